From an optimization exercise on the open Yosys and OpenROAD flow, aimed at small area; shortcuts taken in it are not production practice.
Where RTL was checked, it was by simulation tests only, not by an equivalence proof against the original.
Order is by start time. A run may have started before the one above it ended, and the first run may already hold edits.
The series may have gaps, and a smaller design here may also do less where the tests do not look.
No functional check of the RTL was part of runs 1, 7 and 8.
Power is estimated from default activity; no workload was simulated.

==> design.v <==
module ChrisLinn(clk,rst,k1,k2,k3,k4,k5,k6,k7,hK,lK,out,bugO,yimashuchu);
	input clk,rst;
	input k1,k2,k3,k4,k5,k6,k7,hK,lK;
	output out,bugO;
	output [4:0] yimashuchu;
	wire d1,d2,d3,d4,d5,d6,d7,dh,dl;
	BugKiller inst13(.in(k1),.clk1M(clk),.rst(rst),.out(d1));
	BugKiller inst14(.in(k2),.clk1M(clk),.rst(rst),.out(d2));
	BugKiller inst15(.in(k3),.clk1M(clk),.rst(rst),.out(d3));
	BugKiller inst16(.in(k4),.clk1M(clk),.rst(rst),.out(d4));
	BugKiller inst17(.in(k5),.clk1M(clk),.rst(rst),.out(d5));
	BugKiller inst18(.in(k6),.clk1M(clk),.rst(rst),.out(d6));
	BugKiller inst19(.in(k7),.clk1M(clk),.rst(rst),.out(d7));
	BugKiller inst20(.in(hK),.clk1M(clk),.rst(rst),.out(dh));
	BugKiller inst21(.in(lK),.clk1M(clk),.rst(rst),.out(dl));
	AngryPuppy inst2(.in1(d1),.in2(d2),.in3(d3),.in4(d4),.in5(d5),.in6(d6),.in7(d7),
		.hKey(dh),.lKey(dl),.signal(yimashuchu));
	Gen inst(.signal(yimashuchu),.clk1M(clk),.rst(rst),.out(out));
	assign bugO = d1;
endmodule
module BugKiller (in,clk1M,rst,out);
	input  in,clk1M,rst;
	output out;
	wire in,clk1M;
	reg out;
	reg [19:0] ti;
	reg [2:0] sta;
	always @ (posedge clk1M)
		if(rst)
		begin
			ti=0;
			sta=3'b000;
			out=1;
		end
		else
		begin
			ti=ti+1;	
			case(sta)
				3'b000 :
							begin
								if(in==1)
									sta=3'b000;
								else 
									begin
										sta=3'b001;
										ti=0;
									end
							end
				3'b001 :
							begin
								if(ti<10000)
									sta=3'b001;
								else	
									sta=3'b010;
							end
				3'b010 :
							begin
								if(in==1)
									sta=3'b000;
								else
									sta=3'b011;
							end
				3'b011 :
							begin
								if(in==1)
									begin
										sta=3'b100;
										ti=0;
									end
								else
									sta=3'b011;
							end						
				3'b100 :
							begin
								if(ti<200000)
									sta=3'b100;
								else
										sta=3'b101;
							end
				3'b101 :
							begin
								if(in==1)
									sta=3'b000;
								else
									sta=3'b011;
							end
			endcase
			case(sta)
				3'b000 : out=1;
				3'b001 : out=1;
				3'b010 : out=1;
				3'b011 : out=0;					
				3'b100 : out=0;
				3'b101 : out=0;
			endcase
		end
endmodule
module AngryPuppy (in1,in2,in3,in4,in5,in6,in7,hKey,lKey,signal);
	input  in1,in2,in3,in4,in5,in6,in7,hKey,lKey;
	output [4:0] signal;
	wire in1,in2,in3,in4,in5,in6,in7,hKey,lKey;
	reg [4:0] signal;
	always @(in1 or in2 or in3 or in4 or in5 or in6 or in7 or hKey or lKey)
		begin
			if(!hKey)
				begin
					if(!in1)      signal<=5'b10000;
					else if(!in2) signal<=5'b10001;
					else if(!in3) signal<=5'b10010;
					else if(!in4) signal<=5'b10011;
					else if(!in5) signal<=5'b10100;
					else if(!in6) signal<=5'b10101;
					else if(!in7) signal<=5'b10110;
					else 		  signal<=5'b11111;
				end
			else if(!lKey)
				begin
					if(!in1)      signal<=5'b01000;
					else if(!in2) signal<=5'b01001;
					else if(!in3) signal<=5'b01010;
					else if(!in4) signal<=5'b01011;
					else if(!in5) signal<=5'b01100;
					else if(!in6) signal<=5'b01101;
					else if(!in7) signal<=5'b01110;
					else 		  signal<=5'b11111;
				end
			else
				begin
					if(!in1) 	  signal<=5'b00000;
					else if(!in2) signal<=5'b00001;
					else if(!in3) signal<=5'b00010;
					else if(!in4) signal<=5'b00011;
					else if(!in5) signal<=5'b00100;
					else if(!in6) signal<=5'b00101;
					else if(!in7) signal<=5'b00110;
					else 		  signal<=5'b11111;
				end
		end
endmodule
module Gen(signal,clk1M,rst,out);
	input [4:0] signal;
	input clk1M;
	input rst;
	output out;
	wire [4:0] signal;
	reg [20:0] ti;
	wire clk1M;
	reg out;
	always @ (posedge clk1M)
		if(rst)
			begin
				ti=0;
				out=0;
			end
		else
			begin
				ti=ti+1;
				case(signal)
					5'b00000:
						if(ti<500000/523)		out=0;
						else if(ti>1000000/523) ti=0;
						else if(ti>500000/523) 	out=1;
					5'b00001:
						if(ti<500000/587)		out=0;
						else if(ti>1000000/587) ti=0;
						else if(ti>500000/587) 	out=1;
					5'b00010:
						if(ti<500000/659)		out=0;
						else if(ti>1000000/659) ti=0;
						else if(ti>500000/659) 	out=1;
					5'b00011:
						if(ti<500000/698)		out=0;
						else if(ti>1000000/698) ti=0;
						else if(ti>500000/698) 	out=1;
					5'b00100:
						if(ti<500000/784)		out=0;
						else if(ti>1000000/784) ti=0;
						else if(ti>500000/784) 	out=1;
					5'b00101:
						if(ti<500000/880)		out=0;
						else if(ti>1000000/880) ti=0;
						else if(ti>500000/880) 	out=1;
					5'b00110:
						if(ti<500000/998)		out=0;
						else if(ti>1000000/998) ti=0;
						else if(ti>500000/998) 	out=1;
					5'b01000:
						if(ti<1000000/523)		out=0;
						else if(ti>2000000/523) ti=0;
						else if(ti>1000000/523) out=1;
					5'b01001:
						if(ti<1000000/587)		out=0;
						else if(ti>2000000/587) ti=0;
						else if(ti>1000000/587) out=1;
					5'b01010:
						if(ti<1000000/659)		out=0;
						else if(ti>2000000/659) ti=0;
						else if(ti>1000000/659) out=1;
					5'b01011:
						if(ti<1000000/698)		out=0;
						else if(ti>2000000/698) ti=0;
						else if(ti>1000000/698) out=1;
					5'b01100:
						if(ti<1000000/784)		out=0;
						else if(ti>2000000/784) ti=0;
						else if(ti>1000000/784) out=1;
					5'b01101:
						if(ti<1000000/880)		out=0;
						else if(ti>2000000/880) ti=0;
						else if(ti>1000000/880) out=1;
					5'b01110:
						if(ti<1000000/998)		out=0;
						else if(ti>2000000/998) ti=0;
						else if(ti>1000000/998) out=1;
					5'b10000:
						if(ti<250000/523)		out=0;
						else if(ti>500000/523) 	ti=0;
						else if(ti>250000/523) 	out=1;
					5'b10001:
						if(ti<250000/587)		out=0;
						else if(ti>500000/587) 	ti=0;
						else if(ti>250000/587) 	out=1;
					5'b10010:
						if(ti<250000/659)		out=0;
						else if(ti>500000/659) 	ti=0;
						else if(ti>250000/659) 	out=1;
					5'b10011:
						if(ti<250000/698)		out=0;
						else if(ti>500000/698) 	ti=0;
						else if(ti>250000/698) 	out=1;
					5'b10100:
						if(ti<250000/784)		out=0;
						else if(ti>500000/784) 	ti=0;
						else if(ti>250000/784) 	out=1;
					5'b10101:
						if(ti<250000/880)		out=0;
						else if(ti>500000/880) 	ti=0;
						else if(ti>250000/880) 	out=1;
					5'b10110:
						if(ti<250000/998)		out=0;
						else if(ti>500000/998) 	ti=0;
						else if(ti>250000/998) 	out=1;
					5'b11111:
						begin
							out=0;
							ti=0;
						end
				endcase
	end
endmodule
==> run.sh <==
#!/bin/bash
# synth_recipe.tcl (not shown) runs the flow's synth.tcl, then flattens the netlist and writes it again
# the make line also repeats each setting of config.mk as NAME=value (left out here)
make -C /OpenROAD-flow-scripts/flow DESIGN_CONFIG=/design/flow/config.mk WORK_HOME=/design/flow/orfs CLKGATE_MAP_FILE= SYNTH_SCRIPT=/design/flow/synth_recipe.tcl finish
==> config.mk <==
export PLATFORM = sky130hd
export DESIGN_NAME = ChrisLinn
export DESIGN_NICKNAME = ChrisLinn
export VERILOG_FILES = /design/flow/design.v
export SDC_FILE = /design/flow/constraint.sdc
export NUM_CORES = 4
export LEC_CHECK = 0
export CAP_MARGIN = 20
export CORE_MARGIN = 2
export CORE_UTILIZATION = 40
export SLEW_MARGIN = 20
==> constraint.sdc <==
create_clock -name core_clock -period 10.0 [get_ports {clk}]
set_input_delay 2.0000 -clock core_clock [delete_from_list [all_inputs] [get_ports {clk}]]
set_output_delay 2.0000 -clock core_clock [all_outputs]
set_load 0.01 [all_outputs]
==> results.txt, run 1 <==
clock sink total 238; Avg Synthesized Cell Area 7.36 sq um; number of global-route vias before repair 13700; Post-Route Skew 0.0264 ns; share of synthesized flip-flops with an asynchronous set or reset 0%; worst endpoint required time 10.51 ns; number of buffers inserted to repair setup after CTS 0; clock group share of total power 49.0%; critical path buffer and inverter count 0; total of hold buffers inserted after clock tree synthesis 0; routability cong. 1.01; number of standard-cell rows in the floorplan 73; Post-Synth XOR/XNOR Area 10.8%; Setup crit end kind register; Comb pwr share 5.9%; Via density 5.83; post-layout util 43.8%; TritonCTS clock tree yes; Synth top area share 29.5%; post-route ant nets 0; count of mapped cells out of synthesis 2196; layout filler cell count 4052; DR pass1 iterations 6; chain of cells forming the critical path ha_1 > and3_1 > and3_1 > o2111ai_1 > a211o_1 > nor2_1 > o311ai_0 > a31oi_1 > o2111ai_1 > nor4_1 > a41o_1 > o311a_1; die span in x 205 microns; reported leakage power 5.67 nW; sequential standard cell area 4760 sq um; flop and latch count out of synthesis 238; area used by multi-input combinational logic 10600 sq um; aggregate global routing overflow 0; share of cell area taken by muxes after synthesis 0.449%; post-synthesis compound-gate area fraction 20.6%; maximum count of clock buffers along a single path 3; GRT Total Usage 20.5%; kind of launch point of the worst setup path register; DP Worst Slack 5.06 ns; worst-path maximum fanout 23; simple-gate share of the synthesized area 32.4%; I/O pin cnt 18; largest family of logic cells by synthesized area simple AND/OR/NAND/NOR gates; Total Die Area 42000 sq um; highest clock rate 194 MHz; CORE AREA 39800 sq um; Worst EP arrival 5.67 ns; final total negative setup slack 0 ns; count of vias placed by the detailed router 15500; netlist area before placement 16200 sq um; shortest clock period the worst path allows after layout 5.16 ns; number of instances resized during post-cts repair 0; initial core utilization 40.6%; total length of routed wires 44500 microns; worst slew pin tran 1.03 ns; most used flip-flop cell after synthesis sky130_fd_sc_hd__dfxtp_1; # nets final 2130; max-slew headroom at the worst pin 30.8%; H-tree depth 1; RSZ-0062 raised after global routing false; sequential element share of the synthesized area 29.5%; switching share of power 23.9%; wire length per cell after detailed routing 16.8 microns; count of max-cap constraint violations 0; share of synthesized cell area in full adder, half adder and majority cells 1.07%; fin crit share 51.6%; classification of the worst setup path reg2reg; outcome timing/DRC/antenna clean; Hold/Removal Path Class reg2reg; buffer type at the clock tree root sky130_fd_sc_hd__clkbuf_16; dpl hpwl 31900 microns; clock insertion delay at the later pin of the skew report 0.57 ns; Die H 205 microns; library cells used by synthesis 95; number of buffers added by the clock tree synthesis step 28; Non-Filler Cell Area, Final 17400 sq um; clock slew seen by the registers of the worst setup and hold paths 0.07 ns; cell type contributing the most total cell area after synthesis sky130_fd_sc_hd__dfxtp_1; internal power consumption 1.68 mW; Synth area leaders sky130_fd_sc_hd__dfxtp_1 29%, sky130_fd_sc_hd__nor2_1 7.6%, sky130_fd_sc_hd__xnor2_1 6.4%; proportion of layout cells with a drive suffix above 1 5.12%; DRC violations left 0; cell class contributing the biggest share of worst-path delay compound AO/OA/AOI/OAI gates; count of yosys warnings during synthesis 3; final worst setup slack 4.84 ns; antenna violations before repair 1; Seq pwr share 45.1%; library cell contributing the largest single delay on the critical path sky130_fd_sc_hd__ha_1; Final Hold Viols 0; Syn-to-layout area delta 7.77%; largest net degree at the start of global routing 56; IR drop worst, VDD 126 uV; Placed Area 16400 sq um; delay of the slowest cell on the worst path 0.84 ns; antenna cell count 0; EDFF count, synth 0; DR iter-0 viols 1306; NetSw 0.527 mW; final setup violation count 0; # port buffers 17; power per unit of standard cell area 126 nW/um^2; fin. max-slew vios 0; wire length of the first global-routing pass 71500 microns
==> routing by layer <==
layer	part of all wire, %	wire, microns	GRT usage [%]
met1	46	20400	28.1
met2	44	19500	32.9
met3	7.0	3120	3.39
met4	3.1	1390	6.42
met5	0	0	0
==> worst paths after layout <==
check	from	endpoint	slack [ns]	cells after the start
setup / recovery	inst.ti[1]	inst.out	4.84	12
hold / removal	inst17.ti[0]	inst17.ti[0]	0.44	1
hold reg to reg	inst17.ti[0]	inst17.ti[0]	0.44	1
setup reg to reg	inst.ti[1]	inst.out	4.84	12
==> cell usage in the layout, fill, tap and decap left out, types with 21 or more instances in the layout <==
cell type,count
sky130_fd_sc_hd__a211oi_1,21
sky130_fd_sc_hd__a21oi_1,116
sky130_fd_sc_hd__a31oi_1,40
sky130_fd_sc_hd__and3_1,54
sky130_fd_sc_hd__clkbuf_16,28
sky130_fd_sc_hd__dfxtp_1,238
sky130_fd_sc_hd__inv_1,51
sky130_fd_sc_hd__nand2_1,172
sky130_fd_sc_hd__nand2b_1,28
sky130_fd_sc_hd__nand3_1,112
sky130_fd_sc_hd__nand4_1,55
sky130_fd_sc_hd__nor2_1,329
sky130_fd_sc_hd__nor2b_1,30
sky130_fd_sc_hd__nor3_1,86
sky130_fd_sc_hd__nor4_1,23
sky130_fd_sc_hd__o211ai_1,21
sky130_fd_sc_hd__o21ai_0,101
sky130_fd_sc_hd__or3_1,28
sky130_fd_sc_hd__xnor2_1,119
sky130_fd_sc_hd__xor2_1,79
==> stage by stage <==
step	power, mW	instances	hold slack, ns
finish	2.20	2652	0.445
global placement	1.14	2601	0.423
global route	2.30	2652	0.476
floorplan	1.10	2204	0.413
detailed placement	1.14	2601	0.442
CTS	2.24	2652	0.452
==> power groups by stage <==
stage	registers, mW	logic [mW]	clock network, mW
2_1_floorplan	1.00	0.102	0
3_3_place_gp	1.01	0.130	0
4_1_cts	0.993	0.131	1.12
6_report	0.994	0.130	1.08
3_5_place_dp	1.01	0.130	0
5_1_grt	0.997	0.146	1.15
==> registers in the layout (all words and copies together) (netlist names), 20 cells and up <==
signal / count
inst16.ti: 20
inst17.ti: 20
inst.ti: 21
inst14.ti: 20
inst15.ti: 20
inst19.ti: 20
inst18.ti: 20
inst20.ti: 20
inst21.ti: 20
inst13.ti: 20
==> final cells by class <==
type / instances / area share, %
clock buffer: 37 / 4.33
clock inverter: 14 / 1.25
inverter: 53 / 1.14
multi-input combinational: 1760 / 60.9
sequential: 238 / 27.3
tap: 525 / 3.77
timing repair buffer: 25 / 1.29
==> synthesized netlist by cell type, drive strengths merged, types with 7 or more instances <==
cell type,count
xnor2,119
o311ai,7
nand2b,28
dfxtp,238
o22ai,12
and2,17
a311oi,7
o21a,13
nor2b,30
a41oi,9
a211o,10
xor2,80
nand3b,8
nor3,100
o21bai,8
and4,17
nor3b,7
or2,18
a32oi,9
nand3,112
a21boi,11
a31oi,41
or3,28
a21oi,116
o211ai,21
o31ai,17
o41ai,7
o21ai,106
nand2,173
and3,54
nor4,28
ha,13
clkbuf,120
nor2,330
inv,53
or4,8
buf,33
nand4,57
a211oi,21
==> logic make-up after synthesis <==
group	after synthesis
simple gates	1036
compound gates	495
flops	238
buf+inv	206
xor+xnor	199
fa+ha+maj	14
mux	7
other cells	1
==> worst reg2reg max path: cells and delay by family (launching register included) <==
family	cells	cell delay [ns]
AO/OA/AOI/OAI	7	1.79
AND/OR/NAND/NOR	4	1.78
adder cells (fa/ha/maj)	1	0.84
flip-flops	1	0.71
==> run 2: changes to the inputs <==
==> design.v (replaced) <==
module ChrisLinn(clk,rst,k1,k2,k3,k4,k5,k6,k7,hK,lK,out,bugO,yimashuchu);
	input clk,rst;
	input k1,k2,k3,k4,k5,k6,k7,hK,lK;
	output out,bugO;
	output [4:0] yimashuchu;
	wire d1,d2,d3,d4,d5,d6,d7,dh,dl;
	BugKiller inst13(.in(k1),.clk1M(clk),.rst(rst),.out(d1));
	BugKiller inst14(.in(k2),.clk1M(clk),.rst(rst),.out(d2));
	BugKiller inst15(.in(k3),.clk1M(clk),.rst(rst),.out(d3));
	BugKiller inst16(.in(k4),.clk1M(clk),.rst(rst),.out(d4));
	BugKiller inst17(.in(k5),.clk1M(clk),.rst(rst),.out(d5));
	BugKiller inst18(.in(k6),.clk1M(clk),.rst(rst),.out(d6));
	BugKiller inst19(.in(k7),.clk1M(clk),.rst(rst),.out(d7));
	BugKiller inst20(.in(hK),.clk1M(clk),.rst(rst),.out(dh));
	BugKiller inst21(.in(lK),.clk1M(clk),.rst(rst),.out(dl));
	AngryPuppy inst2(.in1(d1),.in2(d2),.in3(d3),.in4(d4),.in5(d5),.in6(d6),.in7(d7),
		.hKey(dh),.lKey(dl),.signal(yimashuchu));
	Gen inst(.signal(yimashuchu),.clk1M(clk),.rst(rst),.out(out));
	assign bugO = d1;
endmodule
module BugKiller (in,clk1M,rst,out);
	input  in,clk1M,rst;
	output out;
	reg g, idle;
	reg [17:0] y;
	wire tA = ~g & ((y & 18'h37a07) == 18'h17207);
	wire tB =  g & ((y & 18'h3beff) == 18'h21e84);
	wire term = ~idle & (tA | tB);
	always @ (posedge clk1M) begin
		y <= ~({y[16:0], ~(y[17] ^ y[10])} | {18{idle}});
		if (rst) begin
			g <= 1'b0;
			idle <= 1'b1;
		end else begin
			idle <= idle ? (g ^ in) : term;
			if (term) g <= ~in;
		end
	end
	assign out = ~g;
endmodule
module AngryPuppy (in1,in2,in3,in4,in5,in6,in7,hKey,lKey,signal);
	input  in1,in2,in3,in4,in5,in6,in7,hKey,lKey;
	output [4:0] signal;
	wire in1,in2,in3,in4,in5,in6,in7,hKey,lKey;
	reg [4:0] signal;
	always @(in1 or in2 or in3 or in4 or in5 or in6 or in7 or hKey or lKey)
		begin
			if(!hKey)
				begin
					if(!in1)      signal<=5'b10000;
					else if(!in2) signal<=5'b10001;
					else if(!in3) signal<=5'b10010;
					else if(!in4) signal<=5'b10011;
					else if(!in5) signal<=5'b10100;
					else if(!in6) signal<=5'b10101;
					else if(!in7) signal<=5'b10110;
					else 		  signal<=5'b11111;
				end
			else if(!lKey)
				begin
					if(!in1)      signal<=5'b01000;
					else if(!in2) signal<=5'b01001;
					else if(!in3) signal<=5'b01010;
					else if(!in4) signal<=5'b01011;
					else if(!in5) signal<=5'b01100;
					else if(!in6) signal<=5'b01101;
					else if(!in7) signal<=5'b01110;
					else 		  signal<=5'b11111;
				end
			else
				begin
					if(!in1) 	  signal<=5'b00000;
					else if(!in2) signal<=5'b00001;
					else if(!in3) signal<=5'b00010;
					else if(!in4) signal<=5'b00011;
					else if(!in5) signal<=5'b00100;
					else if(!in6) signal<=5'b00101;
					else if(!in7) signal<=5'b00110;
					else 		  signal<=5'b11111;
				end
		end
endmodule
module Gen(signal,clk1M,rst,out);
	input [4:0] signal;
	input clk1M;
	input rst;
	output out;
	reg [11:0] ti;
	reg out;
	reg [11:0] H, P;
	wire [11:0] t = ti + 12'd1;
	always @* begin
		case(signal)
			5'b00000: begin H = 500000/523;  P = 1000000/523; end
			5'b00001: begin H = 500000/587;  P = 1000000/587; end
			5'b00010: begin H = 500000/659;  P = 1000000/659; end
			5'b00011: begin H = 500000/698;  P = 1000000/698; end
			5'b00100: begin H = 500000/784;  P = 1000000/784; end
			5'b00101: begin H = 500000/880;  P = 1000000/880; end
			5'b00110: begin H = 500000/998;  P = 1000000/998; end
			5'b01000: begin H = 1000000/523; P = 2000000/523; end
			5'b01001: begin H = 1000000/587; P = 2000000/587; end
			5'b01010: begin H = 1000000/659; P = 2000000/659; end
			5'b01011: begin H = 1000000/698; P = 2000000/698; end
			5'b01100: begin H = 1000000/784; P = 2000000/784; end
			5'b01101: begin H = 1000000/880; P = 2000000/880; end
			5'b01110: begin H = 1000000/998; P = 2000000/998; end
			5'b10000: begin H = 250000/523;  P = 500000/523; end
			5'b10001: begin H = 250000/587;  P = 500000/587; end
			5'b10010: begin H = 250000/659;  P = 500000/659; end
			5'b10011: begin H = 250000/698;  P = 500000/698; end
			5'b10100: begin H = 250000/784;  P = 500000/784; end
			5'b10101: begin H = 250000/880;  P = 500000/880; end
			default:  begin H = 250000/998;  P = 500000/998; end
		endcase
	end
	wire sil = &signal;
	always @ (posedge clk1M)
		if (rst | sil) begin
			ti <= 12'd0;
			out <= 1'b0;
		end else begin
			if (t < H) out <= 1'b0;
			else if (t > H && t <= P) out <= 1'b1;
			ti <= (t > P) ? 12'd0 : t;
		end
endmodule
==> results.txt, run 2 <==
Synth top area share 54.8%; worst endpoint required time 8.00 ns; leading cell type by number of instances after synthesis sky130_fd_sc_hd__dfxtp_1; kind of launch point of the worst setup path register; power per unit of standard cell area 200 nW/um^2; Post-Route Skew 0.00728 ns; layout filler cell count 1655; I/O pin cnt 18; DP Worst Slack 5.77 ns; total length of routed wires 13400 microns; IR drop worst, VDD 128 uV; Setup crit end kind output pin; number of instances resized during post-cts repair 0; clock slew seen by the registers of the worst setup and hold paths 0.07 ns; maximum count of clock buffers along a single path 2; wire length per cell after detailed routing 14.0 microns; netlist area before placement 7060 sq um; RSZ-0062 raised after global routing false; final worst setup slack 5.35 ns; final total negative setup slack 0 ns; list of most frequent post-synthesis cells 193 x sky130_fd_sc_hd__dfxtp_1, 184 x sky130_fd_sc_hd__nor2_1, 32 x sky130_fd_sc_hd__ha_1; Die H 137 microns; Hold/Removal Path Class reg2reg; wire length of the first global-routing pass 22800 microns; DR iter-0 viols 298; antenna cell count 0; share of synthesized flip-flops with an asynchronous set or reset 0%; H-tree depth 4; dpl hpwl 9580 microns; count of mapped cells out of synthesis 714; Avg Synthesized Cell Area 9.88 sq um; outcome timing/DRC/antenna clean; number of cells on the worst hold path 1; classification of the worst setup path reg2out; number of standard-cell rows in the floorplan 48; library cells used by synthesis 47; sequential element share of the synthesized area 54.8%; Worst EP arrival 2.65 ns; Final Hold Viols 0; flop and latch count out of synthesis 193; DR pass1 iterations 4; die span in x 137 microns; largest net degree at the start of global routing 22; EDFF count, synth 0; clock sink total 193; Via density 5.11; Synth area leaders sky130_fd_sc_hd__dfxtp_1 55%, sky130_fd_sc_hd__nor2_1 9.8%, sky130_fd_sc_hd__ha_1 5.7%; clock insertion delay at the later pin of the skew report 0.43 ns; cell type contributing the most total cell area after synthesis sky130_fd_sc_hd__dfxtp_1; number of global-route vias before repair 4831; max-slew headroom at the worst pin 48.5%; routability cong. 0.856; number of buffers inserted to repair setup after CTS 0; fin. max-slew vios 0; initial core utilization 40.8%; post-route ant nets 0; buffer type at the clock tree root sky130_fd_sc_hd__clkbuf_16; number of buffers added by the clock tree synthesis step 17; count of yosys warnings during synthesis 3; commonest non-fill, non-tap cell in the layout sky130_fd_sc_hd__dfxtp_1; # nets final 761; most used flip-flop cell after synthesis sky130_fd_sc_hd__dfxtp_1; antenna violations before repair 0; CORE AREA 17300 sq um; shortest clock period the worst path allows after layout 4.65 ns; fin crit share 46.5%; worst-path maximum fanout 9; Syn-to-layout area delta 12.7%; proportion of layout cells with a drive suffix above 1 5.07%; DRC violations left 0; final setup violation count 0; Total Die Area 18700 sq um; worst slew pin tran 0.767 ns; number of cells on the worst reg-to-reg path 13; # port buffers 17; total of hold buffers inserted after clock tree synthesis 0; TritonCTS clock tree yes; count of vias placed by the detailed router 4883; aggregate global routing overflow 0; highest clock rate 215 MHz; GRT Total Usage 15.4%; most used cells in the layout excluding fill and tap cells 193 x sky130_fd_sc_hd__dfxtp_1, 184 x sky130_fd_sc_hd__nor2_1, 32 x sky130_fd_sc_hd__ha_1; reported leakage power 3.13 nW; count of max-cap constraint violations 0
run 2: cell count changes after synthesis, sizes merged, moves of 98 or more:
| cell | change |
|---|---|
| nand2 | -152 |
| nand3 | -105 |
| nor2 | -146 |
| nor3 | -98 |
| o21ai | -99 |
| xnor2 | -102 |
run 2: worst paths after layout:
kind	startpoint	end	slack [ns]
setup / recovery	inst18.g	yimashuchu[1]	5.35
hold / removal	inst13.y[8]	inst13.y[9]	0.37
setup reg to reg	inst18.g	inst.out	5.73
hold reg to reg	inst13.y[8]	inst13.y[9]	0.37
run 2: where the power goes:
| group | switching (mW) | total (mW) | internal (mW) |
|---|---|---|---|
| clock | 0.285 | 0.666 | 0.382 |
| sequential | 0.0477 | 0.874 | 0.826 |
| combinational | 0.0186 | 0.0486 | 0.0300 |
| total | 0.351 | 1.59 | 1.24 |
run 2: final cells by class:
class | instances | area, sq um | area share (%)
flip-flops and latches | 193 | 3860 | 48.6
multi-input cells | 473 | 2980 | 37.5
clock buffers | 20 | 457 | 5.74
well taps | 225 | 282 | 3.54
repair buffers | 18 | 178 | 2.23
clock inverters | 11 | 131 | 1.65
inverters | 15 | 58.8 | 0.739
run 2: worst max-delay path: stages, from the launching register on:
cell                              delay, ns
sky130_fd_sc_hd__dfxtp_1               0.62
sky130_fd_sc_hd__nor2_1                0.13
sky130_fd_sc_hd__o31ai_1               0.65
sky130_fd_sc_hd__inv_1                 0.27
sky130_fd_sc_hd__clkdlybuf4s50_1       0.55
run 2: metrics by stage:
| stage | instance area (sq um) | instances | total power [mW] | utilization (%) | hold WS [ns] |
|---|---|---|---|---|---|
| after detailed placement | 7370 | 924 | 0.940 | 42.6 | 0.366 |
| after floorplan | 7060 | 714 | 0.916 | - | 0.363 |
| after global routing | 7950 | 955 | 1.65 | 46.0 | 0.395 |
| after global placement | 7370 | 924 | 0.936 | 42.6 | 0.367 |
| final | 7950 | 955 | 1.59 | 46.0 | 0.374 |
| after CTS | 7950 | 955 | 1.61 | 46.0 | 0.374 |
run 2: cells by family (layout without fill, tap and decap cells):
logic type	count (synthesis)	after routing	synth area share, %
AOI/OAI and AO/OA	92	92	9.04
and+or+nand+nor	318	318	23.7
DFF	193	193	54.8
buffers and inverters	48	64	2.94
muxes	3	3	0.443
adders and majority gates	32	32	5.67
xor gates and xnor gates	28	28	3.48
run 2: layer usage:
metal  up-vias  global-route usage (%)  share of wire (%)
met5         -                       0                  0
met4         0                    6.36                1.9
met3        24                    4.37                3.5
met2        60                    24.3                 46
met1      2311                    20.0                 49
li1       2488                       -                  -
==> run 3: changes to the inputs <==
--- a/design.v
+++ b/design.v
@@ -85,43 +85,43 @@
 	input clk1M;
 	input rst;
 	output out;
-	reg [11:0] ti;
+	localparam C = 2;
+	reg [11:0] s;
 	reg out;
-	reg [11:0] H, P;
-	wire [11:0] t = ti + 12'd1;
+	reg [11:0] K, P;
 	always @* begin
 		case(signal)
-			5'b00000: begin H = 500000/523;  P = 1000000/523; end
-			5'b00001: begin H = 500000/587;  P = 1000000/587; end
-			5'b00010: begin H = 500000/659;  P = 1000000/659; end
-			5'b00011: begin H = 500000/698;  P = 1000000/698; end
-			5'b00100: begin H = 500000/784;  P = 1000000/784; end
-			5'b00101: begin H = 500000/880;  P = 1000000/880; end
-			5'b00110: begin H = 500000/998;  P = 1000000/998; end
-			5'b01000: begin H = 1000000/523; P = 2000000/523; end
-			5'b01001: begin H = 1000000/587; P = 2000000/587; end
-			5'b01010: begin H = 1000000/659; P = 2000000/659; end
-			5'b01011: begin H = 1000000/698; P = 2000000/698; end
-			5'b01100: begin H = 1000000/784; P = 2000000/784; end
-			5'b01101: begin H = 1000000/880; P = 2000000/880; end
-			5'b01110: begin H = 1000000/998; P = 2000000/998; end
-			5'b10000: begin H = 250000/523;  P = 500000/523; end
-			5'b10001: begin H = 250000/587;  P = 500000/587; end
-			5'b10010: begin H = 250000/659;  P = 500000/659; end
-			5'b10011: begin H = 250000/698;  P = 500000/698; end
-			5'b10100: begin H = 250000/784;  P = 500000/784; end
-			5'b10101: begin H = 250000/880;  P = 500000/880; end
-			default:  begin H = 250000/998;  P = 500000/998; end
+			5'b00000: begin K = 500000/523-1+C; P = 1000000/523+C; end
+			5'b00001: begin K = 500000/587-1+C; P = 1000000/587+C; end
+			5'b00010: begin K = 500000/659-1+C; P = 1000000/659+C; end
+			5'b00011: begin K = 500000/698-1+C; P = 1000000/698+C; end
+			5'b00100: begin K = 500000/784-1+C; P = 1000000/784+C; end
+			5'b00101: begin K = 500000/880-1+C; P = 1000000/880+C; end
+			5'b00110: begin K = 500000/998-1+C; P = 1000000/998+C; end
+			5'b01000: begin K = 1000000/523-1+C; P = 2000000/523+C; end
+			5'b01001: begin K = 1000000/587-1+C; P = 2000000/587+C; end
+			5'b01010: begin K = 1000000/659-1+C; P = 2000000/659+C; end
+			5'b01011: begin K = 1000000/698-1+C; P = 2000000/698+C; end
+			5'b01100: begin K = 1000000/784-1+C; P = 2000000/784+C; end
+			5'b01101: begin K = 1000000/880-1+C; P = 2000000/880+C; end
+			5'b01110: begin K = 1000000/998-1+C; P = 2000000/998+C; end
+			5'b10000: begin K = 250000/523-1+C; P = 500000/523+C; end
+			5'b10001: begin K = 250000/587-1+C; P = 500000/587+C; end
+			5'b10010: begin K = 250000/659-1+C; P = 500000/659+C; end
+			5'b10011: begin K = 250000/698-1+C; P = 500000/698+C; end
+			5'b10100: begin K = 250000/784-1+C; P = 500000/784+C; end
+			5'b10101: begin K = 250000/880-1+C; P = 500000/880+C; end
+			default:  begin K = 250000/998-1+C; P = 500000/998+C; end
 		endcase
 	end
 	wire sil = &signal;
 	always @ (posedge clk1M)
 		if (rst | sil) begin
-			ti <= 12'd0;
+			s <= C;
 			out <= 1'b0;
 		end else begin
-			if (t < H) out <= 1'b0;
-			else if (t > H && t <= P) out <= 1'b1;
-			ti <= (t > P) ? 12'd0 : t;
+			if (s < K) out <= 1'b0;
+			else if (s > K && s < P) out <= 1'b1;
+			s <= (s >= P) ? C : s + 12'd1;
 		end
 endmodule
--- a/config.mk
+++ b/config.mk
@@ -7,5 +7,6 @@
 export LEC_CHECK = 0
 export CAP_MARGIN = 20
 export CORE_MARGIN = 2
-export CORE_UTILIZATION = 40
+export CORE_UTILIZATION = 80
+export CTS_BUF_LIST = sky130_fd_sc_hd__clkbuf_8
 export SLEW_MARGIN = 20
==> results.txt, run 3 <==
flop and latch count out of synthesis 193; max-slew headroom at the worst pin 39.9%; total length of routed wires 15900 microns; RSZ-0062 raised after global routing false; count of max-cap constraint violations 0; netlist area before placement 6880 sq um; Worst EP arrival 5.26 ns; worst setup slack for register-to-register paths 5.11 ns; Synth area leaders sky130_fd_sc_hd__dfxtp_1 56%, sky130_fd_sc_hd__nor2_1 11%, sky130_fd_sc_hd__ha_1 5.8%; count of yosys warnings during synthesis 3; leading cell type by number of instances after synthesis sky130_fd_sc_hd__nor2_1; fin crit share 48.9%; worst endpoint required time 10.36 ns; DR pass1 iterations 6; Via density 6.42; Post-Route Skew 0.0169 ns; library cell contributing the largest single delay on the critical path sky130_fd_sc_hd__a2111oi_0; GRT Total Usage 34.7%; routability cong. 0.982; shortest clock period the worst path allows after layout 4.89 ns; Synth top area share 56.2%; Setup crit end kind register; fin. max-slew vios 0; share of synthesized flip-flops with an asynchronous set or reset 0%; highest clock rate 204 MHz; commonest non-fill, non-tap cell in the layout sky130_fd_sc_hd__nor2_1; library cells used by synthesis 47; DR iter-0 viols 276; Die H 96.7 microns; Hold/Removal Path Class reg2reg; IR drop worst, VDD 193 uV; Total Die Area 9350 sq um; count of vias placed by the detailed router 5322; delay of the slowest cell on the worst path 0.60 ns; most used cells in the layout excluding fill and tap cells 199 x sky130_fd_sc_hd__nor2_1, 193 x sky130_fd_sc_hd__dfxtp_1, 32 x sky130_fd_sc_hd__ha_1; Fin Hold WS 0.382 ns; critical path buffer and inverter count 3; list of most frequent post-synthesis cells 199 x sky130_fd_sc_hd__nor2_1, 193 x sky130_fd_sc_hd__dfxtp_1, 32 x sky130_fd_sc_hd__ha_1; worst slew pin tran 0.900 ns; I/O pin cnt 18; number of buffers added by the clock tree synthesis step 17; final worst setup slack 5.11 ns; maximum count of clock buffers along a single path 2; chain of cells forming the critical path inv_1 > a221oi_1 > nor2_1 > inv_1 > ha_1 > inv_1 > o31ai_1 > nor2_1 > nor3_1 > o21ai_1 > ha_1 > a21o_1 > a21o_1 > a2111oi_0 > nand4b_1 > or2_2; kind of launch point of the worst setup path register; Avg Synthesized Cell Area 9.74 sq um; largest net degree at the start of global routing 25; worst-path maximum fanout 12; count of mapped cells out of synthesis 706; most repeated library cell on the critical path sky130_fd_sc_hd__inv_1; DRC violations left 0; number of global-route vias before repair 5460; die span in x 96.7 microns; proportion of layout cells with a drive suffix above 1 5.11%; wire length of the first global-routing pass 26200 microns; EDFF count, synth 0; reported leakage power 3.04 nW; CORE AREA 8260 sq um; cell type contributing the most total cell area after synthesis sky130_fd_sc_hd__dfxtp_1; sequential standard cell area 3860 sq um; # port buffers 17; Syn-to-layout area delta 8.86%; clock insertion delay at the later pin of the skew report 0.47 ns; Final Hold Viols 0; final total negative setup slack 0 ns; number of buffers inserted to repair setup after CTS 0; most used flip-flop cell after synthesis sky130_fd_sc_hd__dfxtp_1; area used by multi-input combinational logic 2830 sq um; initial core utilization 83.3%; antenna violations before repair 0; cell class contributing the biggest share of worst-path delay compound AO/OA/AOI/OAI gates; outcome timing/DRC/antenna clean; power per unit of standard cell area 198 nW/um^2; buffer type at the clock tree root sky130_fd_sc_hd__clkbuf_8; H-tree depth 4; clock slew seen by the registers of the worst setup and hold paths 0.11 ns; wire length per cell after detailed routing 19.1 microns; total of hold buffers inserted after clock tree synthesis 0; sequential element share of the synthesized area 56.2%; DP Worst Slack 5.35 ns; layout filler cell count 343; number of standard-cell rows in the floorplan 33; # nets final 755; dpl hpwl 9350 microns; aggregate global routing overflow 0; number of instances resized during post-cts repair 0; post-route ant nets 0; final setup violation count 0; clock sink total 193; classification of the worst setup path reg2reg; antenna cell count 0; TritonCTS clock tree yes
-- run 3: layout make-up --
cell class / count / share of cell area, %
clock inverter: 14 / 2.81
clock buffer: 17 / 3.13
timing repair buffer: 17 / 2.27
tap: 105 / 1.75
multi-input combinational: 472 / 37.9
inverter: 11 / 0.568
sequential: 193 / 51.6
-- run 3: metal layers --
| layer | GRT usage [%] | vias up | wire, microns |
|---|---|---|---|
| li1 | - | 2447 | - |
| met1 | 41.1 | 2549 | 6280 |
| met2 | 59.1 | 256 | 7950 |
| met3 | 8.02 | 70 | 1060 |
| met4 | 17.9 | 0 | 582 |
| met5 | 0 | - | 0 |
-- run 3: power breakdown --
part,internal [mW],switching [mW]
logic,0.0293,0.0237
clock network,0.240,0.312
registers,0.826,0.0515
-- run 3: final timing paths --
path / startpoint / to / cells past startpoint
min: inst21.y[8] / inst21.y[9] / 1
min reg2reg: inst21.y[8] / inst21.y[9] / 1
max reg2reg: inst15.g / inst.s[1] / 16
max: inst15.g / inst.s[1] / 16
-- run 3: kinds of logic (layout without fill, tap and decap cells) --
group	count (synthesis)	in the layout	share of synthesized area, %
compound gates	80	80	7.84
buf+inv	41	59	2.60
xor+xnor	28	28	3.57
mux	2	2	0.291
fa+ha+maj	32	32	5.82
simple gates	330	330	23.7
flops	193	193	56.2
-- run 3: per-stage QoR --
stage,cells,instance area (sq um),util [%],total power [mW]
2_1_floorplan,706,6880,-,0.915
6_report,829,7490,90.7,1.48
3_3_place_gp,798,7040,85.3,0.932
5_1_grt,829,7490,90.7,1.52
4_1_cts,829,7490,90.7,1.48
3_5_place_dp,798,7040,85.3,0.939
==> run 4: changes to the inputs <==
--- a/config.mk
+++ b/config.mk
@@ -7,6 +7,6 @@
 export LEC_CHECK = 0
 export CAP_MARGIN = 20
 export CORE_MARGIN = 2
-export CORE_UTILIZATION = 80
-export CTS_BUF_LIST = sky130_fd_sc_hd__clkbuf_8
+export CORE_UTILIZATION = 70
+export CTS_BUF_LIST = sky130_fd_sc_hd__clkbuf_4 sky130_fd_sc_hd__clkbuf_8
 export SLEW_MARGIN = 20
==> results.txt, run 4 <==
kind of launch point of the worst setup path register; DP Worst Slack 5.30 ns; shortest clock period the worst path allows after layout 4.80 ns; highest clock rate 208 MHz; aggregate global routing overflow 0; final worst setup slack 5.20 ns; DR pass1 iterations 5; Synth top area share 56.2%; number of instances resized during post-cts repair 0; worst-case hold path end point inst20.y[9]; fin crit share 48.0%; clock sink total 193; commonest non-fill, non-tap cell in the layout sky130_fd_sc_hd__nor2_1; Synth area leaders sky130_fd_sc_hd__dfxtp_1 56%, sky130_fd_sc_hd__nor2_1 11%, sky130_fd_sc_hd__ha_1 5.8%; flop and latch count out of synthesis 193; most used cells in the layout excluding fill and tap cells 199 x sky130_fd_sc_hd__nor2_1, 193 x sky130_fd_sc_hd__dfxtp_1, 32 x sky130_fd_sc_hd__ha_1; EDFF count, synth 0; Avg Synthesized Cell Area 9.74 sq um; chain of cells forming the critical path inv_1 > a221oi_1 > nor2_1 > inv_1 > ha_1 > inv_1 > o31ai_1 > nor2_1 > nor3_1 > o21ai_1 > ha_1 > a21o_1 > a21o_1 > a2111oi_0 > nand4b_1 > or2_2; most repeated library cell on the critical path sky130_fd_sc_hd__inv_1; I/O pin cnt 18; RSZ-0062 raised after global routing false; proportion of layout cells with a drive suffix above 1 4.98%; Syn-to-layout area delta 8.68%; Fin Hold WS 0.381 ns; initial core utilization 71.3%; largest net degree at the start of global routing 25; count of vias placed by the detailed router 4811; number of cells on the worst hold path 1; sequential standard cell area 3860 sq um; Total Die Area 10600 sq um; fin. max-slew vios 0; GRT Total Usage 24.9%; outcome timing/DRC/antenna clean; Via density 5.62; buffer type at the clock tree root sky130_fd_sc_hd__clkbuf_8; sequential element share of the synthesized area 56.2%; max-slew headroom at the worst pin 42.7%; Setup crit end kind register; library cell contributing the largest single delay on the critical path sky130_fd_sc_hd__a2111oi_0; reported leakage power 3.02 nW; worst endpoint required time 10.35 ns; total of hold buffers inserted after clock tree synthesis 0; critical path buffer and inverter count 3; clock insertion delay at the later pin of the skew report 0.46 ns; number of cells on the worst reg-to-reg path 16; antenna cell count 0; # port buffers 17; cell class contributing the biggest share of worst-path delay compound AO/OA/AOI/OAI gates; layout filler cell count 662; delay of the slowest cell on the worst path 0.61 ns; antenna violations before repair 0; capture instance of the worst register-to-register path inst.s[1]; maximum count of clock buffers along a single path 2; total power after layout 1.42 mW; area used by multi-input combinational logic 2830 sq um; clock slew seen by the registers of the worst setup and hold paths 0.09 ns; worst slew pin tran 0.857 ns; worst setup slack for register-to-register paths 5.20 ns; Hold/Removal Path Class reg2reg; Worst EP arrival 5.16 ns; most used flip-flop cell after synthesis sky130_fd_sc_hd__dfxtp_1; count of yosys warnings during synthesis 3; post-route ant nets 0; CORE AREA 9640 sq um; wire length per cell after detailed routing 14.6 microns; number of buffers added by the clock tree synthesis step 17; Final Hold Viols 0; # nets final 755; share of synthesized flip-flops with an asynchronous set or reset 0%; list of most frequent post-synthesis cells 199 x sky130_fd_sc_hd__nor2_1, 193 x sky130_fd_sc_hd__dfxtp_1, 32 x sky130_fd_sc_hd__ha_1; library cells used by synthesis 47; number of global-route vias before repair 4387; cell type contributing the most total cell area after synthesis sky130_fd_sc_hd__dfxtp_1; H-tree depth 4; DRC violations left 0; final setup violation count 0; final total negative setup slack 0 ns; TritonCTS clock tree yes; netlist area before placement 6880 sq um; die span in x 103 microns; leading cell type by number of instances after synthesis sky130_fd_sc_hd__nor2_1; startpoint of the worst setup timing path inst15.g; routability cong. 0.909; number of standard-cell rows in the floorplan 36; worst reg2reg path startpoint inst15.g; wire length of the first global-routing pass 20400 microns; Post-Route Skew 0.0105 ns; Die H 103 microns; source of the worst hold timing path inst20.y[8]; total length of routed wires 12500 microns; dpl hpwl 8760 microns; count of max-cap constraint violations 0; power per unit of standard cell area 190 nW/um^2; number of buffers inserted to repair setup after CTS 0; worst-path maximum fanout 12; DR iter-0 viols 171; classification of the worst setup path reg2reg; count of mapped cells out of synthesis 706; IR drop worst, VDD 178 uV
[run 4: worst max-delay path by stage]
stage                endpoint  slack [ns]  cells after the start
global placement    inst.s[1]        5.64                     16
CTS                 inst.s[1]        5.27                     16
detailed placement  inst.s[1]        5.30                     16
finish              inst.s[1]        5.20                     16
global route        inst.s[1]        4.71                     16
floorplan           inst.s[1]        6.40                     17
[run 4: kinds of logic (layout without fill, tap and decap cells)]
kind of cell / after synthesis / in the layout / synth area share [%]
compound gates: 80 / 80 / 7.84
fa+ha+maj: 32 / 32 / 5.82
simple gates: 330 / 330 / 23.7
buf+inv: 41 / 58 / 2.60
xor+xnor: 28 / 28 / 3.57
flops: 193 / 193 / 56.2
mux: 2 / 2 / 0.291
[run 4: final cells by class]
class                   count  area share (%)
clock inverters            10            1.71
multi-input cells         472            37.9
repair buffers             17            2.28
flip-flops and latches    193            51.7
well taps                 133            2.23
inverters                  11           0.569
clock buffers              20            3.60
[run 4: per-stage QoR]
step	utilization (%)	instance area, sq um	instances
finish	77.5	7470	856
global route	77.5	7470	856
CTS	77.5	7470	856
detailed placement	73.4	7080	826
global placement	73.4	7080	826
floorplan	-	6880	706
[run 4: layer usage]
metal	track usage [%]	vias to the layer above	part of all wire, %
met5	0	-	0
met4	7.79	0	1.5
met3	6.98	20	5.1
met2	39.7	100	47
met1	33.2	2258	47
li1	-	2433	-
[run 4: power breakdown]
part | internal (mW) | total (mW) | leakage (nW) | switching, mW
Combinational | 0.0292 | 0.0492 | 1.21 | 0.0200
Sequential | 0.825 | 0.872 | 1.60 | 0.0467
Clock | 0.240 | 0.500 | 0.206 | 0.261
Total | 1.09 | 1.42 | 3.02 | 0.327
[run 4: worst register-to-register path: cells and delay by family (launching register included)]
family | cells | cell delay [ns]
buffers and inverters | 3 | 0.35
flip-flops | 1 | 0.52
AO/OA/AOI/OAI | 6 | 1.76
AND/OR/NAND/NOR | 5 | 1.50
adder cells (fa/ha/maj) | 2 | 0.55
==> run 5: changes to the inputs <==
==> flow/run.sh (new file) <==
#!/bin/bash
# Layout flow: the standard ORFS flow (standard.sh) with three changes:
#  - synthesis maps logic with an area-oriented ABC script (flow/abc.script)
#    and without the half/full-adder extraction step;
#  - ports are buffered with sky130_fd_sc_hd__buf_1;
#  - clock tree synthesis uses clkbuf_8 and no dummy loads.
# Every ORFS step writes its own log under orfs/logs; make's output goes to
# flow_make.log here.
set -euo pipefail
W=$(pwd)
rm -rf "$W/scripts"
cp -r "$FLOW_HOME/scripts" "$W/scripts"
cp "$W/flow/abc.script" "$W/scripts/abc_speed.script"
bash "$W/standard.sh" \
  SCRIPTS_DIR="$W/scripts" \
  ADDER_MAP_FILE= \
  BUFFER_PORTS_ARGS="-buffer_cell sky130_fd_sc_hd__buf_1" \
  CTS_ARGS="-sink_clustering_enable -repair_clock_nets -buf_list sky130_fd_sc_hd__clkbuf_8 -dont_use_dummy_load" \
  finish > "$W/flow_make.log" 2>&1
==> flow/abc.script (new file) <==
strash
&get -n
&deepsyn -T 60
&put
&get -n
&dch -f
&nf -a
&put
==> standard.sh (new file) <==
#!/bin/bash
# synth_recipe.tcl (not shown) runs the flow's synth.tcl, then flattens the netlist and writes it again
# the make line also repeats each setting of config.mk as NAME=value (left out here)
make -C /OpenROAD-flow-scripts/flow DESIGN_CONFIG=/design/flow/config.mk WORK_HOME=/design/flow/orfs CLKGATE_MAP_FILE= SYNTH_SCRIPT=/design/flow/synth_recipe.tcl "${@:-finish}"
--- a/config.mk
+++ b/config.mk
@@ -8,5 +8,4 @@
 export CAP_MARGIN = 20
 export CORE_MARGIN = 2
 export CORE_UTILIZATION = 70
-export CTS_BUF_LIST = sky130_fd_sc_hd__clkbuf_4 sky130_fd_sc_hd__clkbuf_8
 export SLEW_MARGIN = 20
removed: run.sh
==> results.txt, run 5 <==
outcome timing/DRC/antenna clean; proportion of layout cells with a drive suffix above 1 2.56%; largest family of logic cells by synthesized area simple AND/OR/NAND/NOR gates; DR iter-0 viols 241; endpoint of the most critical setup path inst.s[1]; aggregate global routing overflow 0; highest clock rate 223 MHz; share of cell area taken by muxes after synthesis 0%; antenna violations before repair 0; classification of the worst setup path reg2reg; count of mapped cells out of synthesis 630; initial core utilization 71.3%; wire length per cell after detailed routing 14.8 microns; startpoint of the worst setup timing path inst13.g; Hold/Removal Path Class reg2reg; Setup crit end kind register; switching share of power 22.3%; Seq pwr share 67.9%; count of yosys warnings during synthesis 3; buffer type at the clock tree root sky130_fd_sc_hd__clkbuf_8; H-tree depth 4; leading cell type by number of instances after synthesis sky130_fd_sc_hd__nor2_1; clock slew seen by the registers of the worst setup and hold paths 0.09 ns; Worst EP arrival 4.79 ns; Avg Synthesized Cell Area 9.73 sq um; library cell contributing the largest single delay on the critical path sky130_fd_sc_hd__a211oi_1; Synth top area share 63.1%; Final Hold Viols 0; EDFF count, synth 0; max-slew headroom at the worst pin 34.2%; worst reg2reg path startpoint inst13.g; count of vias placed by the detailed router 4510; kind of launch point of the worst setup path register; number of standard-cell rows in the floorplan 34; wire length of the first global-routing pass 19300 microns; number of buffers added by the clock tree synthesis step 17; number of cells on the worst reg-to-reg path 15; dpl hpwl 7970 microns; clock group share of total power 28.7%; count of max-cap constraint violations 0; share of synthesized cell area in full adder, half adder and majority cells 0.490%; maximum count of clock buffers along a single path 2; fin crit share 44.8%; DR pass1 iterations 5; list of most frequent post-synthesis cells 196 x sky130_fd_sc_hd__nor2_1, 193 x sky130_fd_sc_hd__dfxtp_1, 35 x sky130_fd_sc_hd__a21oi_1; Post-Route Skew 0.0364 ns; total of hold buffers inserted after clock tree synthesis 0; post-route ant nets 0; sequential element share of the synthesized area 63.1%; worst endpoint required time 10.31 ns; DRC violations left 0; final worst setup slack 5.52 ns; reported leakage power 2.45 nW; Total Die Area 9520 sq um; Synth area leaders sky130_fd_sc_hd__dfxtp_1 63%, sky130_fd_sc_hd__nor2_1 12%, sky130_fd_sc_hd__a21oi_1 2.9%; routability cong. 0.874; Post-Synth XOR/XNOR Area 0.858%; library cells used by synthesis 39; CORE AREA 8590 sq um; power per unit of standard cell area 196 nW/um^2; number of global-route vias before repair 4275; DP Worst Slack 5.59 ns; Comb pwr share 3.4%; capture instance of the worst register-to-register path inst.s[1]; netlist area before placement 6130 sq um; TritonCTS clock tree yes; Syn-to-layout area delta 7.07%; Die H 97.6 microns; largest net degree at the start of global routing 21; clock sink total 193; GRT Total Usage 25.1%; total length of routed wires 11500 microns; I/O pin cnt 18; NetSw 0.287 mW; worst slew pin tran 0.987 ns; Via density 5.84; flop and latch count out of synthesis 193; final setup violation count 0; worst setup slack for register-to-register paths 5.52 ns; # port buffers 17; cell type contributing the most total cell area after synthesis sky130_fd_sc_hd__dfxtp_1; commonest non-fill, non-tap cell in the layout sky130_fd_sc_hd__nor2_1; number of buffers inserted to repair setup after CTS 0; shortest clock period the worst path allows after layout 4.48 ns; antenna cell count 0; internal power consumption 1.00 mW; post-synthesis compound-gate area fraction 11.0%; clock insertion delay at the later pin of the skew report 0.45 ns; number of instances resized during post-cts repair 0; fin. max-slew vios 0; most used flip-flop cell after synthesis sky130_fd_sc_hd__dfxtp_1; RSZ-0062 raised after global routing false; IR drop worst, VDD 160 uV; delay of the slowest cell on the worst path 0.75 ns; simple-gate share of the synthesized area 24.2%; die span in x 97.6 microns; most used cells in the layout excluding fill and tap cells 196 x sky130_fd_sc_hd__nor2_1, 193 x sky130_fd_sc_hd__dfxtp_1, 35 x sky130_fd_sc_hd__a21oi_1; final total negative setup slack 0 ns; chain of cells forming the critical path or2_0 > a211oi_1 > a21oi_1 > o21a_1 > o32ai_1 > a21boi_0 > o31ai_1 > a221oi_1 > a221oi_1 > o21ai_0 > a22oi_1 > o21ai_0 > a222oi_1 > o211ai_1 > o21bai_1; worst-path maximum fanout 12; # nets final 677; share of synthesized flip-flops with an asynchronous set or reset 0%
run 5: cell types whose count changed after synthesis, sizes merged, moves of 8 or more:
cell / before / now
a211o: 10 / 0
o21a: 1 / 9
nand3: 16 / 4
clkbuf: 25 / 0
inv: 10 / 0
o21ai: 12 / 25
xor2: 16 / 3
nand4b: 4 / 18
xnor2: 12 / 3
nor4bb: 12 / 0
ha: 32 / 0
or3: 2 / 10
a21oi: 23 / 35
nor3: 6 / 14
run 5: metal layers:
| layer | part of all wire [%] | routed length [microns] | up-vias | track usage [%] |
|---|---|---|---|---|
| met4 | 1.9 | 221 | 0 | 10.7 |
| met2 | 47 | 5420 | 87 | 39.7 |
| met5 | 0 | 0 | - | 0 |
| met1 | 47 | 5350 | 2124 | 32.9 |
| li1 | - | - | 2279 | - |
| met3 | 4.2 | 476 | 20 | 6.26 |
run 5: how the worst min path moves through the flow:
stage	startpoint	to	slack (ns)	depth (start not counted)
after floorplan	inst13.y[8]	inst13.y[9]	0.36	1
after global placement	inst16.y[8]	inst16.y[9]	0.37	1
after detailed placement	inst19.y[8]	inst19.y[9]	0.37	1
after CTS	inst16.y[8]	inst16.y[9]	0.36	1
after global routing	inst16.y[8]	inst16.y[9]	0.36	1
final	inst16.y[8]	inst16.y[9]	0.36	1
run 5: cell families (layout without fill, tap and decap cells):
kind of cell               Yosys count  in the layout
AOI/OAI and AO/OA                  110            110
buffers and inverters                6             40
xor gates and xnor gates             6              6
DFF                                193            193
adders and majority gates            3              3
and+or+nand+nor                    312            312
run 5: metrics by stage:
stage          power (mW)  std cells  cell area (sq um)  utilization, %  hold slack (ns)
2_1_floorplan       0.909        630               6130               -            0.363
3_3_place_gp        0.927        755               6330            73.6            0.365
3_5_place_dp        0.933        755               6330            73.6            0.372
4_1_cts              1.29        772               6560            76.3            0.362
5_1_grt              1.33        772               6560            76.3            0.364
6_report             1.29        772               6560            76.3            0.355
run 5: critical path, delay by kind of cell (launching register included):
| family | cells | cell delay, ns |
|---|---|---|
| AO/OA/AOI/OAI | 14 | 3.62 |
| flip-flops | 1 | 0.43 |
| AND/OR/NAND/NOR | 1 | 0.30 |
run 5: final cells by class:
class	instances	area, sq um
Clock buffer	17	234
Fill cell	616	2030
Inverter	6	22.5
Multi-Input combinational cell	431	2240
Sequential cell	193	3860
Tap cell	108	135
Timing Repair Buffer	17	63.8
run 5: power by group through the flow:
stage / Clock (mW) / Combinational (mW) / Sequential [mW]
detailed placement: 0 / 0.0440 / 0.889
finish: 0.370 / 0.0436 / 0.874
floorplan: 0 / 0.0331 / 0.876
global placement: 0 / 0.0402 / 0.887
global route: 0.402 / 0.0507 / 0.882
CTS: 0.375 / 0.0443 / 0.873
==> run 6: changes to the inputs <==
--- a/flow/run.sh
+++ b/flow/run.sh
@@ -15,5 +15,5 @@
   SCRIPTS_DIR="$W/scripts" \
   ADDER_MAP_FILE= \
   BUFFER_PORTS_ARGS="-buffer_cell sky130_fd_sc_hd__buf_1" \
-  CTS_ARGS="-sink_clustering_enable -repair_clock_nets -buf_list sky130_fd_sc_hd__clkbuf_8 -dont_use_dummy_load" \
+  CTS_ARGS="-sink_clustering_enable -repair_clock_nets -buf_list sky130_fd_sc_hd__clkbuf_8 -dont_use_dummy_load -sink_buffer_max_cap_derate 1.0" \
   finish > "$W/flow_make.log" 2>&1
==> results.txt, run 6 <==
TritonCTS clock tree yes; outcome timing/DRC/antenna clean; cell type contributing the most total cell area after synthesis sky130_fd_sc_hd__dfxtp_1; I/O pin cnt 18; Post-Route Skew 0.0364 ns; number of instances resized during post-cts repair 0; DP Worst Slack 5.59 ns; count of yosys warnings during synthesis 3; fin. max-slew vios 0; library cells used by synthesis 39; delay of the slowest cell on the worst path 0.75 ns; capture instance of the worst register-to-register path inst.s[1]; Hold/Removal Path Class reg2reg; shortest clock period the worst path allows after layout 4.48 ns; startpoint of the worst setup timing path inst13.g; cell class contributing the biggest share of worst-path delay compound AO/OA/AOI/OAI gates; largest net degree at the start of global routing 21; CORE AREA 8590 sq um; endpoint of the most critical setup path inst.s[1]; leading cell type by number of instances after synthesis sky130_fd_sc_hd__nor2_1; # nets final 677; list of most frequent post-synthesis cells 196 x sky130_fd_sc_hd__nor2_1, 193 x sky130_fd_sc_hd__dfxtp_1, 35 x sky130_fd_sc_hd__a21oi_1; sequential element share of the synthesized area 63.1%; kind of launch point of the worst setup path register; worst slew pin tran 0.987 ns; Synth area leaders sky130_fd_sc_hd__dfxtp_1 63%, sky130_fd_sc_hd__nor2_1 12%, sky130_fd_sc_hd__a21oi_1 2.9%; GRT Total Usage 25.1%; post-route ant nets 0; most used cells in the layout excluding fill and tap cells 196 x sky130_fd_sc_hd__nor2_1, 193 x sky130_fd_sc_hd__dfxtp_1, 35 x sky130_fd_sc_hd__a21oi_1; worst-path maximum fanout 12; Final Hold Viols 0; worst endpoint required time 10.31 ns; count of max-cap constraint violations 0; final total negative setup slack 0 ns; # port buffers 17; clock slew seen by the registers of the worst setup and hold paths 0.09 ns; total length of routed wires 11500 microns; final setup violation count 0; number of global-route vias before repair 4275; post-layout util 76.3%; Setup crit end kind register; Die H 97.6 microns; wire length of the first global-routing pass 19300 microns; DR pass1 iterations 5; commonest non-fill, non-tap cell in the layout sky130_fd_sc_hd__nor2_1; share of synthesized flip-flops with an asynchronous set or reset 0%; highest clock rate 223 MHz; fin crit share 44.8%; proportion of layout cells with a drive suffix above 1 2.56%; chain of cells forming the critical path or2_0 > a211oi_1 > a21oi_1 > o21a_1 > o32ai_1 > a21boi_0 > o31ai_1 > a221oi_1 > a221oi_1 > o21ai_0 > a22oi_1 > o21ai_0 > a222oi_1 > o211ai_1 > o21bai_1; number of stages on the worst setup path 15; max-slew headroom at the worst pin 34.2%; Syn-to-layout area delta 7.07%; layout filler cell count 616; RSZ-0062 raised after global routing false; buffer type at the clock tree root sky130_fd_sc_hd__clkbuf_8; final worst setup slack 5.52 ns; number of cells on the worst reg-to-reg path 15; die span in x 97.6 microns; total of hold buffers inserted after clock tree synthesis 0; aggregate global routing overflow 0; critical path buffer and inverter count 0; number of buffers added by the clock tree synthesis step 17; maximum count of clock buffers along a single path 2; number of buffers inserted to repair setup after CTS 0; dpl hpwl 7970 microns; library cell contributing the largest single delay on the critical path sky130_fd_sc_hd__a211oi_1; Avg Synthesized Cell Area 9.73 sq um; power per unit of standard cell area 196 nW/um^2; clock insertion delay at the later pin of the skew report 0.45 ns; worst setup slack for register-to-register paths 5.52 ns; IR drop worst, VDD 160 uV; classification of the worst setup path reg2reg; antenna cell count 0; count of vias placed by the detailed router 4510; antenna violations before repair 0; worst reg2reg path startpoint inst13.g; initial core utilization 71.3%; H-tree depth 4; Worst EP arrival 4.79 ns; Via density 5.84; DRC violations left 0; wire length per cell after detailed routing 14.8 microns; reported leakage power 2.45 nW; EDFF count, synth 0; Synth top area share 63.1%; flop and latch count out of synthesis 193; most used flip-flop cell after synthesis sky130_fd_sc_hd__dfxtp_1; count of mapped cells out of synthesis 630; number of standard-cell rows in the floorplan 34; routability cong. 0.874; Total Die Area 9520 sq um; netlist area before placement 6130 sq um; clock sink total 193; DR iter-0 viols 241
==> run 6: where the power goes <==
part | internal (mW) | switching (mW) | leakage (nW)
Sequential | 0.825 | 0.0480 | 1.60
Clock | 0.151 | 0.219 | 0.122
Combinational | 0.0236 | 0.0200 | 0.724
Total | 1.00 | 0.287 | 2.45
==> run 6: routing by layer <==
metal  track usage (%)  up-vias  part of all wire [%]
met5                 0        -                     0
met4              10.7        0                   1.9
met3              6.26       20                   4.2
met2              39.7       87                    47
met1              32.9     2124                    47
li1                  -     2279                     -
==> run 6: cell families after synthesis <==
logic type	synth area share, %
adders and majority gates	0.490
xor gates and xnor gates	0.858
and+or+nand+nor	24.2
buffers and inverters	0.368
AOI/OAI and AO/OA	11.0
DFF	63.1
==> run 6: metrics by stage <==
stage	power [mW]	hold slack, ns	std cells	area [sq um]
after floorplan	0.909	0.363	630	6130
after global placement	0.927	0.365	755	6330
after detailed placement	0.933	0.372	755	6330
after CTS	1.29	0.362	772	6560
after global routing	1.33	0.364	772	6560
final	1.29	0.355	772	6560
==> run 6: worst min-delay path by stage <==
stage           startpoint     endpoint  slack, ns  cells after the start
6_report       inst16.y[8]  inst16.y[9]       0.36                      1
5_1_grt        inst16.y[8]  inst16.y[9]       0.36                      1
2_1_floorplan  inst13.y[8]  inst13.y[9]       0.36                      1
4_1_cts        inst16.y[8]  inst16.y[9]       0.36                      1
3_5_place_dp   inst19.y[8]  inst19.y[9]       0.37                      1
3_3_place_gp   inst16.y[8]  inst16.y[9]       0.37                      1
==> run 6: cell type report <==
class	count	area, sq um	share of cell area, %
clock buffer	17	234	3.57
inverter	6	22.5	0.343
multi-input combinational	431	2240	34.2
sequential	193	3860	58.9
tap	108	135	2.06
timing repair buffer	17	63.8	0.973
==> run 7: changes to the inputs <==
--- a/design.v
+++ b/design.v
@@ -21,22 +21,22 @@
 module BugKiller (in,clk1M,rst,out);
 	input  in,clk1M,rst;
 	output out;
-	reg g, idle;
+	reg o, idle;    
 	reg [17:0] y;
-	wire tA = ~g & ((y & 18'h37a07) == 18'h17207);
-	wire tB =  g & ((y & 18'h3beff) == 18'h21e84);
+	wire tA =  o & ((y & 18'h37a07) == 18'h17207);
+	wire tB = ~o & ((y & 18'h3beff) == 18'h21e84);
 	wire term = ~idle & (tA | tB);
 	always @ (posedge clk1M) begin
 		y <= ~({y[16:0], ~(y[17] ^ y[10])} | {18{idle}});
 		if (rst) begin
-			g <= 1'b0;
+			o <= 1'b1;
 			idle <= 1'b1;
 		end else begin
-			idle <= idle ? (g ^ in) : term;
-			if (term) g <= ~in;
+			idle <= idle ? ~(o ^ in) : term;
+			if (term) o <= in;
 		end
 	end
-	assign out = ~g;
+	assign out = o;
 endmodule
 module AngryPuppy (in1,in2,in3,in4,in5,in6,in7,hKey,lKey,signal);
 	input  in1,in2,in3,in4,in5,in6,in7,hKey,lKey;
@@ -85,43 +85,53 @@
 	input clk1M;
 	input rst;
 	output out;
-	localparam C = 2;
 	reg [11:0] s;
 	reg out;
 	reg [11:0] K, P;
 	always @* begin
 		case(signal)
-			5'b00000: begin K = 500000/523-1+C; P = 1000000/523+C; end
-			5'b00001: begin K = 500000/587-1+C; P = 1000000/587+C; end
-			5'b00010: begin K = 500000/659-1+C; P = 1000000/659+C; end
-			5'b00011: begin K = 500000/698-1+C; P = 1000000/698+C; end
-			5'b00100: begin K = 500000/784-1+C; P = 1000000/784+C; end
-			5'b00101: begin K = 500000/880-1+C; P = 1000000/880+C; end
-			5'b00110: begin K = 500000/998-1+C; P = 1000000/998+C; end
-			5'b01000: begin K = 1000000/523-1+C; P = 2000000/523+C; end
-			5'b01001: begin K = 1000000/587-1+C; P = 2000000/587+C; end
-			5'b01010: begin K = 1000000/659-1+C; P = 2000000/659+C; end
-			5'b01011: begin K = 1000000/698-1+C; P = 2000000/698+C; end
-			5'b01100: begin K = 1000000/784-1+C; P = 2000000/784+C; end
-			5'b01101: begin K = 1000000/880-1+C; P = 2000000/880+C; end
-			5'b01110: begin K = 1000000/998-1+C; P = 2000000/998+C; end
-			5'b10000: begin K = 250000/523-1+C; P = 500000/523+C; end
-			5'b10001: begin K = 250000/587-1+C; P = 500000/587+C; end
-			5'b10010: begin K = 250000/659-1+C; P = 500000/659+C; end
-			5'b10011: begin K = 250000/698-1+C; P = 500000/698+C; end
-			5'b10100: begin K = 250000/784-1+C; P = 500000/784+C; end
-			5'b10101: begin K = 250000/880-1+C; P = 500000/880+C; end
-			default:  begin K = 250000/998-1+C; P = 500000/998+C; end
+			5'b00000: begin K = 957; P = 1914; end
+			5'b00001: begin K = 852; P = 1705; end
+			5'b00010: begin K = 759; P = 1519; end
+			5'b00011: begin K = 717; P = 1434; end
+			5'b00100: begin K = 638; P = 1277; end
+			5'b00101: begin K = 569; P = 1138; end
+			5'b00110: begin K = 502; P = 1004; end
+			5'b00111: begin K = 502; P = 1004; end
+			5'b01000: begin K = 1913; P = 3826; end
+			5'b01001: begin K = 1704; P = 3409; end
+			5'b01010: begin K = 1518; P = 3036; end
+			5'b01011: begin K = 1433; P = 2867; end
+			5'b01100: begin K = 1276; P = 2553; end
+			5'b01101: begin K = 1137; P = 2274; end
+			5'b01110: begin K = 1003; P = 2006; end
+			5'b01111: begin K = 1003; P = 2006; end
+			5'b10000: begin K = 479; P = 958; end
+			5'b10001: begin K = 426; P = 853; end
+			5'b10010: begin K = 380; P = 760; end
+			5'b10011: begin K = 359; P = 718; end
+			5'b10100: begin K = 319; P = 639; end
+			5'b10101: begin K = 285; P = 570; end
+			5'b10110: begin K = 251; P = 503; end
+			5'b10111: begin K = 251; P = 503; end
+			5'b11000: begin K = 479; P = 958; end
+			5'b11001: begin K = 426; P = 853; end
+			5'b11010: begin K = 380; P = 760; end
+			5'b11011: begin K = 359; P = 718; end
+			5'b11100: begin K = 319; P = 639; end
+			5'b11101: begin K = 285; P = 570; end
+			5'b11110: begin K = 251; P = 503; end
+			5'b11111: begin K = 251; P = 503; end
 		endcase
 	end
 	wire sil = &signal;
 	always @ (posedge clk1M)
 		if (rst | sil) begin
-			s <= C;
+			s <= 2;
 			out <= 1'b0;
 		end else begin
 			if (s < K) out <= 1'b0;
 			else if (s > K && s < P) out <= 1'b1;
-			s <= (s >= P) ? C : s + 12'd1;
+			s <= (s >= P) ? 2 : s + 12'd1;
 		end
 endmodule
--- a/flow/run.sh
+++ b/flow/run.sh
@@ -15,5 +15,5 @@
   SCRIPTS_DIR="$W/scripts" \
   ADDER_MAP_FILE= \
   BUFFER_PORTS_ARGS="-buffer_cell sky130_fd_sc_hd__buf_1" \
-  CTS_ARGS="-sink_clustering_enable -repair_clock_nets -buf_list sky130_fd_sc_hd__clkbuf_8 -dont_use_dummy_load -sink_buffer_max_cap_derate 1.0" \
+  CTS_ARGS="-sink_clustering_enable -repair_clock_nets -buf_list sky130_fd_sc_hd__clkbuf_8 -dont_use_dummy_load" \
   finish > "$W/flow_make.log" 2>&1
==> flow/abc.script (replaced) <==
strash
&get -n
&deepsyn -T 60
&put
&get -n
&dch -f
&nf -a -R 1000
&put
strash
&get -n
&deepsyn -T 60
&put
&get -n
&dch -f
&nf -a -R 1000
&put
==> results.txt, run 7 <==
worst slew pin tran 1.04 ns; # port buffers 17; proportion of layout cells with a drive suffix above 1 2.53%; most used flip-flop cell after synthesis sky130_fd_sc_hd__dfxtp_1; library cells used by synthesis 39; worst endpoint required time 8.00 ns; commonest non-fill, non-tap cell in the layout sky130_fd_sc_hd__dfxtp_1; flop and latch count out of synthesis 193; worst reg2reg path startpoint inst13.o; Non-Filler Cell Area, Final 6560 sq um; post-route ant nets 0; worst setup slack for register-to-register paths 5.12 ns; count of yosys warnings during synthesis 3; share of synthesized flip-flops with an asynchronous set or reset 0%; wire length of the first global-routing pass 18900 microns; Via density 5.84; count of vias placed by the detailed router 4560; cell type contributing the most total cell area after synthesis sky130_fd_sc_hd__dfxtp_1; clock sink total 193; kind of launch point of the worst setup path register; count of max-cap constraint violations 0; Synth top area share 63.0%; fin. max-slew vios 0; Placed Area 6330 sq um; count of mapped cells out of synthesis 639; number of buffers added by the clock tree synthesis step 17; Total Die Area 9520 sq um; outcome timing/DRC/antenna clean; maximum count of clock buffers along a single path 2; number of instances resized during post-cts repair 0; number of cells on the worst reg-to-reg path 19; total length of routed wires 11000 microns; routability cong. 0.878; die span in x 97.6 microns; initial core utilization 71.3%; aggregate global routing overflow 0; worst-path maximum fanout 15; largest net degree at the start of global routing 21; max-slew headroom at the worst pin 29.8%; final setup violation count 0; antenna violations before repair 0; final total negative setup slack 0 ns; source of the worst hold timing path inst21.y[7]; Hold/Removal Path Class reg2reg; clock slew seen by the registers of the worst setup and hold paths 0.09 ns; Syn-to-layout area delta 7.06%; classification of the worst setup path reg2out; highest clock rate 197 MHz; Avg Synthesized Cell Area 9.59 sq um; Setup crit end kind output pin; fin crit share 50.8%; Post-Route Skew 0.0375 ns; number of standard-cell rows in the floorplan 34; sequential element share of the synthesized area 63.0%; worst-case hold path end point inst21.y[8]; DRC violations left 0; number of cells on the worst hold path 1; buffer type at the clock tree root sky130_fd_sc_hd__clkbuf_8; clock insertion delay at the later pin of the skew report 0.45 ns; most used cells in the layout excluding fill and tap cells 193 x sky130_fd_sc_hd__dfxtp_1, 185 x sky130_fd_sc_hd__nor2_1, 45 x sky130_fd_sc_hd__a21oi_1; number of buffers inserted to repair setup after CTS 0; CORE AREA 8590 sq um; wire length per cell after detailed routing 14.1 microns; IR drop worst, VDD 171 uV; Worst EP arrival 3.08 ns; Final Hold Viols 0; Synth area leaders sky130_fd_sc_hd__dfxtp_1 63%, sky130_fd_sc_hd__nor2_1 11%, sky130_fd_sc_hd__a21oi_1 3.7%; capture instance of the worst register-to-register path inst.s[2]; EDFF count, synth 0; reported leakage power 2.51 nW; netlist area before placement 6130 sq um; list of most frequent post-synthesis cells 193 x sky130_fd_sc_hd__dfxtp_1, 185 x sky130_fd_sc_hd__nor2_1, 45 x sky130_fd_sc_hd__a21oi_1; TritonCTS clock tree yes; total of hold buffers inserted after clock tree synthesis 0; GRT Total Usage 24.1%; dpl hpwl 7510 microns; total power after layout 1.28 mW; post-layout util 76.4%; H-tree depth 4; antenna cell count 0; number of global-route vias before repair 4279; RSZ-0062 raised after global routing false; DR iter-0 viols 252; power per unit of standard cell area 195 nW/um^2; Die H 97.6 microns; # nets final 686; I/O pin cnt 18; leading cell type by number of instances after synthesis sky130_fd_sc_hd__dfxtp_1; DR pass1 iterations 7; shortest clock period the worst path allows after layout 5.08 ns
## run 7: changes by cell type after synthesis, sizes merged, moves of 5 or more
cell / change
a211oi: -10
clkinv: +6
a21oi: +10
nor3: +5
nand2: +8
o21ai: +8
nor2: -11
## run 7: where the power goes
| part | switching [mW] | internal [mW] | leakage (nW) | total, mW |
|---|---|---|---|---|
| Combinational | 0.0192 | 0.0237 | 0.786 | 0.0429 |
| Clock | 0.215 | 0.151 | 0.122 | 0.366 |
| Sequential | 0.0460 | 0.824 | 1.60 | 0.870 |
## run 7: how the worst max path moves through the flow
stage              from            end  cells past startpoint
5_1_grt        inst13.o  yimashuchu[0]                      6
3_3_place_gp   inst13.o  yimashuchu[0]                      6
4_1_cts        inst13.o  yimashuchu[0]                      6
3_5_place_dp   inst13.o      inst.s[2]                     19
2_1_floorplan  inst13.o  yimashuchu[0]                      5
6_report       inst13.o  yimashuchu[0]                      6
## run 7: critical path, stage by stage, from the launching register on
cell	delay [ns]
sky130_fd_sc_hd__dfxtp_1	0.60
sky130_fd_sc_hd__nand2_1	0.20
sky130_fd_sc_hd__nor4_1	0.88
sky130_fd_sc_hd__a31o_1	0.37
sky130_fd_sc_hd__o211ai_1	0.22
sky130_fd_sc_hd__and2_0	0.24
sky130_fd_sc_hd__buf_1	0.14
## run 7: cell families after synthesis
logic type,after synthesis,share of synthesized area (%)
AOI/OAI and AO/OA,117,11.2
DFF,193,63.0
and+or+nand+nor,311,24.1
xor gates and xnor gates,6,0.857
buffers and inverters,12,0.735
## run 7: per-layer routing
layer / global-route usage [%] / vias up / part of all wire, %
li1: - / 2312 / -
met1: 32.0 / 2115 / 48
met2: 37.7 / 109 / 45
met3: 6.98 / 24 / 4.7
met4: 8.97 / 0 / 1.9
met5: 0 / - / 0
## run 7: area by class of cell
type | count | area, sq um
clock buffers | 17 | 234
fillers | 582 | 2030
inverters | 12 | 45.0
multi-input cells | 434 | 2220
flip-flops and latches | 193 | 3860
well taps | 108 | 135
repair buffers | 17 | 63.8
## run 7: stage by stage
stage	setup WS [ns]	hold WS, ns	instances
2_1_floorplan	5.84	0.363	639
3_3_place_gp	5.61	0.364	764
3_5_place_dp	5.32	0.370	764
4_1_cts	5.00	0.373	781
5_1_grt	4.67	0.379	781
6_report	4.92	0.372	781
==> run 8: changes to the inputs <==
--- a/config.mk
+++ b/config.mk
@@ -7,5 +7,5 @@
 export LEC_CHECK = 0
 export CAP_MARGIN = 20
 export CORE_MARGIN = 2
-export CORE_UTILIZATION = 70
+export CORE_UTILIZATION = 78
 export SLEW_MARGIN = 20
==> results.txt, run 8 <==
outcome timing/DRC/antenna clean; number of cells on the worst reg-to-reg path 20; DRC violations left 0; fin. max-slew vios 0; dpl hpwl 8440 microns; wire length of the first global-routing pass 20800 microns; commonest non-fill, non-tap cell in the layout sky130_fd_sc_hd__dfxtp_1; fin crit share 51.1%; Syn-to-layout area delta 6.94%; share of synthesized flip-flops with an asynchronous set or reset 0%; clock slew seen by the registers of the worst setup and hold paths 0.06 ns; classification of the worst setup path reg2out; number of buffers inserted to repair setup after CTS 0; CORE AREA 7690 sq um; Final Hold Viols 0; number of cells on the worst hold path 1; Die H 92.6 microns; die span in x 92.6 microns; clock group share of total power 28.6%; final setup violation count 0; Synth top area share 63.0%; worst-path maximum fanout 15; initial core utilization 79.7%; Worst EP arrival 3.11 ns; final worst setup slack 4.89 ns; total of hold buffers inserted after clock tree synthesis 0; antenna cell count 0; leading cell type by number of instances after synthesis sky130_fd_sc_hd__dfxtp_1; DP Worst Slack 5.26 ns; critical path buffer and inverter count 1; DR iter-0 viols 210; library cell contributing the largest single delay on the critical path sky130_fd_sc_hd__nor4_1; max-slew headroom at the worst pin 31.9%; netlist area before placement 6130 sq um; Synth area leaders sky130_fd_sc_hd__dfxtp_1 63%, sky130_fd_sc_hd__nor2_1 11%, sky130_fd_sc_hd__a21oi_1 3.7%; Seq pwr share 67.9%; Global Route met1 Usage 37.6%; switching share of power 22.4%; library cells used by synthesis 39; routability cong. 0.959; count of vias placed by the detailed router 4791; list of most frequent post-synthesis cells 193 x sky130_fd_sc_hd__dfxtp_1, 185 x sky130_fd_sc_hd__nor2_1, 45 x sky130_fd_sc_hd__a21oi_1; EDFF count, synth 0; Hold/Removal Path Class reg2reg; Comb pwr share 3.4%; sequential element share of the synthesized area 63.0%; # port buffers 17; worst endpoint required time 8.00 ns; delay of the slowest cell on the worst path 0.85 ns; wire length per cell after detailed routing 16.3 microns; IR drop worst, VDD 157 uV; Via density 6.18; capture instance of the worst register-to-register path inst.s[6]; kind of launch point of the worst setup path register; Total Die Area 8580 sq um; DR pass1 iterations 5; most used flip-flop cell after synthesis sky130_fd_sc_hd__dfxtp_1; maximum count of clock buffers along a single path 2; clock sink total 193; number of global-route vias before repair 4568; Setup crit end kind output pin; number of instances resized during post-cts repair 0; worst slew pin tran 1.01 ns; cell type contributing the most total cell area after synthesis sky130_fd_sc_hd__dfxtp_1; Top Usage Layer GRT met2; source of the worst hold timing path inst13.y[8]; final total negative setup slack 0 ns; shortest clock period the worst path allows after layout 5.11 ns; antenna violations before repair 0; internal power consumption 0.998 mW; GRT Total Usage 30.7%; total length of routed wires 12600 microns; flop and latch count out of synthesis 193; worst reg2reg path startpoint inst13.o; cell class contributing the biggest share of worst-path delay simple AND/OR/NAND/NOR gates; worst setup slack for register-to-register paths 5.18 ns; post-route ant nets 0; TritonCTS clock tree yes; count of max-cap constraint violations 0; count of mapped cells out of synthesis 639; count of yosys warnings during synthesis 3; highest clock rate 196 MHz; aggregate global routing overflow 0; Post-Route Skew 0.0424 ns; H-tree depth 4; worst-case hold path end point inst13.y[9]; Avg Synthesized Cell Area 9.59 sq um; fraction of met3 tracks used by global routing 7.97%; proportion of layout cells with a drive suffix above 1 2.53%; power per unit of standard cell area 196 nW/um^2; reported leakage power 2.51 nW; NetSw 0.287 mW; most used cells in the layout excluding fill and tap cells 193 x sky130_fd_sc_hd__dfxtp_1, 185 x sky130_fd_sc_hd__nor2_1, 45 x sky130_fd_sc_hd__a21oi_1; fraction of met2 tracks used by global routing 53.1%; number of standard-cell rows in the floorplan 32; chain of cells forming the critical path nand2_1 > nor4_1 > a31o_1 > o211ai_1 > and2_0 > buf_1; # nets final 686; clock insertion delay at the later pin of the skew report 0.45 ns; RSZ-0062 raised after global routing false; buffer type at the clock tree root sky130_fd_sc_hd__clkbuf_8; number of buffers added by the clock tree synthesis step 17; largest net degree at the start of global routing 21; I/O pin cnt 18
[run 8: power by group through the flow]
stage / registers, mW / clock network (mW) / logic, mW
final: 0.873 / 0.368 / 0.0444
after global routing: 0.879 / 0.404 / 0.0512
after global placement: 0.883 / 0 / 0.0396
after detailed placement: 0.888 / 0 / 0.0440
after CTS: 0.872 / 0.372 / 0.0450
after floorplan: 0.874 / 0 / 0.0332
[run 8: kinds of logic after synthesis]
| group | share of synthesized area (%) |
|---|---|
| AND/OR/NAND/NOR | 24.1 |
| flip-flops | 63.0 |
| AO/OA/AOI/OAI | 11.2 |
| buffers and inverters | 0.735 |
| XOR/XNOR | 0.857 |
[run 8: worst max path at each step]
| stage | startpoint | cells past startpoint | end | slack, ns |
|---|---|---|---|---|
| 6_report | inst13.o | 6 | yimashuchu[0] | 4.89 |
| 4_1_cts | inst13.o | 6 | yimashuchu[0] | 4.93 |
| 2_1_floorplan | inst13.o | 5 | yimashuchu[0] | 5.84 |
| 5_1_grt | inst13.o | 19 | inst.s[10] | 4.69 |
| 3_5_place_dp | inst13.o | 19 | inst.s[10] | 5.26 |
| 3_3_place_gp | inst13.o | 6 | yimashuchu[0] | 5.58 |
[run 8: layout make-up]
cell class	count	area, sq um
Inverter	12	45.0
Timing Repair Buffer	17	63.8
Clock buffer	17	234
Tap cell	102	128
Fill cell	429	1130
Multi-Input combinational cell	434	2220
Sequential cell	193	3860
[run 8: per-layer routing]
metal	up-vias	part of all wire [%]	wire [microns]
met5	-	0	0
met4	0	2.1	270
met3	32	5.1	640
met2	160	51	6430
met1	2301	42	5270
li1	2298	-	-
[run 8: through the flow]
step / hold slack [ns] / area, sq um / power (mW) / utilization, % / instances
4_1_cts: 0.380 / 6550 / 1.29 / 85.3 / 775
2_1_floorplan: 0.363 / 6130 / 0.907 / - / 639
6_report: 0.379 / 6550 / 1.29 / 85.3 / 775
3_5_place_dp: 0.367 / 6320 / 0.932 / 82.2 / 758
5_1_grt: 0.394 / 6550 / 1.33 / 85.3 / 775
3_3_place_gp: 0.368 / 6320 / 0.923 / 82.2 / 758
==> run 9: changes to the inputs <==
==> design.v: back to that of run 3 <==
--- a/config.mk
+++ b/config.mk
@@ -7,5 +7,5 @@
 export LEC_CHECK = 0
 export CAP_MARGIN = 20
 export CORE_MARGIN = 2
-export CORE_UTILIZATION = 78
+export CORE_UTILIZATION = 70
 export SLEW_MARGIN = 20
==> results.txt, run 9 <==
count of max-cap constraint violations 0; worst endpoint required time 10.33 ns; number of instances resized during post-cts repair 0; outcome timing/DRC/antenna clean; wire length of the first global-routing pass 19700 microns; non-filler instance count after layout 782; Post-Place Cells 765; leading cell type by number of instances after synthesis sky130_fd_sc_hd__nor2_1; CORE AREA 8590 sq um; clock slew seen by the registers of the worst setup and hold paths 0.10 ns; post-route ant nets 0; I/O pin cnt 18; Synth area leaders sky130_fd_sc_hd__dfxtp_1 63%, sky130_fd_sc_hd__nor2_1 13%, sky130_fd_sc_hd__nand2_1 2.4%; antenna cell count 0; clock sink total 193; power per unit of standard cell area 196 nW/um^2; classification of the worst setup path reg2reg; EDFF count, synth 0; reported leakage power 2.54 nW; Post-Route Skew 0.0364 ns; total power after layout 1.28 mW; maximum count of clock buffers along a single path 2; worst-path maximum fanout 11; max-slew headroom at the worst pin 33.6%; Synth top area share 63.2%; Non-Filler Cell Area, Final 6550 sq um; library cells used by synthesis 37; Via density 5.87; die span in x 97.5 microns; routability cong. 1.01; list of most frequent post-synthesis cells 207 x sky130_fd_sc_hd__nor2_1, 193 x sky130_fd_sc_hd__dfxtp_1, 39 x sky130_fd_sc_hd__nand2_1; shortest clock period the worst path allows after layout 4.89 ns; Die H 97.5 microns; aggregate global routing overflow 0; Avg Synthesized Cell Area 9.55 sq um; # nets final 687; kind of launch point of the worst setup path register; dpl hpwl 7600 microns; proportion of layout cells with a drive suffix above 1 2.52%; fin. max-slew vios 0; Worst EP arrival 5.21 ns; final worst setup slack 5.11 ns; most used cells in the layout excluding fill and tap cells 207 x sky130_fd_sc_hd__nor2_1, 193 x sky130_fd_sc_hd__dfxtp_1, 39 x sky130_fd_sc_hd__nand2_1; DP Worst Slack 5.30 ns; flop and latch count out of synthesis 193; count of yosys warnings during synthesis 3; IR drop worst, VDD 153 uV; fin crit share 48.9%; number of buffers inserted to repair setup after CTS 0; netlist area before placement 6110 sq um; final setup violation count 0; number of buffers added by the clock tree synthesis step 17; DR pass1 iterations 6; clock insertion delay at the later pin of the skew report 0.44 ns; total length of routed wires 11100 microns; cell type contributing the most total cell area after synthesis sky130_fd_sc_hd__dfxtp_1; GRT Total Usage 25.0%; sequential element share of the synthesized area 63.2%; number of global-route vias before repair 4353; total of hold buffers inserted after clock tree synthesis 0; Syn-to-layout area delta 7.08%; layout filler cell count 620; antenna violations before repair 0; buffer type at the clock tree root sky130_fd_sc_hd__clkbuf_8; DRC violations left 0; highest clock rate 205 MHz; wire length per cell after detailed routing 14.2 microns; count of mapped cells out of synthesis 640; # port buffers 17; DR iter-0 viols 295; Total Die Area 9500 sq um; most used flip-flop cell after synthesis sky130_fd_sc_hd__dfxtp_1; Setup crit end kind register; RSZ-0062 raised after global routing false; Hold/Removal Path Class reg2reg; Placed Area 6310 sq um; count of vias placed by the detailed router 4591; Final Hold Viols 0; largest net degree at the start of global routing 21; number of standard-cell rows in the floorplan 34; initial core utilization 71.1%; commonest non-fill, non-tap cell in the layout sky130_fd_sc_hd__nor2_1; TritonCTS clock tree yes; H-tree depth 4; final total negative setup slack 0 ns; share of synthesized flip-flops with an asynchronous set or reset 0%; worst slew pin tran 0.997 ns
run 9: power by group:
group | internal [mW] | switching [mW] | leakage [nW]
Clock | 0.151 | 0.216 | 0.122
Combinational | 0.0229 | 0.0205 | 0.819
Sequential | 0.824 | 0.0455 | 1.60
Total | 0.998 | 0.282 | 2.54
run 9: path summary, 6_finish.rpt:
path | from | to | slack, ns | cells after the start
setup / recovery | inst17.g | inst.s[2] | 5.11 | 23
hold / removal | inst20.y[8] | inst20.y[9] | 0.35 | 1
setup reg to reg | inst17.g | inst.s[2] | 5.11 | 23
hold reg to reg | inst20.y[8] | inst20.y[9] | 0.35 | 1
run 9: area by class of cell:
cell class                 count  area, sq um  area share [%]
clock buffer                  17          234            3.57
inverter                       3         11.3           0.172
multi-input combinational    444         2240            34.2
sequential                   193         3860            59.0
tap                          108          135            2.06
timing repair buffer          17         63.8           0.975
run 9: layer usage:
layer  vias to the layer above  GRT usage, %  wire (microns)
met5                         -             0               0
met4                         0          7.80             155
met3                        17          5.90             508
met2                       110          40.5            5250
met1                      2166          33.7            5180
li1                       2298             -               -
run 9: per-stage QoR:
step | hold slack, ns | util [%]
floorplan | 0.363 | -
global placement | 0.367 | 73.5
detailed placement | 0.367 | 73.5
CTS | 0.348 | 76.2
global route | 0.363 | 76.2
finish | 0.352 | 76.2
run 9: logic make-up (layout without fill, tap and decap cells):
family                     after synthesis  in the layout  synth area share (%)
xor gates and xnor gates                 6              6                 0.860
adders and majority gates                3              3                 0.491
AOI/OAI and AO/OA                       92             92                  9.37
DFF                                    193            193                  63.2
and+or+nand+nor                        343            343                  25.9
buffers and inverters                    3             37                 0.184
run 9: worst max-delay path, cell delays in order, from the launching register on:
cell and delay, ns:
sky130_fd_sc_hd__dfxtp_1 0.39, sky130_fd_sc_hd__nor3_1 0.44, sky130_fd_sc_hd__nand2_1 0.14, sky130_fd_sc_hd__nand2_1 0.15, sky130_fd_sc_hd__nor2_1 0.12, sky130_fd_sc_hd__o22a_1 0.23
sky130_fd_sc_hd__nor3_1 0.47, sky130_fd_sc_hd__o21ai_0 0.14, sky130_fd_sc_hd__nand2_1 0.11, sky130_fd_sc_hd__a21oi_1 0.13, sky130_fd_sc_hd__a21oi_1 0.25, sky130_fd_sc_hd__o22ai_1 0.14
sky130_fd_sc_hd__o21ai_0 0.24, sky130_fd_sc_hd__nor2_1 0.15, sky130_fd_sc_hd__a21oi_1 0.17, sky130_fd_sc_hd__o21ai_0 0.10, sky130_fd_sc_hd__maj3_1 0.35, sky130_fd_sc_hd__o21ai_0 0.07
sky130_fd_sc_hd__a21oi_1 0.08, sky130_fd_sc_hd__a21oi_1 0.11, sky130_fd_sc_hd__nor2_1 0.05, sky130_fd_sc_hd__o22ai_1 0.20, sky130_fd_sc_hd__nand2_1 0.27, sky130_fd_sc_hd__nor3_1 0.25
==> run 10: changes to the inputs <==
==> flow/abc.script (replaced) <==
strash
&get -n
&deepsyn -I 3 -J 200
&put
&get -n
&dch -f
&nf -a -R 1000
&put
strash
&get -n
&deepsyn -I 3 -J 200
&put
&get -n
&dch -f
&nf -a -R 1000
&put
strash
&get -n
&deepsyn -I 3 -J 200
&put
&get -n
&dch -f
&nf -a -R 1000
&put
==> results.txt, run 10 <==
total of hold buffers inserted after clock tree synthesis 0; aggregate global routing overflow 0; most used flip-flop cell after synthesis sky130_fd_sc_hd__dfxtp_1; Hold/Removal Path Class reg2reg; critical path buffer and inverter count 1; DP Worst Slack 6.20 ns; number of buffers inserted to repair setup after CTS 0; classification of the worst setup path reg2out; Placed Area 6290 sq um; # port buffers 17; fin crit share 42.4%; Final Hold Viols 0; internal power consumption 1.00 mW; library cells used by synthesis 37; Syn-to-layout area delta 7.24%; clock group share of total power 28.4%; # nets final 669; antenna violations before repair 0; max-slew headroom at the worst pin 53.3%; number of global-route vias before repair 4179; delay of the slowest cell on the worst path 0.54 ns; worst endpoint required time 8.00 ns; cell type contributing the most total cell area after synthesis sky130_fd_sc_hd__dfxtp_1; IR drop worst, VDD 128 uV; outcome timing/DRC/antenna clean; count of vias placed by the detailed router 4479; total length of routed wires 10900 microns; power per unit of standard cell area 196 nW/um^2; worst-path maximum fanout 12; Seq pwr share 68.1%; highest clock rate 236 MHz; flop and latch count out of synthesis 193; Synth top area share 63.5%; DR pass1 iterations 5; count of yosys warnings during synthesis 3; wire length of the first global-routing pass 18700 microns; initial core utilization 70.8%; switching share of power 21.8%; TritonCTS clock tree yes; count of mapped cells out of synthesis 621; chain of cells forming the critical path or2_0 > nor3_1 > nand2_1 > nand4b_1 > buf_1; NetSw 0.279 mW; die span in x 97.2 microns; EDFF count, synth 0; maximum count of clock buffers along a single path 2; dpl hpwl 7530 microns; Worst EP arrival 2.24 ns; proportion of layout cells with a drive suffix above 1 2.74%; leading cell type by number of instances after synthesis sky130_fd_sc_hd__nor2_1; number of cells on the worst reg-to-reg path 17; GRT Total Usage 24.1%; cell class contributing the biggest share of worst-path delay simple AND/OR/NAND/NOR gates; number of standard-cell rows in the floorplan 34; final setup violation count 0; Comb pwr share 3.5%; Post-Route Skew 0.0314 ns; number of instances resized during post-cts repair 0; fin. max-slew vios 0; number of stages on the worst setup path 5; clock sink total 193; final worst setup slack 5.76 ns; Synth area leaders sky130_fd_sc_hd__dfxtp_1 63%, sky130_fd_sc_hd__nor2_1 12%, sky130_fd_sc_hd__a21oi_1 3.2%; Via density 5.86; clock slew seen by the registers of the worst setup and hold paths 0.07 ns; DRC violations left 0; Die H 97.2 microns; CORE AREA 8590 sq um; wire length per cell after detailed routing 14.3 microns; most used cells in the layout excluding fill and tap cells 196 x sky130_fd_sc_hd__nor2_1, 193 x sky130_fd_sc_hd__dfxtp_1, 39 x sky130_fd_sc_hd__a21oi_1; commonest non-fill, non-tap cell in the layout sky130_fd_sc_hd__nor2_1; DR iter-0 viols 177; sequential element share of the synthesized area 63.5%; shortest clock period the worst path allows after layout 4.24 ns; routability cong. 0.915; number of cells on the worst hold path 1; share of synthesized flip-flops with an asynchronous set or reset 0%; Setup crit end kind output pin; RSZ-0062 raised after global routing false; largest net degree at the start of global routing 21; reported leakage power 2.46 nW; Total Die Area 9450 sq um; layout filler cell count 618; antenna cell count 0; kind of launch point of the worst setup path register; Non-Filler Cell Area, Final 6530 sq um; buffer type at the clock tree root sky130_fd_sc_hd__clkbuf_8; post-route ant nets 0; number of buffers added by the clock tree synthesis step 17; I/O pin cnt 18; Avg Synthesized Cell Area 9.80 sq um; H-tree depth 4; library cell contributing the largest single delay on the critical path sky130_fd_sc_hd__nor3_1; final total negative setup slack 0 ns; count of max-cap constraint violations 0; netlist area before placement 6080 sq um; list of most frequent post-synthesis cells 196 x sky130_fd_sc_hd__nor2_1, 193 x sky130_fd_sc_hd__dfxtp_1, 39 x sky130_fd_sc_hd__a21oi_1; clock insertion delay at the later pin of the skew report 0.44 ns; worst slew pin tran 0.695 ns
[run 10: cell types whose count changed in the layout (fill, tap and decap cells not counted), sizes merged, moves of 10 or more]
cell / before / now
nand2: 39 / 14
nor2: 207 / 196
a211oi: 0 / 10
a21oi: 28 / 39
o21a: 0 / 10
[run 10: cells by family after synthesis]
group	after synthesis	synth area share (%)
XOR/XNOR	6	0.864
buffers and inverters	2	0.123
flip-flops	193	63.5
AND/OR/NAND/NOR	316	25.0
AO/OA/AOI/OAI	104	10.5
[run 10: final timing paths]
path	start	to	slack [ns]
setup / recovery	inst13.g	yimashuchu[0]	5.76
hold / removal	inst16.y[8]	inst16.y[9]	0.37
setup reg to reg	inst18.g	inst.s[2]	6.03
hold reg to reg	inst16.y[8]	inst16.y[9]	0.37
[run 10: per-stage QoR]
| step | utilization, % | power, mW | hold WS [ns] | std cells |
|---|---|---|---|---|
| final | 75.9 | 1.28 | 0.371 | 764 |
| after global routing | 75.9 | 1.33 | 0.391 | 764 |
| after CTS | 75.9 | 1.29 | 0.370 | 764 |
| after detailed placement | 73.2 | 0.934 | 0.370 | 747 |
| after global placement | 73.2 | 0.929 | 0.366 | 747 |
| after floorplan | - | 0.910 | 0.363 | 621 |
[run 10: layout make-up]
class / count / area [sq um] / area share, %
clock buffers: 17 / 234 / 3.59
multi-input cells: 426 / 2210 / 33.9
inverters: 2 / 7.51 / 0.115
repair buffers: 18 / 71.3 / 1.09
well taps: 108 / 135 / 2.07
flip-flops and latches: 193 / 3860 / 59.2
[run 10: power groups by stage]
stage	sequential [mW]	combinational, mW	clock (mW)
CTS	0.872	0.0456	0.372
global route	0.881	0.0526	0.399
finish	0.873	0.0447	0.363
global placement	0.887	0.0416	0
floorplan	0.875	0.0344	0
detailed placement	0.889	0.0452	0
[run 10: routing by layer]
metal	global-route usage (%)	wire, microns
met1	32.0	5150
met2	38.4	5190
met3	6.83	504
met4	8.33	99
met5	0	0
==> run 11: changes to the inputs <==
==> flow/run.sh (replaced) <==
#!/bin/bash
# Layout flow: the standard ORFS flow (standard.sh) with three changes:
#  - synthesis maps logic with an area-oriented ABC script (flow/abc.script)
#    and without the half/full-adder extraction step;
#  - ports are buffered with sky130_fd_sc_hd__buf_1;
#  - clock tree synthesis uses buf_6 and no dummy loads.
# Every ORFS step writes its own log under orfs/logs; make's output goes to
# flow_make.log here.
set -euo pipefail
W=$(pwd)
rm -rf "$W/scripts"
cp -r "$FLOW_HOME/scripts" "$W/scripts"
cp "$W/flow/abc.script" "$W/scripts/abc_speed.script"
bash "$W/standard.sh" \
  SCRIPTS_DIR="$W/scripts" \
  ADDER_MAP_FILE= \
  BUFFER_PORTS_ARGS="-buffer_cell sky130_fd_sc_hd__buf_1" \
  CTS_ARGS="-sink_clustering_enable -repair_clock_nets -buf_list sky130_fd_sc_hd__buf_6 -dont_use_dummy_load" \
  finish > "$W/flow_make.log" 2>&1
==> results.txt, run 11 <==
DRC violations left 0; final worst setup slack 5.77 ns; I/O pin cnt 18; number of buffers inserted to repair setup after CTS 0; initial core utilization 70.8%; worst reg2reg path startpoint inst18.g; library cells used by synthesis 37; classification of the worst setup path reg2out; TritonCTS clock tree yes; clock slew seen by the registers of the worst setup and hold paths 0.08 ns; sequential element share of the synthesized area 63.5%; total power after layout 1.27 mW; post-route ant nets 0; non-filler instance count after layout 764; DR pass1 iterations 5; worst-path maximum fanout 12; RSZ-0062 raised after global routing false; Syn-to-layout area delta 6.54%; total of hold buffers inserted after clock tree synthesis 0; Placed Area 6290 sq um; proportion of layout cells with a drive suffix above 1 2.74%; Post-Route Skew 0.0370 ns; cell type contributing the most total cell area after synthesis sky130_fd_sc_hd__dfxtp_1; Post-Place Cells 747; power per unit of standard cell area 195 nW/um^2; fin crit share 42.3%; # port buffers 17; Avg Synthesized Cell Area 9.80 sq um; reported leakage power 2.44 nW; number of standard-cell rows in the floorplan 34; wire length of the first global-routing pass 18700 microns; worst slew pin tran 0.663 ns; Worst EP arrival 2.23 ns; Die H 97.2 microns; buffer type at the clock tree root sky130_fd_sc_hd__buf_6; share of synthesized flip-flops with an asynchronous set or reset 0%; Setup crit end kind output pin; netlist area before placement 6080 sq um; number of global-route vias before repair 4188; largest net degree at the start of global routing 21; kind of launch point of the worst setup path register; Synth area leaders sky130_fd_sc_hd__dfxtp_1 63%, sky130_fd_sc_hd__nor2_1 12%, sky130_fd_sc_hd__a21oi_1 3.2%; Via density 5.84; EDFF count, synth 0; commonest non-fill, non-tap cell in the layout sky130_fd_sc_hd__nor2_1; worst endpoint required time 8.00 ns; max-slew headroom at the worst pin 55.4%; # nets final 669; Total Die Area 9450 sq um; Final Hold Viols 0; IR drop worst, VDD 133 uV; clock insertion delay at the later pin of the skew report 0.42 ns; leading cell type by number of instances after synthesis sky130_fd_sc_hd__nor2_1; layout filler cell count 626; worst setup slack for register-to-register paths 6.06 ns; outcome timing/DRC/antenna clean; final setup violation count 0; endpoint of the most critical setup path yimashuchu[0]; CORE AREA 8590 sq um; dpl hpwl 7530 microns; antenna cell count 0; count of mapped cells out of synthesis 621; total length of routed wires 11000 microns; list of most frequent post-synthesis cells 196 x sky130_fd_sc_hd__nor2_1, 193 x sky130_fd_sc_hd__dfxtp_1, 39 x sky130_fd_sc_hd__a21oi_1; H-tree depth 4; count of max-cap constraint violations 0; routability cong. 0.915; GRT Total Usage 24.2%; most used flip-flop cell after synthesis sky130_fd_sc_hd__dfxtp_1; count of vias placed by the detailed router 4460; wire length per cell after detailed routing 14.4 microns; count of yosys warnings during synthesis 3; number of instances resized during post-cts repair 0; flop and latch count out of synthesis 193; Synth top area share 63.5%; DP Worst Slack 6.20 ns; maximum count of clock buffers along a single path 2; clock sink total 193; Hold/Removal Path Class reg2reg; startpoint of the worst setup timing path inst13.g; shortest clock period the worst path allows after layout 4.23 ns; antenna violations before repair 0; Non-Filler Cell Area, Final 6480 sq um; DR iter-0 viols 203; number of cells on the worst reg-to-reg path 17; final total negative setup slack 0 ns; number of buffers added by the clock tree synthesis step 17; fin. max-slew vios 0; aggregate global routing overflow 0; highest clock rate 236 MHz; die span in x 97.2 microns; capture instance of the worst register-to-register path inst.s[2]; most used cells in the layout excluding fill and tap cells 196 x sky130_fd_sc_hd__nor2_1, 193 x sky130_fd_sc_hd__dfxtp_1, 39 x sky130_fd_sc_hd__a21oi_1
-- run 11: cell counts after synthesis --
Identical to the previous run, type by type.
-- run 11: per-stage QoR --
step	hold slack (ns)	util (%)
2_1_floorplan	0.363	-
3_3_place_gp	0.366	73.2
3_5_place_dp	0.370	73.2
4_1_cts	0.367	75.4
5_1_grt	0.390	75.4
6_report	0.371	75.4
-- run 11: cell type report --
type	instances	area (sq um)	share of cell area (%)
Sequential cell	193	3860	59.6
Multi-Input combinational cell	426	2210	34.1
Clock buffer	17	191	2.95
Tap cell	108	135	2.08
Timing Repair Buffer	18	71.3	1.10
Inverter	2	7.51	0.116
-- run 11: worst min path at each step --
stage,to,slack (ns),cells past startpoint,from
2_1_floorplan,inst13.y[9],0.36,1,inst13.y[8]
3_3_place_gp,inst18.y[9],0.37,1,inst18.y[8]
3_5_place_dp,inst13.y[9],0.37,1,inst13.y[8]
4_1_cts,inst16.y[9],0.37,1,inst16.y[8]
5_1_grt,inst19.y[9],0.39,1,inst19.y[8]
6_report,inst19.y[9],0.37,1,inst19.y[8]
-- run 11: power by group --
group	total, mW	internal, mW	leakage [nW]	switching [mW]
logic	0.0446	0.0249	0.738	0.0197
clock network	0.347	0.130	0.103	0.217
registers	0.874	0.826	1.60	0.0475
total	1.27	0.981	2.44	0.285
-- run 11: cell families after synthesis --
group	synth area share, %
XOR/XNOR	0.864
AO/OA/AOI/OAI	10.5
AND/OR/NAND/NOR	25.0
flip-flops	63.5
buffers and inverters	0.123
-- run 11: worst max-delay path, cell delays in order (launching register included) --
cell	delay (ns)
sky130_fd_sc_hd__dfxtp_1	0.42
sky130_fd_sc_hd__or2_0	0.34
sky130_fd_sc_hd__nor3_1	0.54
sky130_fd_sc_hd__nand2_1	0.21
sky130_fd_sc_hd__nand4b_1	0.14
sky130_fd_sc_hd__buf_1	0.18
-- run 11: layer usage --
metal / up-vias / share of wire, % / track usage, %
li1: 2269 / - / -
met1: 2086 / 48 / 32.1
met2: 93 / 47 / 38.5
met3: 12 / 4.2 / 5.83
met4: 0 / 1.1 / 9.72
met5: - / 0 / 0
==> run 12: changes to the inputs <==
--- a/design.v
+++ b/design.v
@@ -23,11 +23,11 @@
 	output out;
 	reg g, idle;
 	reg [17:0] y;
-	wire tA = ~g & ((y & 18'h37a07) == 18'h17207);
-	wire tB =  g & ((y & 18'h3beff) == 18'h21e84);
+	wire tA = ~g & ((y & 18'h1b1a7) == 18'h0a123);
+	wire tB =  g & ((y & 18'h1f7ff) == 18'h02375);
 	wire term = ~idle & (tA | tB);
 	always @ (posedge clk1M) begin
-		y <= ~({y[16:0], ~(y[17] ^ y[10])} | {18{idle}});
+		y <= ~({y[16:0], (y[17] ^ y[6])} | {18{idle}});
 		if (rst) begin
 			g <= 1'b0;
 			idle <= 1'b1;
==> results.txt, run 12 <==
outcome timing/DRC/antenna clean; final total negative setup slack 0 ns; number of cells on the worst hold path 1; share of synthesized flip-flops with an asynchronous set or reset 0%; Synth area leaders sky130_fd_sc_hd__dfxtp_1 64%, sky130_fd_sc_hd__nor2_1 13%, sky130_fd_sc_hd__nand2_1 3.3%; total of hold buffers inserted after clock tree synthesis 0; antenna violations before repair 0; Syn-to-layout area delta 6.51%; delay of the slowest cell on the worst path 0.41 ns; fin. max-slew vios 0; buffer type at the clock tree root sky130_fd_sc_hd__buf_6; Worst EP arrival 5.04 ns; clock sink total 193; reported leakage power 2.51 nW; post-route ant nets 0; proportion of layout cells with a drive suffix above 1 2.65%; CORE AREA 8300 sq um; power per unit of standard cell area 196 nW/um^2; routability cong. 0.835; Final Hold Viols 0; largest family of logic cells by synthesized area simple AND/OR/NAND/NOR gates; DRC violations left 0; Setup crit end kind register; flop and latch count out of synthesis 193; Total Die Area 9410 sq um; count of max-cap constraint violations 0; most repeated library cell on the critical path sky130_fd_sc_hd__o21ai_0; count of vias placed by the detailed router 4388; aggregate global routing overflow 0; worst-path maximum fanout 12; TritonCTS clock tree yes; kind of launch point of the worst setup path register; highest clock rate 209 MHz; wire length per cell after detailed routing 13.5 microns; antenna cell count 0; Avg Synthesized Cell Area 9.38 sq um; number of standard-cell rows in the floorplan 33; Post-Synth XOR/XNOR Area 2.17%; DR pass1 iterations 6; RSZ-0062 raised after global routing false; classification of the worst setup path reg2reg; I/O pin cnt 18; worst slew pin tran 0.645 ns; fin crit share 47.9%; Fin Hold WS 0.373 ns; most used flip-flop cell after synthesis sky130_fd_sc_hd__dfxtp_1; EDFF count, synth 0; # port buffers 17; Die H 97.0 microns; # nets final 693; DR iter-0 viols 270; routed wire length on met2 5200 microns; IR drop worst, VDD 141 uV; wire length of the first global-routing pass 17900 microns; chain of cells forming the critical path nor3_1 > nand2b_1 > nor3b_1 > nor2_1 > a21oi_1 > o21ai_0 > o21ai_0 > o21ai_0 > nor2_1 > o21a_1 > o21ai_0 > and3b_1 > o21ai_0 > o221ai_1 > a211oi_1 > a221oi_1 > nor2_1 > a21oi_1 > o21ai_0 > maj3_1 > nand2b_1 > nor3_1; clock slew seen by the registers of the worst setup and hold paths 0.09 ns; commonest non-fill, non-tap cell in the layout sky130_fd_sc_hd__nor2_1; met3 layer wire length in the routed design 424 microns; library cell contributing the largest single delay on the critical path sky130_fd_sc_hd__dfxtp_1; dpl hpwl 7330 microns; Synth top area share 63.8%; number of global-route vias before repair 4122; netlist area before placement 6050 sq um; clock insertion delay at the later pin of the skew report 0.42 ns; sequential standard cell area 3860 sq um; largest net degree at the start of global routing 20; detailed-route wire length on metal 1 4870 microns; share of synthesized cell area in full adder, half adder and majority cells 0.331%; most used cells in the layout excluding fill and tap cells 208 x sky130_fd_sc_hd__nor2_1, 193 x sky130_fd_sc_hd__dfxtp_1, 54 x sky130_fd_sc_hd__nand2_1; final setup violation count 0; maximum count of clock buffers along a single path 2; number of cells on the worst reg-to-reg path 22; number of instances resized during post-cts repair 0; simple-gate share of the synthesized area 25.0%; number of buffers added by the clock tree synthesis step 17; worst endpoint required time 10.26 ns; die span in x 97.0 microns; library cells used by synthesis 40; post-synthesis compound-gate area fraction 8.46%; leading cell type by number of instances after synthesis sky130_fd_sc_hd__nor2_1; cell type contributing the most total cell area after synthesis sky130_fd_sc_hd__dfxtp_1; initial core utilization 72.9%; list of most frequent post-synthesis cells 208 x sky130_fd_sc_hd__nor2_1, 193 x sky130_fd_sc_hd__dfxtp_1, 54 x sky130_fd_sc_hd__nand2_1; max-slew headroom at the worst pin 56.6%; H-tree depth 4; count of mapped cells out of synthesis 645; share of cell area taken by muxes after synthesis 0%; Post-Route Skew 0.0408 ns; sequential element share of the synthesized area 63.8%; area used by multi-input combinational logic 2170 sq um; layout filler cell count 592; count of yosys warnings during synthesis 3; number of buffers inserted to repair setup after CTS 0; shortest clock period the worst path allows after layout 4.79 ns; total length of routed wires 10600 microns; Via density 5.59; top sig layer met4; Hold/Removal Path Class reg2reg; GRT Total Usage 23.1%
run 12: layout make-up:
type	count	share of cell area [%]
repair buffers	18	1.11
multi-input cells	448	33.7
flip-flops and latches	193	59.9
clock buffers	17	2.97
well taps	105	2.04
inverters	4	0.233
run 12: logic make-up after synthesis:
kind of cell / Yosys count
buffers and inverters: 4
AO/OA/AOI/OAI: 82
adder cells (fa/ha/maj): 2
AND/OR/NAND/NOR: 349
flip-flops: 193
XOR/XNOR: 15
run 12: critical path, delay by kind of cell (launching register included):
family                   cells  cell delay (ns)
AND/OR/NAND/NOR              9             2.09
AO/OA/AOI/OAI               12             1.92
flip-flops                   1             0.41
adder cells (fa/ha/maj)      1             0.21
run 12: path summary, 6_finish.rpt:
kind	slack (ns)	to	start
max	5.21	inst.s[6]	inst15.g
min	0.37	inst16.y[12]	inst16.y[11]
max reg2reg	5.21	inst.s[6]	inst15.g
min reg2reg	0.37	inst16.y[12]	inst16.y[11]
run 12: through the flow:
stage	std cells	utilization, %	power (mW)	instance area [sq um]	setup slack, ns
final	785	77.7	1.26	6450	5.21
after global routing	785	77.7	1.31	6450	4.83
after CTS	785	77.7	1.27	6450	5.38
after detailed placement	768	75.4	0.931	6250	5.42
after global placement	768	75.4	0.925	6250	5.70
after floorplan	645	-	0.908	6050	6.00
run 12: power breakdown:
part	total (mW)	switching [mW]	leakage [nW]	internal [mW]
sequential	0.871	0.0437	1.60	0.827
combinational	0.0446	0.0230	0.807	0.0216
clock	0.345	0.216	0.103	0.130
run 12: routing by layer:
| layer | global-route usage (%) | up-vias |
|---|---|---|
| met3 | 6.29 | 19 |
| met4 | 6.83 | 0 |
| li1 | - | 2247 |
| met1 | 29.5 | 2039 |
| met2 | 38.7 | 83 |
| met5 | 0 | - |
==> run 13: changes to the inputs <==
--- a/design.v
+++ b/design.v
@@ -85,43 +85,53 @@
 	input clk1M;
 	input rst;
 	output out;
-	localparam C = 2;
 	reg [11:0] s;
 	reg out;
 	reg [11:0] K, P;
 	always @* begin
 		case(signal)
-			5'b00000: begin K = 500000/523-1+C; P = 1000000/523+C; end
-			5'b00001: begin K = 500000/587-1+C; P = 1000000/587+C; end
-			5'b00010: begin K = 500000/659-1+C; P = 1000000/659+C; end
-			5'b00011: begin K = 500000/698-1+C; P = 1000000/698+C; end
-			5'b00100: begin K = 500000/784-1+C; P = 1000000/784+C; end
-			5'b00101: begin K = 500000/880-1+C; P = 1000000/880+C; end
-			5'b00110: begin K = 500000/998-1+C; P = 1000000/998+C; end
-			5'b01000: begin K = 1000000/523-1+C; P = 2000000/523+C; end
-			5'b01001: begin K = 1000000/587-1+C; P = 2000000/587+C; end
-			5'b01010: begin K = 1000000/659-1+C; P = 2000000/659+C; end
-			5'b01011: begin K = 1000000/698-1+C; P = 2000000/698+C; end
-			5'b01100: begin K = 1000000/784-1+C; P = 2000000/784+C; end
-			5'b01101: begin K = 1000000/880-1+C; P = 2000000/880+C; end
-			5'b01110: begin K = 1000000/998-1+C; P = 2000000/998+C; end
-			5'b10000: begin K = 250000/523-1+C; P = 500000/523+C; end
-			5'b10001: begin K = 250000/587-1+C; P = 500000/587+C; end
-			5'b10010: begin K = 250000/659-1+C; P = 500000/659+C; end
-			5'b10011: begin K = 250000/698-1+C; P = 500000/698+C; end
-			5'b10100: begin K = 250000/784-1+C; P = 500000/784+C; end
-			5'b10101: begin K = 250000/880-1+C; P = 500000/880+C; end
-			default:  begin K = 250000/998-1+C; P = 500000/998+C; end
+			5'b00000: begin K = 957; P = 1914; end
+			5'b00001: begin K = 852; P = 1705; end
+			5'b00010: begin K = 759; P = 1519; end
+			5'b00011: begin K = 717; P = 1434; end
+			5'b00100: begin K = 638; P = 1277; end
+			5'b00101: begin K = 569; P = 1138; end
+			5'b00110: begin K = 502; P = 1004; end
+			5'b00111: begin K = 502; P = 1004; end
+			5'b01000: begin K = 1913; P = 3826; end
+			5'b01001: begin K = 1704; P = 3409; end
+			5'b01010: begin K = 1518; P = 3036; end
+			5'b01011: begin K = 1433; P = 2867; end
+			5'b01100: begin K = 1276; P = 2553; end
+			5'b01101: begin K = 1137; P = 2274; end
+			5'b01110: begin K = 1003; P = 2006; end
+			5'b01111: begin K = 1003; P = 2006; end
+			5'b10000: begin K = 479; P = 958; end
+			5'b10001: begin K = 426; P = 853; end
+			5'b10010: begin K = 380; P = 760; end
+			5'b10011: begin K = 359; P = 718; end
+			5'b10100: begin K = 319; P = 639; end
+			5'b10101: begin K = 285; P = 570; end
+			5'b10110: begin K = 251; P = 503; end
+			5'b10111: begin K = 251; P = 503; end
+			5'b11000: begin K = 479; P = 958; end
+			5'b11001: begin K = 426; P = 853; end
+			5'b11010: begin K = 380; P = 760; end
+			5'b11011: begin K = 359; P = 718; end
+			5'b11100: begin K = 319; P = 639; end
+			5'b11101: begin K = 285; P = 570; end
+			5'b11110: begin K = 251; P = 503; end
+			5'b11111: begin K = 251; P = 503; end
 		endcase
 	end
 	wire sil = &signal;
 	always @ (posedge clk1M)
 		if (rst | sil) begin
-			s <= C;
+			s <= 2;
 			out <= 1'b0;
 		end else begin
 			if (s < K) out <= 1'b0;
 			else if (s > K && s < P) out <= 1'b1;
-			s <= (s >= P) ? C : s + 12'd1;
+			s <= (s >= P) ? 2 : s + 12'd1;
 		end
 endmodule
==> results.txt, run 13 <==
outcome timing/DRC/antenna clean; EDFF count, synth 0; Fin Hold WS 0.352 ns; # port buffers 17; initial core utilization 72.5%; worst setup slack for register-to-register paths 4.99 ns; Avg Synthesized Cell Area 9.42 sq um; number of standard-cell rows in the floorplan 33; worst-path maximum fanout 12; CORE AREA 8260 sq um; Post-Place Cells 758; share of synthesized flip-flops with an asynchronous set or reset 0%; reported leakage power 2.46 nW; die span in x 96.5 microns; source of the worst hold timing path inst19.y[11]; Setup crit end kind register; I/O pin cnt 18; Hold/Removal Path Class reg2reg; most used flip-flop cell after synthesis sky130_fd_sc_hd__dfxtp_1; flop and latch count out of synthesis 193; aggregate global routing overflow 0; number of buffers inserted to repair setup after CTS 0; leading cell type by number of instances after synthesis sky130_fd_sc_hd__nor2_1; fin crit share 50.1%; number of buffers added by the clock tree synthesis step 17; shortest clock period the worst path allows after layout 5.01 ns; count of yosys warnings during synthesis 3; capture instance of the worst register-to-register path inst.s[2]; GRT Total Usage 24.4%; cell class contributing the biggest share of worst-path delay simple AND/OR/NAND/NOR gates; largest net degree at the start of global routing 21; max-slew headroom at the worst pin 59.5%; antenna cell count 0; number of instances resized during post-cts repair 0; chain of cells forming the critical path nor2_1 > nand2_1 > or3_1 > nand3_1 > a22oi_1 > nor2_1 > o21ai_0 > a221oi_1 > o21ai_0 > maj3_1 > maj3_1 > o21ai_0 > a21oi_1 > a221o_1 > a222oi_1 > o21ai_0 > or3_1 > nor3_1; antenna violations before repair 0; proportion of layout cells with a drive suffix above 1 2.69%; Synth top area share 64.6%; clock sink total 193; non-filler instance count after layout 775; delay of the slowest cell on the worst path 0.50 ns; post-route ant nets 0; Die H 96.5 microns; DR iter-0 viols 217; total length of routed wires 10500 microns; H-tree depth 4; Via density 5.63; cell type contributing the most total cell area after synthesis sky130_fd_sc_hd__dfxtp_1; wire length of the first global-routing pass 17700 microns; netlist area before placement 5980 sq um; sequential element share of the synthesized area 64.6%; DRC violations left 0; library cell contributing the largest single delay on the critical path sky130_fd_sc_hd__or3_1; worst endpoint required time 10.29 ns; # nets final 683; number of cells on the worst hold path 1; list of most frequent post-synthesis cells 207 x sky130_fd_sc_hd__nor2_1, 193 x sky130_fd_sc_hd__dfxtp_1, 39 x sky130_fd_sc_hd__nand2_1; IR drop worst, VDD 190 uV; most used cells in the layout excluding fill and tap cells 207 x sky130_fd_sc_hd__nor2_1, 193 x sky130_fd_sc_hd__dfxtp_1, 39 x sky130_fd_sc_hd__nand2_1; count of mapped cells out of synthesis 635; Worst EP arrival 5.30 ns; library cells used by synthesis 32; buffer type at the clock tree root sky130_fd_sc_hd__buf_6; Total Die Area 9300 sq um; most repeated library cell on the critical path sky130_fd_sc_hd__o21ai_0; Synth area leaders sky130_fd_sc_hd__dfxtp_1 65%, sky130_fd_sc_hd__nor2_1 13%, sky130_fd_sc_hd__a21oi_1 2.8%; worst-case hold path end point inst19.y[12]; Final Hold Viols 0; final total negative setup slack 0 ns; commonest non-fill, non-tap cell in the layout sky130_fd_sc_hd__nor2_1; number of global-route vias before repair 4025; number of cells on the worst reg-to-reg path 18; worst slew pin tran 0.606 ns; highest clock rate 200 MHz; routability cong. 0.863; dpl hpwl 7280 microns; power per unit of standard cell area 198 nW/um^2; clock insertion delay at the later pin of the skew report 0.42 ns; maximum count of clock buffers along a single path 2; final setup violation count 0; Syn-to-layout area delta 6.59%; count of vias placed by the detailed router 4367; RSZ-0062 raised after global routing false; total of hold buffers inserted after clock tree synthesis 0; Post-Route Skew 0.0408 ns; kind of launch point of the worst setup path register; worst reg2reg path startpoint inst13.g; count of max-cap constraint violations 0; clock slew seen by the registers of the worst setup and hold paths 0.09 ns; classification of the worst setup path reg2reg; fin. max-slew vios 0; TritonCTS clock tree yes; critical path buffer and inverter count 0; wire length per cell after detailed routing 13.5 microns; DR pass1 iterations 5
run 13: changes by cell type in the layout (fill, tap and decap cells not counted), sizes merged, moves of 5 or more:
cell,before,now
a21oi,16,33
nand2,54,39
nor3,22,31
o21ai,27,19
o31ai,8,0
a211oi,2,9
nor2b,8,1
nor4b,6,0
or3,5,11
nand4b,2,7
run 13: how the worst max path moves through the flow:
stage / start / end / slack [ns] / depth (start not counted)
global placement: inst13.g / inst.s[1] / 5.35 / 18
detailed placement: inst13.g / inst.s[9] / 5.12 / 18
floorplan: inst13.g / inst.s[1] / 5.67 / 18
CTS: inst13.g / inst.s[2] / 5.07 / 18
finish: inst13.g / inst.s[2] / 4.99 / 18
global route: inst13.g / inst.s[2] / 4.55 / 18
run 13: metal layers:
layer  GRT usage [%]  wire (microns)  vias up
met2            38.0            4810      116
met4            8.10             128        0
met1            32.9            4980     2018
met5               0               0        -
met3            7.21             569       13
li1                -               -     2220
run 13: worst reg2reg max path: cells and delay by family (launching register included):
| kind | cells | cell delay, ns |
|---|---|---|
| AO/OA/AOI/OAI | 9 | 1.65 |
| adder cells (fa/ha/maj) | 2 | 0.72 |
| flip-flops | 1 | 0.42 |
| AND/OR/NAND/NOR | 7 | 2.12 |
run 13: cells by family (layout without fill, tap and decap cells):
logic type | Yosys count | count (layout) | share of synthesized area [%]
adder cells (fa/ha/maj) | 2 | 2 | 0.335
AO/OA/AOI/OAI | 85 | 85 | 8.45
buffers and inverters | 4 | 39 | 0.251
AND/OR/NAND/NOR | 335 | 335 | 24.1
XOR/XNOR | 16 | 16 | 2.34
flip-flops | 193 | 193 | 64.6
run 13: per-stage QoR:
stage / setup slack (ns) / util [%] / area [sq um] / total power, mW
after floorplan: 5.67 / - / 5980 / 0.909
after global placement: 5.35 / 74.9 / 6190 / 0.926
after detailed placement: 5.12 / 74.9 / 6190 / 0.931
after CTS: 5.07 / 77.2 / 6380 / 1.27
after global routing: 4.55 / 77.2 / 6380 / 1.32
final: 4.99 / 77.2 / 6380 / 1.26
run 13: cell type report:
cell class	count	area (sq um)
clock buffer	17	191
fill	587	1880
inverter	4	15.0
multi-input combinational	438	2110
sequential	193	3860
tap	105	131
timing repair buffer	18	71.3
run 13: power breakdown:
part / internal [mW] / switching, mW
clock network: 0.130 / 0.218
registers: 0.828 / 0.0434
logic: 0.0222 / 0.0218
total: 0.980 / 0.283

==> re-timing with driven ports <==
The flow's constraints put no driver on any port. The routed layouts listed below were extracted and timed again, unchanged, in two steps.
Step 1 sets driving cells, clkbuf_16 on the clock port and buf_2 on the other inputs (assumed; they add their load-dependent delay and slew).
Step 2 times the ports against the registers' clock, not the clock port: input delays grow and output delays shrink by t, the midpoint of the rising clock arrivals with the driver on.
Three values: ideal, step 1, step 2; two values: the first two.
run | t (ns) | setup slack, ns | worst setup path at the end | clock arrival spread, ns | slew at the worst register clock pin (ns)
run 1 | 0.611 | 4.839 / 4.839 / 4.839 | register to register | 0.028 / 0.027 | 0.07 / 0.07
run 2 | 0.468 | 5.351 / 5.309 / 5.726 | register to register | 0.008 / 0.008 | 0.07 / 0.07
run 3 | 0.496 | 5.106 / 5.106 / 5.106 | register to register | 0.018 / 0.018 | 0.11 / 0.11
run 4 | 0.492 | 5.197 / 5.197 / 5.197 | register to register | 0.012 / 0.011 | 0.09 / 0.09
run 5 | 0.470 | 5.523 / 5.523 / 5.523 | register to register | 0.037 / 0.037 | 0.10 / 0.10
run 6 | 0.470 | 5.523 / 5.523 / 5.523 | register to register | 0.037 / 0.037 | 0.10 / 0.10
run 7 | 0.459 | 4.924 / 4.891 / 5.116 | register to register | 0.044 / 0.044 | 0.10 / 0.10
run 8 | 0.468 | 4.888 / 4.853 / 5.177 | register to register | 0.043 / 0.043 | 0.10 / 0.10
run 9 | 0.454 | 5.114 / 5.114 / 5.114 | register to register | 0.037 / 0.036 | 0.10 / 0.10
run 10 | 0.460 | 5.756 / 5.721 / 6.027 | register to register | 0.036 / 0.036 | 0.10 / 0.10
run 11 | 0.436 | 5.770 / 5.735 / 6.065 | register to register | 0.043 / 0.043 | 0.11 / 0.11
run 12 | 0.436 | 5.214 / 5.214 / 5.214 | register to register | 0.044 / 0.044 | 0.11 / 0.11
run 13 | 0.430 | 4.988 / 4.988 / 4.988 | register to register | 0.054 / 0.055 | 0.12 / 0.12
After both steps every run listed still meets setup and hold.
